Background: an optimization exercise with open tools, aiming at small area. Do not read the settings as production practice. Where RTL was checked, it was by simulation tests only, not by an equivalence proof against the original. The runs stand in the order in which they began. Some may have run side by side, so a run need not build on the results above it, and the first need not be the original design. The series may have gaps, and a smaller design here may also do less where the tests do not look. The RTL of runs 3, 4, 7 and 8 was laid out without a check of its function. Power is estimated from default activity; no workload was simulated.

==> design/flow/design.v <==
`timescale 1ns / 100ps
module P1_Reg_8_bit (DataIn, DataOut, en, rst, clk);
    input [7:0] DataIn;
    output [7:0] DataOut;
    input en;
    input rst;
    input clk;
    reg [7:0] DataReg;
    always @(posedge clk or posedge rst)
        if(rst)
            DataReg <= 8'b0;
        else if(en)
            DataReg <= DataIn;
    assign DataOut = DataReg;
endmodule
module P1_Reg_5_bit (DataIn, DataOut, en, rst, clk);
    input [4:0] DataIn;
    output [4:0] DataOut;
    input en;
    input rst;
    input clk;
    reg [4:0] DataReg;
    always @(posedge clk or posedge rst)
        if(rst)
            DataReg <= 5'b0;
        else if(en)
            DataReg <= DataIn;
    assign DataOut = DataReg;
endmodule
module P1_Reg_4_bit (DataIn, DataOut, en, rst, clk);
    input [3:0] DataIn;
    output [3:0] DataOut;
    input en;
    input rst;
    input clk;
    reg [3:0] DataReg;
    always @(posedge clk or posedge rst)
        if(rst)
            DataReg <= 4'b0;
        else if(en)
            DataReg <= DataIn;
    assign DataOut = DataReg;
endmodule
module M216A_TopModule(
    clk_i,
    width_i,
    height_i,
    index_x_o,
    index_y_o,
    strike_o,
    rst_i
);
input clk_i;
input [4:0] width_i;
input [4:0] height_i;
output [7:0] index_x_o;
output [7:0] index_y_o;
output [3:0] strike_o;
input rst_i;
wire [4:0] width;
wire [4:0] height;
wire en1;
wire en2;
wire en3;
wire en4;
wire [3:0] strip_ID_addr;
wire [3:0] Id1;
wire [3:0] Id2;
wire [3:0] Id3;
wire [7:0] Width1;
wire [7:0] Width2;
wire [7:0] Width3;
wire [3:0] Id_optimal;
wire [7:0] Width_optimal;
wire strike;
wire [7:0] index_x_o_w;
wire [7:0] index_y_o_w;
wire [3:0] strike_o_w;
reg [4:0] width_reg;
controller controller_inst(
    .height(height_i),
    .clk(clk_i),
    .rst(rst_i),
    .en1(en1),
    .en2(en2),
    .en3(en3),
    .en4(en4)
);
P1_Reg_5_bit input_height_reg_5(
    .DataIn(height_i),
    .DataOut(height),
    .en(en1),
    .rst(rst_i),
    .clk(clk_i)
);
P1_Reg_5_bit input_width_reg_5(
    .DataIn(width_i),
    .DataOut(width),
    .en(en1),
    .rst(rst_i),
    .clk(clk_i)
);
preprocess p1(
    .clk(clk_i),
    .en(en2),
    .rst(rst_i),
    .height(height),
    .addr(strip_ID_addr)
);
rom_strip_id rom_strip_id_inst(
    .addr(strip_ID_addr), 
    .clk(clk_i),
    .en(en3),
    .Id1(Id1), 
    .Id2(Id2),
    .Id3(Id3),
    .rst(rst_i)
);
ram_occupied_width ram_occupied_width_inst(
    .clk(clk_i),
    .rst(rst_i),
    .en(en4),                
    .we(en3),                
    .write_id(Id_optimal),    
    .write_width(width_reg), 
    .Id1(Id1),         
    .Id2(Id2),
    .Id3(Id3),
    .Width1(Width1),
    .Width2(Width2),
    .Width3(Width3),
    .strike(strike)
);
optimal_strip_calculator optimal_strip_calculator_inst(
    .clk(clk_i),
    .rst(rst_i),
    .en(en1),
    .Id1(Id1),         
    .Id2(Id2),
    .Id3(Id3),
    .Width1(Width1),
    .Width2(Width2),
    .Width3(Width3),
    .Id_optimal(Id_optimal),
    .Width_optimal(Width_optimal)
);
always@(posedge clk_i or posedge rst_i) begin
    if (rst_i) begin
        width_reg <= 5'b0;
    end else if (en1) begin
        width_reg <= width;
    end
end
max_wdith_checker max_wdith_checker_inst(
    .clk(clk_i),
    .en(en2),
    .rst(rst_i),
    .width_i(width_reg),
    .occupied_width(Width_optimal),
    .strike(strike)
);
index_calc index_calc_inst(
    .clk(clk_i),
    .en(en3),
    .rst(rst_i),
    .strike(strike),
    .strip_id(Id_optimal),
    .occupied_width(Width_optimal),
    .index_x_o(index_x_o_w),
    .index_y_o(index_y_o_w),
    .strike_o(strike_o_w)
);
P1_Reg_8_bit output_width_reg_8(
    .DataIn(index_x_o_w),
    .DataOut(index_x_o),
    .en(en4),
    .rst(rst_i),
    .clk(clk_i)
);
P1_Reg_8_bit output_height_reg_8(
    .DataIn(index_y_o_w),
    .DataOut(index_y_o),
    .en(en4),
    .rst(rst_i),
    .clk(clk_i)
);
P1_Reg_4_bit output_strike_reg_4(
    .DataIn(strike_o_w),
    .DataOut(strike_o),
    .en(en4),
    .rst(rst_i),
    .clk(clk_i)
);
endmodule
module controller(
    input [4:0]height,
    input clk,
    input rst,
    output en1,
    output en2,
    output en3,
    output en4
);
wire start1;
assign start1 = (height!=5'b0);
reg start2;
reg [1:0]state;
always@(posedge clk or posedge rst)begin
    if(rst) begin
        state <= 2'b00;
        start2 <= 1'b0;
    end
    else if(start1 || start2) begin
        start2 <= 1'b1;
        case(state)
            2'b00:begin
                state <= 2'b01;
            end
            2'b01:begin
                state <= 2'b10;
            end
            2'b10:begin
                state <= 2'b11;
            end
            2'b11:begin
                state <= 2'b00;
            end
        endcase
    end
end
assign en1 = (state==2'b00) && (start1 || start2);
assign en2 = (state==2'b01);
assign en3 = (state==2'b10);
assign en4 = (state==2'b11);
endmodule
module preprocess(
    input [4:0]height,
    input clk,
    input en,
    input rst,
    output reg [3:0]addr
);
wire [4:0]sub4;
assign sub4 = height - 4;
always@(posedge clk or posedge rst)begin
    if(rst)
        addr <= 4'd0;
    else if(en)
        addr <= (sub4[3:0] >= 9)? 9 : sub4[3:0];
end
endmodule
module rom_strip_id(
    input [3:0] addr, 
    input clk,
    input en,
    input rst,
    output reg[3:0]Id1, 
    output reg[3:0]Id2,
    output reg[3:0]Id3
);
wire [11:0] DataID[9:0];
assign  DataID[0] = 12'h97D; 
assign  DataID[1] = 12'h75D; 
assign  DataID[2] = 12'h53D; 
assign  DataID[3] = 12'h301; 
assign  DataID[4] = 12'h012; 
assign  DataID[5] = 12'h24D; 
assign  DataID[6] = 12'h46D; 
assign  DataID[7] = 12'h68D; 
assign  DataID[8] = 12'h8DD; 
assign  DataID[9] = 12'hCBA; 
always@(posedge clk or posedge rst)begin
    if(rst)begin
        Id1 <= 4'd0;
        Id2 <= 4'd0;
        Id3 <= 4'd0;
    end
    else if(en)
    begin
        Id1 <= DataID[addr][11:8];
        Id2 <= DataID[addr][7:4];
        Id3 <= DataID[addr][3:0];
    end
end
endmodule
module ram_occupied_width(
    input clk,
    input rst,
    input en,                
    input we,                
    input [3:0] write_id,    
    input [4:0] write_width, 
    input [3:0] Id1,         
    input [3:0] Id2,
    input [3:0] Id3,
    input strike,
    output reg [7:0] Width1,
    output reg [7:0] Width2,
    output reg [7:0] Width3
);
    reg [7:0] mem [0:13];
    integer i;
    always @ (posedge clk or posedge rst) begin
        if (rst) begin
            mem[13] <= 8'd255;
            for (i = 0; i <= 12; i = i + 1) begin
                mem[i] <= 8'b0;
            end
        end else if (we) begin
            if(!strike)
                mem[write_id] <= mem[write_id]+ write_width;
        end
    end
    always @(posedge clk or posedge rst) begin
        if (rst) begin
            Width1 <= 8'd0;
            Width2 <= 8'd0;
            Width3 <= 8'd0;
        end
        else if (en) begin
            Width1 <= mem[Id1];
            Width2 <= mem[Id2];
            Width3 <= mem[Id3];
        end
    end
endmodule
module optimal_strip_calculator(
    input clk,
    input rst,
    input en,
    input [3:0] Id1,         
    input [3:0] Id2,
    input [3:0] Id3,
    input [7:0] Width1,
    input [7:0] Width2,
    input [7:0] Width3,
    output reg [3:0] Id_optimal,
    output reg [7:0] Width_optimal
);
    reg [3:0] id;
    reg [7:0] wid;
    always @(*) begin
        wid = Width1;
        id = Id1;
        if (Width2 < wid) begin
            wid = Width2;
            id = Id2;
        end
        if (Width3 < wid) begin
            wid = Width3;
            id = Id3;
        end
    end
    always @(posedge clk or posedge rst) begin
        if (rst) begin
            Id_optimal <= 4'd0;
            Width_optimal <= 8'd0;
        end
        else if (en) begin
            Id_optimal <= id;
            Width_optimal <= wid;
        end
    end
endmodule
module max_wdith_checker(
    input clk,
    input en,
    input rst,
    input [4:0] width_i,
    input [7:0] occupied_width,
    output reg strike
);
wire [7:0] sum_w = width_i + occupied_width;
wire strike_w = (sum_w > 8'd128) ? 1'b1 : 1'b0;
always @(posedge clk or posedge rst) begin
    if (rst) strike <= 1'b0;
    else if (en) strike <= strike_w;
end
endmodule
module rom_y_coord(
    input [3:0] addr,  
    input clk,
    input en,
    input rst,
    output reg[6:0] index_y  
);
wire [6:0] DataReg[13:0];
assign  DataReg[0]  = 7'd0;
assign  DataReg[1]  = 7'd8;
assign  DataReg[2]  = 7'd16;
assign  DataReg[3]  = 7'd25;
assign  DataReg[4]  = 7'd32;
assign  DataReg[5]  = 7'd42;
assign  DataReg[6]  = 7'd48;
assign  DataReg[7]  = 7'd59;
assign  DataReg[8]  = 7'd64;
assign  DataReg[9]  = 7'd76;
assign  DataReg[10] = 7'd80;
assign  DataReg[11] = 7'd96;
assign  DataReg[12] = 7'd112;
assign  DataReg[13] = 7'd0;
always@(posedge clk or posedge rst)begin
    if(rst)
        index_y <= 7'd0;
    else if(en)
        index_y <= DataReg[addr];
end
endmodule
module index_calc(
    input clk,
    input en,
    input rst,
    input strike,
    input [3:0] strip_id,
    input [7:0] occupied_width,
    output [7:0] index_x_o,
    output [7:0] index_y_o,
    output [3:0] strike_o
);
wire rom_en = (~strike && en);
reg [3:0] strike_count;
wire [6:0] index_y;
rom_y_coord ROM_Y (.clk(clk),
                    .en(rom_en),
                    .addr(strip_id),
                    .index_y(index_y),
                    .rst(rst));
assign index_y_o = (strike == 1'b1) ? 8'd128 : {1'b0, index_y};
assign index_x_o = (strike == 1'b1) ? 8'd128 : occupied_width;
assign strike_o = strike_count;
always@(posedge clk or posedge rst) begin
    if (rst) begin
        strike_count <= 4'b0;
    end
    else if (en) begin
        if (strike) begin
            strike_count <= strike_count + 4'b1;
        end
    end
end
endmodule
==> design/flow/run.sh <==
#!/bin/bash
# synth_recipe.tcl (not shown) runs the flow's synth.tcl, then flattens the netlist and writes it again
# the make line also repeats each setting of config.mk as NAME=value (left out here)
make -C /OpenROAD-flow-scripts/flow DESIGN_CONFIG=/design/flow/config.mk WORK_HOME=/design/flow/orfs CLKGATE_MAP_FILE= SYNTH_SCRIPT=/design/flow/synth_recipe.tcl finish
==> design/flow/config.mk <==
export PLATFORM = sky130hd
export DESIGN_NAME = M216A_TopModule
export DESIGN_NICKNAME = M216A_TopModule
export VERILOG_FILES = /design/flow/design.v
export SDC_FILE = /design/flow/constraint.sdc
export NUM_CORES = 4
export LEC_CHECK = 0
export CAP_MARGIN = 20
export CORE_MARGIN = 2
export CORE_UTILIZATION = 40
export SLEW_MARGIN = 20
==> design/flow/constraint.sdc <==
create_clock -name core_clock -period 6.0 [get_ports {clk_i}]
set_input_delay 1.2000 -clock core_clock [delete_from_list [all_inputs] [get_ports {clk_i}]]
set_output_delay 1.2000 -clock core_clock [all_outputs]
set_load 0.01 [all_outputs]
==> results of run 1 <==
==> per-stage QoR <==
step | worst slack (ps) | hold WS [ps]
after global routing | 1566 | 485.8
after floorplan | 2036 | 436.2
after global placement | 1872 | 450.5
final | 1770 | 461.9
after detailed placement | 1759 | 454.7
after CTS | 1721 | 466.0
==> worst max-delay path by stage <==
stage                                                      startpoint                                           to  slack, ps  depth (start not counted)
after floorplan                                                 rst_i                       controller_inst.start2       2040                          1
after global placement    optimal_strip_calculator_inst.Id_optimal[1]            ram_occupied_width_inst.mem[7][5]       1870                         12
after detailed placement  optimal_strip_calculator_inst.Id_optimal[1]            ram_occupied_width_inst.mem[1][5]       1760                         12
after CTS                 optimal_strip_calculator_inst.Id_optimal[1]            ram_occupied_width_inst.mem[1][5]       1720                         12
after global routing                ram_occupied_width_inst.Width1[2]  optimal_strip_calculator_inst.Id_optimal[1]       1570                         13
final                     optimal_strip_calculator_inst.Id_optimal[1]            ram_occupied_width_inst.mem[8][7]       1770                         14
==> cells by family (layout without fill, tap and decap cells) <==
group / Yosys count / after routing / synth area share
AOI/OAI and AO/OA: 541 / 541 / 0.2624
xor gates and xnor gates: 13 / 13 / 0.009104
adders and majority gates: 35 / 35 / 0.03398
buffers and inverters: 171 / 161 / 0.05134
DFF: 213 / 213 / 0.4006
muxes: 106 / 106 / 0.08897
and+or+nand+nor: 467 / 467 / 0.1536
==> worst max-delay path, cell delays in order (launching register included) <==
cell	delay, ps
dfrtp_1	320
buf_4	360
nor2_1	260
a22o_1	360
a222oi_1	370
nand3b_1	150
a221o_1	300
ha_1	290
a21o_1	110
a21oi_1	80
o21ai_0	490
nand3_1	250
xnor2_1	340
buf_4	260
o21ai_0	110
==> layout by cell type (no fill, tap or decap), types with 13 or more instances in the layout <==
master	count
nor2_1	100
nand3_1	44
o211ai_1	17
o21ai_1	21
a31oi_1	27
a221oi_1	17
mux2_2	59
nor3_1	20
a22oi_1	36
clkbuf_16	24
nand2b_1	13
nor2b_1	28
mux2i_1	42
a22o_1	34
o221ai_1	19
o21ai_0	167
buf_4	38
dfrtp_1	205
a32oi_1	16
inv_1	42
clkdlybuf4s50_1	31
a21oi_1	96
nand2_1	228
ha_1	32
==> cell type report <==
class,count,share of cell area
timing repair buffer,70,0.04132
clock inverter,15,0.01453
clock buffer,29,0.04426
tap,442,0.03712
multi-input combinational,1162,0.4922
sequential,213,0.3584
inverter,47,0.01209
==> layer usage <==
metal | part of all wire | up-vias | global-route usage
met5 | 0.00042 | - | 0
met4 | 0.066 | 4 | 0.1685
met3 | 0.11 | 228 | 0.08858
met2 | 0.41 | 794 | 0.4749
met1 | 0.41 | 6251 | 0.4433
li1 | - | 5629 | -
==> impl_metrics.yaml, run 1 <==
critical_path:
  cp_data_arrival_time_ps: 4610
  worstPathRequired_ps: 6380
  crit_type: "register to register"
  crit_path_start_kind: "register"
  cp_max_fo: 36
  ff2ff_path_depth: 14
  worstSetupEndpointType: "register"
  worstReg2RegEnd: "ram_occupied_width_inst.mem[8][7]"
  reg2reg_from: "optimal_strip_calculator_inst.Id_optimal[1]"
  r2r_slack_ps: 1770
logic_synthesis:
  avgSynthCellArea_um2: 8.623
  yosysMostFrequentCell: "nand2_1"
  ys_ff_latch: 213
  yosys-top-cells-area: "dfrtp_1 (38%), nand2_1 (6.4%), o21ai_0 (6.3%), mux2_2 (5.0%), a21oi_1 (3.6%)"
  synthCells: 1546
  async_reset_ff_frac: 1.000
  yosysWarnings: 13
  synth_ff_type: "dfrtp_1"
  synth_edf_count: 0
  yosysSeqAreaShare: 0.4006
  synth.top_cell.area_share: 0.3848
  syn_area_um2: 13330
  synth_area_leader_cell: "dfrtp_1"
  synth_common_cells: "nand2_1 (228), dfrtp_1 (205), o21ai_0 (167), nor2_1 (101), a21oi_1 (96)"
  synth_cell_types: 72
  syn_nets: 1593
global_route:
  grt_max_degree: 122
  antenna_found_initial: 3
  grt_pass1_vias: 12170
  track_usage: 0.3260
  grt_overflow: 0
  grt_pass1_wl_um: 84320
timing:
  period_share: 0.7051
  finalHoldViolCount: 0
  fmax_mhz: 236.4
  tns_ps: 0
  setup_viol: 0
  maxSlewHeadroom: 0.1124
  fin_skew_ps: 14.38
  slew_viol_final: 0
  rsz0062_at_grt: "false"
  final.min_clock_period_ps: 4230
  tightest_slew_ps: 1329
place:
  gp_congestion: 1.063
  placed_cells: 1934
  port_buffers: 31
  post_dp_cell_area_um2: 14010
  hpwl_um: 40200
min_path:
  worstHoldEndpoint: "index_calc_inst.strike_count[3]"
  hp-start: "index_calc_inst.strike_count[3]"
  hold_class: "register to register"
  worstHoldPathCells: 1
clocking:
  post-cts-setup-buffer-count: 0
  post_cts_resized: 0
  clockRootBuffer: "clkbuf_16"
  clockBufferDepth: 3
  cts_tree: "done"
  clkTransAtPathRegs_ps: 60
  cts_num_sinks: 213
  htreeDepth: 1
  hold_buffers: 0
  clk_latency_ps: 550
  cts_made_buffers: 24
finish:
  antenna_cells: 0
  fin_nets: 1565
  regArea_um2: 5340
  fin_cells: 1978
  layout-drive-gt1-share: 0.1094
  syn_to_final_growth_pct: 11.75
  multi_input_area_um2: 7333
  final_area_um2: 14900
  largest_reg_flops: 112
  regMostFlops: "ram_occupied_width_inst.mem"
  fin_util: 0.4556
  fillers: 3271
floorplan:
  die_h_um: 186.6
  start_util: 0.4077
  rows: 66
  fp.dieArea_um2: 34800
  ios: 32
  fp.dieW_um: 186.6
  core_area_um2: 32700
route:
  num_vias: 12910
  drt_iter0_markers: 1811
  remaining_drc_errors: 0
  dr.pass1.iters: 7
  finalWirelength_um: 57480
  vias_per_cell: 6.525
  postRouteAntennaNets: 0
  post_drt_wl_per_cell_um: 29.06
outcome:
  status: "complete, no violations"
flow_run:
  maxCapViolCount: 0
Power of run 1 is not shown: the default activity estimate is doubtful for this run.
==> inputs of run 2 (changes only) <==
==> design/flow/design.v (replaced) <==
module M216A_TopModule(
    input        clk_i,
    input  [4:0] width_i,
    input  [4:0] height_i,
    output [7:0] index_x_o,
    output [7:0] index_y_o,
    output [3:0] strike_o,
    input        rst_i
);
reg       act;       
reg [1:0] ph;        
reg       v2;        
wire samp  = act ? (ph == 2'd0) : (height_i != 5'd0);
wire shift = act & (ph == 2'd0);
wire fin   = act & (ph == 2'd3) & v2;
always @(posedge clk_i or posedge rst_i) begin
    if (rst_i) begin
        act <= 1'b0;
        ph  <= 2'd0;
        v2  <= 1'b0;
    end else begin
        if (samp) act <= 1'b1;
        if (samp | act) ph <= ph + 2'd1;
        if (shift) v2 <= 1'b1;
    end
end
reg [3:0] h1, h2;
reg [4:0] w1, w2;
always @(posedge clk_i) begin
    if (samp) begin
        h1 <= height_i[3:0];
        w1 <= width_i;
    end
    if (shift) begin
        h2 <= h1;
        w2 <= w1;
    end
end
wire [4:0] w = w2;
reg [6:0] occ [0:12];
reg [3:0] c1, c2, c3;
always @(*) begin
    case (h2)
        4'd4:  begin c1 = 4'd9;  c2 = 4'd7;  c3 = 4'd13; end
        4'd5:  begin c1 = 4'd7;  c2 = 4'd5;  c3 = 4'd13; end
        4'd6:  begin c1 = 4'd5;  c2 = 4'd3;  c3 = 4'd13; end
        4'd7:  begin c1 = 4'd3;  c2 = 4'd0;  c3 = 4'd1;  end
        4'd8:  begin c1 = 4'd0;  c2 = 4'd1;  c3 = 4'd2;  end
        4'd9:  begin c1 = 4'd2;  c2 = 4'd4;  c3 = 4'd13; end
        4'd10: begin c1 = 4'd4;  c2 = 4'd6;  c3 = 4'd13; end
        4'd11: begin c1 = 4'd6;  c2 = 4'd8;  c3 = 4'd13; end
        4'd12: begin c1 = 4'd8;  c2 = 4'd13; c3 = 4'd13; end
        default: begin c1 = 4'd12; c2 = 4'd11; c3 = 4'd10; end
    endcase
end
function [6:0] rd(input [3:0] s);
    rd = (s <= 4'd12) ? occ[s] : 7'd127;
endfunction
wire [6:0] u1 = rd(c1);
wire [6:0] u2 = rd(c2);
wire [6:0] u3 = rd(c3);
reg [6:0] umin;
reg [3:0] b;
always @(*) begin
    umin = u1; b = c1;
    if (u2 < umin) begin umin = u2; b = c2; end
    if (u3 < umin) begin umin = u3; b = c3; end
end
wire       z      = (umin == 7'd0);
wire [7:0] sum    = (umin | {7{z}}) + w;
wire       strike = sum[7] & ~z;
wire [6:0] unew   = sum[6:0];
wire       clr  = ~act;
wire [6:0] wdat = clr ? 7'd0 : unew;
integer i;
always @(posedge clk_i) begin
    for (i = 0; i <= 12; i = i + 1)
        if (clr | (fin & ~strike & (b == i)))
            occ[i] <= wdat;
end
reg [3:0] yc;
always @(*) begin
    case (b)
        4'd0:  yc = 4'd0;
        4'd1:  yc = 4'd1;
        4'd2:  yc = 4'd2;
        4'd3:  yc = 4'd3;
        4'd4:  yc = 4'd4;
        4'd5:  yc = 4'd5;
        4'd6:  yc = 4'd6;
        4'd7:  yc = 4'd7;
        4'd8:  yc = 4'd8;
        4'd9:  yc = 4'd9;
        4'd10: yc = 4'd10;
        4'd11: yc = 4'd12;
        default: yc = 4'd14;
    endcase
end
reg [6:0] xo;
reg [3:0] yo;
reg       so;
reg [3:0] cnt;
always @(posedge clk_i or posedge rst_i) begin
    if (rst_i) begin
        xo  <= 7'd0;
        yo  <= 4'd0;
        so  <= 1'b0;
        cnt <= 4'd0;
    end else if (fin) begin
        xo  <= strike ? 7'd0 : umin;
        yo  <= strike ? 4'd0 : yc;
        so  <= strike;
        cnt <= cnt + {3'd0, strike};
    end
end
wire [7:0] xdec = {1'b0, xo} + {7'd0, xo != 7'd0};
assign index_x_o = {so | xdec[7], xdec[6:0]};
assign index_y_o = {so, yo, yo == 4'd9, yo == 4'd5 || yo == 4'd7, yo == 4'd3 || yo == 4'd7};
assign strike_o  = cnt;
endmodule
--- a/design/flow/config.mk
+++ b/design/flow/config.mk
@@ -7,2 +7,3 @@
 export LEC_CHECK = 0
+export ABC_AREA = 1
 export CAP_MARGIN = 20
==> run 2 against run 1 <==
Clock skew shrank 4.3 ps. Worst hold slack worse by 44 ps. Critical path type unchanged. Largest cell class is now sequential cells. Via count down 42%. Worst setup slack worse by 1600 ps.
==> impl_metrics.yaml, run 2 <==
logic_synthesis:
  synthCells: 928
  avgSynthCellArea_um2: 8.634
  synth.top_cell.area_share: 0.4085
  async_reset_ff_frac: 0.1418
  synth_area_leader_cell: "edfxtp_1"
  synth_ff_type: "edfxtp_1"
  ys_ff_latch: 141
  syn_nets: 969
  yosys-top-cells-area: "edfxtp_1 (41%), nand2_1 (8.9%), o22ai_1 (7.9%), inv_1 (7.0%), dfrtp_1 (6.2%)"
  synth_common_cells: "nand2_1 (189), inv_1 (149), edfxtp_1 (109), o22ai_1 (101), nor2_1 (85)"
  syn_area_um2: 8013
  synth_cell_types: 42
  synth_edf_count: 109
  yosysSeqAreaShare: 0.5009
  yosysWarnings: 2
  yosysMostFrequentCell: "nand2_1"
timing:
  final.min_clock_period_ps: 5841
  tightest_slew_ps: 1015
  fin_skew_ps: 10.05
  slew_viol_final: 0
  period_share: 0.9736
  maxSlewHeadroom: 0.3237
  setup_viol: 0
  finalHoldViolCount: 0
  fmax_mhz: 171.2
flow_run:
  maxCapViolCount: 0
floorplan:
  ios: 32
  core_area_um2: 19590
  fp.dieArea_um2: 21180
  fp.dieW_um: 145.5
  die_h_um: 145.5
  rows: 51
  start_util: 0.4090
critical_path:
  cp_data_arrival_time_ps: 5980
  crit_family: "simple AND/OR/NAND/NOR gates"
  cp-endpoint: "occ[1][5]"
  crit_type: "register to register"
  critPathMaxStageDelay_ps: 410
  cp.buffers_inverters: 9
  crit_path_start_kind: "register"
  ff2ff_path_depth: 40
  worstSetupEndpointType: "register"
  worstPathRequired_ps: 6140
  r2r_slack_ps: 160
  worstReg2RegEnd: "occ[1][5]"
  cp_slowest_cell: "a2111oi_4"
  path_depth: 40
  crit_top_cell: "nand2_2"
  crit_start: "c2[3]"
  reg2reg_from: "c2[3]"
  cp_max_fo: 8
global_route:
  track_usage: 0.2497
  grt_pass1_vias: 6955
  grt_overflow: 0
  grt_pass1_wl_um: 40350
  grt_max_degree: 28
  antenna_found_initial: 0
clocking:
  clkTransAtPathRegs_ps: 60
  clk_latency_ps: 430
  clockBufferDepth: 2
  cts_made_buffers: 17
  cts_tree: "done"
  clockRootBuffer: "clkbuf_16"
  cts_num_sinks: 141
  htreeDepth: 4
min_path:
  hp-start: "w1[1]"
  hold_class: "register to register"
place:
  port_buffers: 31
  post_dp_cell_area_um2: 9562
  gp_congestion: 1.017
  hpwl_um: 19830
finish:
  final_common_cell: "inv_1"
  syn_to_final_growth_pct: 37.74
  final_area_um2: 11040
  largest_reg_flops: 91
  regMostFlops: "occ"
  fillers: 1731
  layout_common_cells: "inv_1 (139), nand2_1 (135), edfxtp_1 (109)"
  largestRegisters: "occ: 91 flops, xo: 7 flops"
  layout-drive-gt1-share: 0.3015
  fin_nets: 1139
  antenna_cells: 0
route:
  vias_per_cell: 5.426
  finalWirelength_um: 26910
  postRouteAntennaNets: 0
  post_drt_wl_per_cell_um: 19.56
  dr.pass1.iters: 5
  remaining_drc_errors: 0
  num_vias: 7466
  drt_iter0_markers: 678
outcome:
  status: "complete, no violations"
run 2: changes by cell type after synthesis, moves of 42 or more:
cell	change
dfrtp_1	-185
mux2i_1	-42
clkbuf_1	-81
inv_1	+106
mux2_2	-59
edfxtp_1	+109
a21oi_1	-75
o21ai_0	-139
o22ai_1	+89
run 2: layout make-up:
| type | instances | area [um2] | share of cell area |
|---|---|---|---|
| inverter | 156 | 585.6 | 0.05306 |
| clock buffer | 18 | 429.2 | 0.03888 |
| timing repair buffer | 160 | 1554 | 0.1408 |
| clock inverter | 14 | 147.6 | 0.01338 |
| sequential | 141 | 4031 | 0.3653 |
| tap | 265 | 331.6 | 0.03004 |
| multi-input combinational | 622 | 3958 | 0.3586 |
run 2: timing repair:
action / 4_1_cts / 5_1_grt
cloned: 0 / 3
endpoints found under the setup margin: 141 / 185
setup buffers: 2 / 24
hold buffers: 0 / 0
pin swaps: 2 / 53
gates resized for setup: 8 / 167
run 2: per-stage QoR:
step	cells	setup WS (ps)	TNS [ps]	hold slack, ps	utilization
after floorplan	928	33.33	0	400.3	-
after global placement	1315	-240.7	-16490	402.8	0.4881
after detailed placement	1315	-338.4	-28360	405.7	0.4881
after CTS	1349	3.450	0	420.8	0.5195
after global routing	1376	-96.54	-7336	433.2	0.5634
final	1376	158.7	0	418.2	0.5634
run 2: worst reg2reg max path, delay by kind of cell, from the launching register on:
family                   cells  cell delay, ps
buffers and inverters        9            1170
adder cells (fa/ha/maj)      3             790
flip-flops                   1             390
AND/OR/NAND/NOR             19            1620
AO/OA/AOI/OAI                9            1610
run 2: worst min-delay path by stage:
stage                        to  slack (ps)  depth (start not counted)
final                     w2[1]         420                          0
after global routing      w2[3]         430                          0
after global placement    w2[2]         400                          0
after floorplan           w2[0]         400                          0
after CTS                 w2[3]         420                          0
after detailed placement  w2[3]         410                          0
run 2: cells by family after synthesis:
group / synth area share
simple gates: 0.2195
compound gates: 0.1440
buf+inv: 0.08167
flops: 0.5009
fa+ha+maj: 0.04622
xor+xnor: 0.007652
run 2: per-layer routing:
layer	vias to the layer above	global-route usage	wire length [um]
met5	-	0	0
met4	0	0.07794	604
met3	49	0.05643	2278
met2	285	0.3723	11960
met1	3550	0.3624	12070
li1	3582	-	-
Power of run 2 is not shown: default switching activity piles up to over one toggle a cycle in this logic, so the estimate is an artifact.
==> inputs of run 3 (changes only) <==
==> design/flow/design.v (replaced) <==
module M216A_TopModule(
    input        clk_i,
    input  [4:0] width_i,
    input  [4:0] height_i,
    output [7:0] index_x_o,
    output [7:0] index_y_o,
    output [3:0] strike_o,
    input        rst_i
);
reg       act;       
reg [1:0] ph;        
reg       v2;        
wire samp  = act ? (ph == 2'd0) : (height_i != 5'd0);
wire shift = act & (ph == 2'd0);
wire fin   = act & (ph == 2'd3) & v2;
always @(posedge clk_i or posedge rst_i) begin
    if (rst_i) begin
        act <= 1'b0;
        ph  <= 2'd0;
        v2  <= 1'b0;
    end else begin
        if (samp) act <= 1'b1;
        if (samp | act) ph <= ph + 2'd1;
        if (shift) v2 <= 1'b1;
    end
end
reg [3:0] h1, h2;
reg [4:0] w1, w2;
always @(posedge clk_i) begin
    if (samp) begin
        h1 <= height_i[3:0];
        w1 <= width_i;
    end
    if (shift) begin
        h2 <= h1;
        w2 <= w1;
    end
end
wire [4:0] w = w2;
reg [6:0] occ [0:12];
wire hA = (h2 == 4'd4), hB = (h2 == 4'd5), hC = (h2 == 4'd6), hD = (h2 == 4'd7),
     hE = (h2 == 4'd8), hF = (h2 == 4'd9), hG = (h2 == 4'd10), hH = (h2 == 4'd11),
     hI = (h2 == 4'd12);
wire hJ = ~(hA | hB | hC | hD | hE | hF | hG | hH | hI);
wire [6:0] u1 = ({7{hA}} & occ[9]) | ({7{hB}} & occ[7]) | ({7{hC}} & occ[5]) |
                ({7{hD}} & occ[3]) | ({7{hE}} & occ[0]) | ({7{hF}} & occ[2]) |
                ({7{hG}} & occ[4]) | ({7{hH}} & occ[6]) | ({7{hI}} & occ[8]) |
                ({7{hJ}} & occ[12]);
wire [6:0] u2 = ({7{hA}} & occ[7]) | ({7{hB}} & occ[5]) | ({7{hC}} & occ[3]) |
                ({7{hD}} & occ[0]) | ({7{hE}} & occ[1]) | ({7{hF}} & occ[4]) |
                ({7{hG}} & occ[6]) | ({7{hH}} & occ[8]) | {7{hI}} |
                ({7{hJ}} & occ[11]);
wire [6:0] u3 = ({7{hD}} & occ[1]) | ({7{hE}} & occ[2]) | ({7{hJ}} & occ[10]) |
                {7{~(hD | hE | hJ)}};
reg l2, l3, strike;
always @(posedge clk_i) begin
    l2 <= u2 < u1;
    l3 <= u3 < (u2 < u1 ? u2 : u1);
end
wire [6:0] u12  = l2 ? u2 : u1;
wire [6:0] umin = l3 ? u3 : u12;
wire       j1   = ~l2 & ~l3;
wire       j2   = l2 & ~l3;
wire       j3   = l3;
wire [12:0] bs;
assign bs[0]  = (hD & j2) | (hE & j1);
assign bs[1]  = (hD & j3) | (hE & j2);
assign bs[2]  = (hE & j3) | (hF & j1);
assign bs[3]  = (hC & j2) | (hD & j1);
assign bs[4]  = (hF & j2) | (hG & j1);
assign bs[5]  = (hB & j2) | (hC & j1);
assign bs[6]  = (hG & j2) | (hH & j1);
assign bs[7]  = (hA & j2) | (hB & j1);
assign bs[8]  = (hH & j2) | hI;
assign bs[9]  = hA & j1;
assign bs[10] = hJ & j3;
assign bs[11] = hJ & j2;
assign bs[12] = hJ & j1;
wire       z      = (umin == 7'd0);
wire [7:0] sum    = (umin | {7{z}}) + w;
always @(posedge clk_i)
    strike <= sum[7] & ~z;
wire [6:0] unew   = sum[6:0];
wire       clr  = ~act;
wire [6:0] wdat = clr ? 7'd0 : unew;
integer i;
always @(posedge clk_i) begin
    for (i = 0; i <= 12; i = i + 1)
        if (clr | (fin & ~strike & bs[i]))
            occ[i] <= wdat;
end
wire [3:0] yc = {bs[8] | bs[9] | bs[10] | bs[11] | bs[12],
                 bs[4] | bs[5] | bs[6] | bs[7] | bs[11] | bs[12],
                 bs[2] | bs[3] | bs[6] | bs[7] | bs[10] | bs[12],
                 bs[1] | bs[3] | bs[5] | bs[7] | bs[9]};
reg [6:0] xo;
reg [3:0] yo;
reg       so;
reg [3:0] cnt;
always @(posedge clk_i or posedge rst_i) begin
    if (rst_i) begin
        xo  <= 7'd0;
        yo  <= 4'd0;
        so  <= 1'b0;
        cnt <= 4'd0;
    end else if (fin) begin
        xo  <= strike ? 7'd0 : umin;
        yo  <= strike ? 4'd0 : yc;
        so  <= strike;
        cnt <= cnt + {3'd0, strike};
    end
end
wire [7:0] xdec = {1'b0, xo} + {7'd0, xo != 7'd0};
assign index_x_o = {so | xdec[7], xdec[6:0]};
assign index_y_o = {so, yo, yo == 4'd9, yo == 4'd5 || yo == 4'd7, yo == 4'd3 || yo == 4'd7};
assign strike_o  = cnt;
endmodule
--- a/design/flow/config.mk
+++ b/design/flow/config.mk
@@ -11,2 +11,5 @@
 export CORE_UTILIZATION = 40
+export CTS_BUF_LIST = sky130_fd_sc_hd__clkbuf_4
+export CTS_CLUSTER_SIZE = 20
+export GPL_TIMING_DRIVEN = 0
 export SLEW_MARGIN = 20
==> run 3 against run 2 <==
Flip-flop and latch count shrank 9. Non-clock buffer count is 113 lower. Cell area decreased by 30%. Area after synthesis down 15%. Routed wire length fell by 32%. Fmax is 16% higher. Synthesized cell count is 22% lower. Global-route usage fell by 3.5 points. Utilization down 10 points. Die area is 15% lower. Via count fell by 28%. Register-to-register slack better by 830 ps. Critical path type unchanged. Critical endpoint is now occ[3][5]. Largest cell class unchanged. Highest routed layer unchanged.
==> impl_metrics.yaml, run 3 <==
floorplan:
  fp.dieW_um: 134.4
  start_util: 0.4101
  die_h_um: 134.4
  rows: 47
  core_area_um2: 16580
  ios: 32
  fp.dieArea_um2: 18060
timing:
  rsz0062_at_grt: "false"
  period_share: 0.8358
  maxSlewHeadroom: 0.3310
  tightest_slew_ps: 999.8
  tns_ps: 0
  fmax_mhz: 199.4
  fin_skew_ps: 23.77
  setup_viol: 0
  final.min_clock_period_ps: 5015
  slew_viol_final: 0
  finalHoldViolCount: 0
finish:
  fin_util: 0.4635
  layout-drive-gt1-share: 0.09682
  final_common_cell: "nand2_1"
  largestRegisters: "occ: 91 flops, xo: 7 flops"
  largest_reg_flops: 91
  regMostFlops: "occ"
  regArea_um2: 3834
  multi_input_area_um2: 2549
  syn_to_final_growth_pct: 13.01
  fillers: 1589
  layout_common_cells: "nand2_1 (200), edfxtp_1 (109), inv_1 (87)"
  fin_nets: 811
clocking:
  cts_made_buffers: 17
  hold_buffers: 0
  cts_tree: "done"
  post_cts_resized: 0
  post-cts-setup-buffer-count: 0
  clkTransAtPathRegs_ps: 100
  htreeDepth: 4
  clockBufferDepth: 2
  clk_latency_ps: 580
  clockRootBuffer: "clkbuf_4"
  cts_num_sinks: 132
place:
  hpwl_um: 13370
  gp_congestion: 0.9223
  port_buffers: 31
outcome:
  status: "complete, no violations"
route:
  postRouteAntennaNets: 0
  post_drt_wl_per_cell_um: 18.21
  finalWirelength_um: 18340
  vias_per_cell: 5.332
  remaining_drc_errors: 0
  num_vias: 5369
  drt_iter0_markers: 545
  dr.pass1.iters: 5
logic_synthesis:
  ys_ff_latch: 132
  yosysMostFrequentCell: "nand2_1"
  yosys-top-cells-area: "edfxtp_1 (48%), nand2_1 (11%), dfrtp_1 (7.4%), inv_1 (4.8%), ha_1 (4.6%)"
  yosysWarnings: 2
  synth_ff_type: "edfxtp_1"
  synth_cell_types: 45
  syn_area_um2: 6802
  synthCells: 721
  avgSynthCellArea_um2: 9.433
  yosysSeqAreaShare: 0.5636
  synth_edf_count: 109
  syn_nets: 759
  synth.top_cell.area_share: 0.4812
  synth_common_cells: "nand2_1 (200), edfxtp_1 (109), inv_1 (87), nor2_1 (65), nand3_1 (45)"
  synth_area_leader_cell: "edfxtp_1"
  async_reset_ff_frac: 0.1515
critical_path:
  worstPathRequired_ps: 6250
  critPathMaxStageDelay_ps: 690
  crit_top_cell: "nand2_1"
  crit_path_start_kind: "register"
  crit_path_cell_trace: "inv_1 > nand2_1 > nor2_1 > buf_2 > nand2_1 > o211ai_1 > nor2_1 > nand3_1 > nand3_1 > nand2_1 > nor2_4 > nand2_4 > nand2_1 > ha_1 > a21oi_1 > inv_1 > a31oi_1 > nor2_1 > a221o_1 > nand2_1 > nand2_1 > nor2_1"
  cp_slowest_cell: "nor2_1"
  r2r_slack_ps: 990
  crit_type: "register to register"
  cp_max_fo: 13
  cp_data_arrival_time_ps: 5260
  worstSetupEndpointType: "register"
power:
  p_per_area_nw_per_um2: 389.8
  power.leakage_nw: 3.303
  ir_drop_mv: 0.1950
global_route:
  gr-usage-met1: 0.2916
  track_usage: 0.2146
  busiest_layer: "met2"
  grt_pass1_vias: 4949
  grt_max_degree: 21
  grt_util_met3: 0.05556
  grt_overflow: 0
  met2_usage: 0.3294
  antenna_found_initial: 1
  grt_pass1_wl_um: 28340
flow_run:
  maxCapViolCount: 0
min_path:
  hold_class: "register to register"
run 3: cell types whose count changed after synthesis, sizes merged, moves of 6 or more:
cell | previous run | this run
nor2 | 96 | 73
nand3 | 74 | 50
o22ai | 101 | 22
inv | 155 | 92
o211ai | 0 | 6
a221oi | 6 | 0
a211oi | 15 | 0
dfxtp | 12 | 3
nor4 | 13 | 2
nand2 | 199 | 210
nand4 | 3 | 12
run 3: final timing paths:
path,startpoint,endpoint,depth (start not counted)
worst max-delay path,h2[3],occ[3][5],22
worst min-delay path,h1[1],h2[1],0
worst max register to register,h2[3],occ[3][5],22
worst min register to register,h1[1],h2[1],0
max in group asynchronous,rst_i,yo[0],2
min in group asynchronous,rst_i,ph[0],2
run 3: where the power goes:
group          internal (mW)  leakage, nW  switching (mW)  total, mW
Combinational          0.339         1.90           0.705       1.04
Sequential              1.32         1.26          0.0664       1.39
Clock                  0.260        0.145           0.305      0.565
run 3: routing by layer:
layer / vias up / wire (um) / share of wire
met3: 48 / 1413 / 0.077
met2: 252 / 8381 / 0.46
met4: 0 / 536 / 0.029
met1: 2535 / 8004 / 0.44
met5: - / 0 / 0
li1: 2534 / - / -
run 3: through the flow:
stage          instances  setup WS [ps]  hold slack, ps  total power, mW  area, um2
4_1_cts             1005           1093           433.4            2.991       7666
3_3_place_gp         972           1180           404.7            2.397       7387
5_1_grt             1006          512.8           437.9            3.170       7684
6_report            1007          985.1           428.8            2.996       7686
3_5_place_dp         974           1114           405.4            2.430       7412
2_1_floorplan        721           2415           400.3            2.010       6802
run 3: cell type report:
type,instances,share of cell area
sequential,132,0.4988
clock buffer,22,0.02149
timing repair buffer,33,0.04232
tap,220,0.03581
inverter,94,0.04623
buffer,14,0.01156
antenna,2,0.0006511
clock inverter,9,0.01156
multi-input combinational,481,0.3316
run 3: critical path, delay by kind of cell, from the launching register on:
kind                       cells  cell delay, ps
adders and majority gates      1             340
DFF                            1             530
AOI/OAI and AO/OA              4             860
buffers and inverters          3             570
and+or+nand+nor               14            2380
run 3: logic make-up (layout without fill, tap and decap cells):
kind of cell | count (synthesis) | after routing | share of synthesized area
flip-flops | 132 | 132 | 0.5637
buffers and inverters | 108 | 172 | 0.06530
AND/OR/NAND/NOR | 361 | 361 | 0.2345
other | 0 | 2 | 0
AO/OA/AOI/OAI | 84 | 84 | 0.07358
XOR/XNOR | 10 | 10 | 0.01398
adder cells (fa/ha/maj) | 26 | 26 | 0.04893
==> inputs of run 4 (changes only) <==
--- a/design/flow/config.mk
+++ b/design/flow/config.mk
@@ -11,5 +11,2 @@
 export CORE_UTILIZATION = 40
-export CTS_BUF_LIST = sky130_fd_sc_hd__clkbuf_4
-export CTS_CLUSTER_SIZE = 20
-export GPL_TIMING_DRIVEN = 0
 export SLEW_MARGIN = 20
==> run 4 against run 3 <==
Still clean. Cell count shrank 0.89%. Die area unchanged. Flip-flop and latch count is the same. Total power is 20% higher. Global-route usage grew 0.62 points. Worst setup slack improved by 81 ps. Clock power increased by 100%. Combinational power about the same. First-iteration DRC count up 4.2%. Clock-buffer cell count down 4. Largest power group unchanged. Highest routed layer unchanged.
==> impl_metrics.yaml, run 4 <==
floorplan:
  start_util: 0.4101
  fp.dieArea_um2: 18060
  rows: 47
  fp.dieW_um: 134.4
  core_area_um2: 16580
  ios: 32
  die_h_um: 134.4
logic_synthesis:
  synth_ff_type: "edfxtp_1"
  yosysMostFrequentCell: "nand2_1"
  synthCells: 721
  avgSynthCellArea_um2: 9.433
  yosys-top-cells-area: "edfxtp_1 (48%), nand2_1 (11%), dfrtp_1 (7.4%), inv_1 (4.8%), ha_1 (4.6%)"
  yosysWarnings: 2
  synth.top_cell.area_share: 0.4812
  syn_area_um2: 6802
  synth_cell_types: 45
  ys_ff_latch: 132
  syn_nets: 759
  synth_common_cells: "nand2_1 (200), edfxtp_1 (109), inv_1 (87), nor2_1 (65), nand3_1 (45)"
  synth_edf_count: 109
  yosysSeqAreaShare: 0.5636
  async_reset_ff_frac: 0.1515
  synth_area_leader_cell: "edfxtp_1"
finish:
  layout_common_cells: "nand2_1 (200), edfxtp_1 (109), inv_1 (87)"
  layout-drive-gt1-share: 0.09254
  largestRegisters: "occ: 91 flops, xo: 7 flops"
  final_area_um2: 8010
  fillers: 1561
  fin_nets: 804
  antenna_cells: 0
  regMostFlops: "occ"
  final_common_cell: "nand2_1"
  syn_to_final_growth_pct: 17.77
  largest_reg_flops: 91
timing:
  final.min_clock_period_ps: 4934
  fin_skew_ps: 6.549
  fmax_mhz: 202.7
  slew_viol_final: 0
  setup_viol: 0
  maxSlewHeadroom: 0.3203
  tns_ps: 0
  finalHoldViolCount: 0
  period_share: 0.8224
  rsz0062_at_grt: "false"
  tightest_slew_ps: 1016
min_path:
  hp-start: "w1[3]"
  worstHoldPathCells: 0
  hold_class: "register to register"
  worstHoldEndpoint: "w2[3]"
route:
  remaining_drc_errors: 0
  post_drt_wl_per_cell_um: 19.07
  num_vias: 5360
  vias_per_cell: 5.371
  postRouteAntennaNets: 0
  drt_iter0_markers: 568
  dr.pass1.iters: 7
  finalWirelength_um: 19030
clocking:
  cts_tree: "done"
  htreeDepth: 4
  post-cts-setup-buffer-count: 0
  clk_latency_ps: 420
  cts_num_sinks: 132
  clkTransAtPathRegs_ps: 60
  hold_buffers: 0
  clockBufferDepth: 2
  clockRootBuffer: "clkbuf_16"
  cts_made_buffers: 17
  post_cts_resized: 0
place:
  port_buffers: 31
  post_dp_cell_area_um2: 7371
  gp_congestion: 0.9177
  hpwl_um: 13660
global_route:
  grt_pass1_vias: 5071
  grt_pass1_wl_um: 29210
  track_usage: 0.2208
  grt_max_degree: 24
  grt_overflow: 0
  antenna_found_initial: 0
critical_path:
  cp_slowest_cell: "nor2_1"
  cp_max_fo: 14
  worstSetupEndpointType: "register"
  reg2reg_from: "h2[3]"
  ff2ff_path_depth: 22
  crit_path_start_kind: "register"
  critPathMaxStageDelay_ps: 660
  worstPathRequired_ps: 6100
  crit_type: "register to register"
  crit_top_cell: "nand2_1"
  worstReg2RegEnd: "occ[0][5]"
  cp_data_arrival_time_ps: 5040
  r2r_slack_ps: 1070
  crit_path_cell_trace: "inv_1 > nor2_2 > nand2_2 > inv_2 > nand2_1 > nand2_1 > inv_1 > nand4_1 > nand3_1 > nand2_1 > nor2_4 > nand2_4 > nand2_1 > ha_1 > a21oi_1 > inv_1 > a31oi_1 > nor2_1 > a221o_1 > nand2_1 > nand2_1 > nor2_1"
power:
  power.leakage_nw: 3.446
  clock_power_share: 0.315
  switchingPower_mw: 1.174
  switching_share: 0.3269
  p_per_area_nw_per_um2: 448.4
  ir_drop_mv: 0.2649
  p_int_mw: 2.418
  p_comb_frac: 0.294
  power.share.sequential: 0.391
outcome:
  status: "complete, no violations"
flow_run:
  maxCapViolCount: 0
run 4: cell counts after synthesis:
No cell type changed its count.
run 4: layout make-up:
cell class	count	area, um2	area share
Clock buffer	18	429.2	0.05358
Inverter	94	355.3	0.04436
Sequential cell	132	3834	0.4786
Multi-Input combinational cell	481	2532	0.3162
Clock inverter	13	206.4	0.02577
Tap cell	220	275.3	0.03436
Timing Repair Buffer	40	377.9	0.04717
run 4: metal layers:
metal	GRT usage	wire (um)	up-vias
met5	0	0	-
met4	0.07602	466	0
met3	0.05593	1603	34
met2	0.3262	8309	260
met1	0.3170	8649	2535
li1	-	-	2531
run 4: worst max-delay path by stage:
stage	start	end	slack [ps]	depth (start not counted)
6_report	h2[3]	occ[0][5]	1070	22
5_1_grt	h2[3]	occ[6][5]	620	24
4_1_cts	h2[3]	occ[8][5]	1050	22
3_5_place_dp	h2[3]	occ[1][5]	1090	22
3_3_place_gp	h2[1]	occ[11][5]	1230	22
2_1_floorplan	h2[1]	occ[0][5]	2420	22
run 4: power groups by stage:
stage	Sequential, mW	Clock (mW)	Combinational (mW)
2_1_floorplan	1.39	0	0.615
3_3_place_gp	1.41	0	1.03
3_5_place_dp	1.42	0	1.05
4_1_cts	1.40	1.14	1.06
5_1_grt	1.42	1.18	1.17
6_report	1.40	1.13	1.06
run 4: metrics by stage:
stage               utilization  hold slack, ps  worst slack (ps)  cells  power [mW]
floorplan                     -           400.3              2415    721       2.010
global placement         0.4442           404.1              1234    967       2.447
detailed placement       0.4445           406.1              1088    967       2.472
CTS                      0.4828           418.3              1050    998       3.602
global route             0.4830           432.1             615.7    998       3.766
finish                   0.4830           414.1              1066    998       3.592
run 4: critical path: cells and delay by family (launching register included):
kind	cells	cell delay, ps
adders and majority gates	1	330
and+or+nand+nor	14	2520
AOI/OAI and AO/OA	3	700
DFF	1	500
buffers and inverters	4	540
run 4: kinds of logic after synthesis:
group / count (synthesis) / share of synthesized area
and+or+nand+nor: 361 / 0.2345
DFF: 132 / 0.5637
buffers and inverters: 108 / 0.06530
AOI/OAI and AO/OA: 84 / 0.07358
adders and majority gates: 26 / 0.04893
xor gates and xnor gates: 10 / 0.01398
==> inputs of run 5 (changes only) <==
==> design/flow/design.v (replaced) <==
module M216A_TopModule(
    input        clk_i,
    input  [4:0] width_i,
    input  [4:0] height_i,
    output [7:0] index_x_o,
    output [7:0] index_y_o,
    output [3:0] strike_o,
    input        rst_i
);
reg       act;       
reg [1:0] ph;        
reg       v2;        
wire samp  = act ? (ph == 2'd0) : (height_i != 5'd0);
wire shift = act & (ph == 2'd0);
wire fin   = act & (ph == 2'd3) & v2;
always @(posedge clk_i or posedge rst_i) begin
    if (rst_i) begin
        act <= 1'b0;
        ph  <= 2'd0;
        v2  <= 1'b0;
    end else begin
        if (samp) act <= 1'b1;
        if (samp | act) ph <= ph + 2'd1;
        if (shift) v2 <= 1'b1;
    end
end
reg [3:0] h1;
reg [4:0] w1, w2;
always @(posedge clk_i) begin
    if (samp) begin
        h1 <= height_i[3:0];
        w1 <= width_i;
    end
    if (shift)
        w2 <= w1;
end
reg [6:0] occ [0:12];
reg [6:0] ru;
reg [3:0] rid;
reg       rf;
wire [12:0] rs;      
genvar g;
generate
    for (g = 0; g <= 12; g = g + 1) begin : dec
        assign rs[g] = (rid == g);
    end
endgenerate
wire hA = (h1 == 4'd4), hB = (h1 == 4'd5), hC = (h1 == 4'd6), hD = (h1 == 4'd7),
     hE = (h1 == 4'd8), hF = (h1 == 4'd9), hG = (h1 == 4'd10), hH = (h1 == 4'd11),
     hI = (h1 == 4'd12);
wire hJ = ~(hA | hB | hC | hD | hE | hF | hG | hH | hI);
wire [12:0] s1 = {hJ, 1'b0, 1'b0, hA, hI, hB, hH, hC, hG, hD, hF, 1'b0, hE};
wire [12:0] s2 = {1'b0, rs[12], 1'b0, 1'b0, rs[6], rs[9], rs[4], rs[7], rs[2],
                  rs[5], 1'b0, rs[0], rs[3]};
wire [12:0] s3 = {1'b0, 1'b0, (rs[12] & ~rf) | (rs[11] & rf), 7'd0,
                  (rs[0] & ~rf) | (rs[1] & rf), (rs[3] & ~rf) | (rs[0] & rf), 1'b0};
wire rd1 = (ph == 2'd0);
wire rd2 = (ph == 2'd1);
wire rd3 = (ph == 2'd2);
wire [12:0] sel = rd1 ? s1 : rd2 ? s2 : rd3 ? s3 : 13'd0;
reg [6:0] cu;
reg [3:0] cid;
integer i;
always @(*) begin
    cu  = 7'd0;
    cid = 4'd0;
    for (i = 0; i <= 12; i = i + 1) begin
        cu  = cu  | ({7{sel[i]}} & occ[i]);
        cid = cid | ({4{sel[i]}} & i[3:0]);
    end
end
wire take = rd1 | ((sel != 13'd0) & (cu < ru));
always @(posedge clk_i) begin
    if (take) begin
        ru  <= cu;
        rid <= cid;
        rf  <= rd2;
    end
end
wire       z      = (ru == 7'd0);
wire [7:0] sum    = (ru | {7{z}}) + w2;
wire       strike = sum[7] & ~z;
wire       clr  = ~act;
wire [6:0] wdat = clr ? 7'd0 : sum[6:0];
always @(posedge clk_i) begin
    for (i = 0; i <= 12; i = i + 1)
        if (clr | (fin & ~strike & rs[i]))
            occ[i] <= wdat;
end
wire [3:0] yc = (rid == 4'd11) ? 4'd12 : (rid == 4'd12) ? 4'd14 : rid;
reg [6:0] xo;
reg [3:0] yo;
reg       so;
reg [3:0] cnt;
always @(posedge clk_i or posedge rst_i) begin
    if (rst_i) begin
        xo  <= 7'd0;
        yo  <= 4'd0;
        so  <= 1'b0;
        cnt <= 4'd0;
    end else if (fin) begin
        xo  <= strike ? 7'd0 : ru;
        yo  <= strike ? 4'd0 : yc;
        so  <= strike;
        cnt <= cnt + {3'd0, strike};
    end
end
wire [7:0] xdec = {1'b0, xo} + {7'd0, xo != 7'd0};
assign index_x_o = {so | xdec[7], xdec[6:0]};
assign index_y_o = {so, yo, yo == 4'd9, yo == 4'd5 || yo == 4'd7, yo == 4'd3 || yo == 4'd7};
assign strike_o  = cnt;
endmodule
--- a/design/flow/config.mk
+++ b/design/flow/config.mk
@@ -10,3 +10,6 @@
 export CORE_MARGIN = 2
-export CORE_UTILIZATION = 40
+export CORE_UTILIZATION = 60
+export CTS_BUF_LIST = sky130_fd_sc_hd__clkbuf_8
+export CTS_CLUSTER_SIZE = 30
+export GPL_TIMING_DRIVEN = 0
 export SLEW_MARGIN = 20
==> run 5 against run 4 <==
Combinational power grew 6%. Clock power down 35%. Worst setup slack improved by 890 ps. Cell area decreased by 12%. Fmax grew 22%. Die area fell by 39%. Worst hold slack better by 8.9 ps. Total power decreased by 6.5%. Synthesized cell count down 25%. Critical endpoint is now ru[4].
==> impl_metrics.yaml, run 5 <==
timing:
  period_share: 0.6743
  slew_viol_final: 0
  fmax_mhz: 247.2
  rsz0062_at_grt: "false"
  tightest_slew_ps: 1034
  maxSlewHeadroom: 0.3108
  finalHoldViolCount: 0
  fin_skew_ps: 12.64
  tns_ps: 0
  final.min_clock_period_ps: 4046
  setup_viol: 0
place:
  hpwl_um: 9671
  gp_congestion: 0.8688
  post_dp_cell_area_um2: 6634
  port_buffers: 31
clocking:
  clkTransAtPathRegs_ps: 80
  clockRootBuffer: "clkbuf_8"
  cts_num_sinks: 137
  cts_made_buffers: 17
  post_cts_resized: 0
  cts_tree: "done"
  clk_latency_ps: 440
  hold_buffers: 0
  htreeDepth: 4
  clockBufferDepth: 2
  post-cts-setup-buffer-count: 0
finish:
  syn_to_final_growth_pct: 14.39
  fin_nets: 628
  antenna_cells: 0
  fillers: 708
  final_area_um2: 7033
  regMostFlops: "occ"
  largest_reg_flops: 91
  largestRegisters: "occ: 91 flops, ru: 7 flops, xo: 7 flops"
  layout_common_cells: "edfxtp_1 (117), nand2_1 (116), inv_1 (65)"
  layout-drive-gt1-share: 0.1102
  final_common_cell: "edfxtp_1"
critical_path:
  worstSetupEndpointType: "register"
  crit_path_start_kind: "register"
  critPathMaxStageDelay_ps: 480
  crit_top_cell: "nand2_1"
  reg2reg_from: "ph[0]"
  worstPathRequired_ps: 6080
  cp_data_arrival_time_ps: 4120
  ff2ff_path_depth: 16
  cp_slowest_cell: "a211oi_1"
  cp_max_fo: 12
  crit_type: "register to register"
  cp.buffers_inverters: 3
  crit_start: "ph[0]"
  crit_path_cell_trace: "inv_1 > ha_1 > buf_4 > nand3_1 > nand2_1 > a22o_1 > a211oi_1 > nand3_1 > ha_1 > nand2_1 > nor2_1 > a211oi_1 > o21ai_1 > inv_1 > nand2_1 > nand2_1"
  worstReg2RegEnd: "ru[4]"
  r2r_slack_ps: 1950
  crit_family: "simple AND/OR/NAND/NOR gates"
route:
  dr.pass1.iters: 6
  drt_iter0_markers: 409
  postRouteAntennaNets: 0
  remaining_drc_errors: 0
  vias_per_cell: 5.657
  post_drt_wl_per_cell_um: 18.33
  finalWirelength_um: 13590
  num_vias: 4192
logic_synthesis:
  avgSynthCellArea_um2: 11.30
  synth.top_cell.area_share: 0.5714
  yosysWarnings: 2
  async_reset_ff_frac: 0.1460
  syn_nets: 577
  yosys-top-cells-area: "edfxtp_1 (57%), dfrtp_1 (8.1%), nand2_1 (7.1%), ha_1 (4.1%), inv_1 (3.8%)"
  synthCells: 544
  yosysSeqAreaShare: 0.6528
  yosysMostFrequentCell: "edfxtp_1"
  ys_ff_latch: 137
  synth_area_leader_cell: "edfxtp_1"
  synth_edf_count: 117
  synth_common_cells: "edfxtp_1 (117), nand2_1 (116), inv_1 (63), nor2_1 (39), nand3_1 (36)"
  synth_ff_type: "edfxtp_1"
  synth_cell_types: 41
  syn_area_um2: 6148
global_route:
  grt_pass1_vias: 3908
  track_usage: 0.2593
  grt_overflow: 0
  antenna_found_initial: 0
  grt_max_degree: 21
  grt_pass1_wl_um: 21080
power:
  ir_drop_mv: 0.2885
  power.leakage_nw: 2.858
  p_per_area_nw_per_um2: 477.5
min_path:
  hp-start: "w1[2]"
  worstHoldEndpoint: "w2[2]"
  hold_class: "register to register"
  worstHoldPathCells: 0
floorplan:
  rows: 36
  ios: 32
  start_util: 0.6233
  core_area_um2: 9864
  fp.dieArea_um2: 11070
  fp.dieW_um: 105.2
  die_h_um: 105.2
outcome:
  status: "complete, no violations"
flow_run:
  maxCapViolCount: 0
## run 5: cell types whose count changed in the layout (fill, tap and decap cells not counted), moves of 6 or more
cell       previous run  this run
inv_1                87        65
clkbuf_16            17         0
edfxtp_1            109       117
a211oi_1              0         7
nand3_1              45        36
a22o_1                0         6
nand2_1             200       116
o21ai_0              24        11
nor2_1               65        38
o22ai_1              22         8
a221oi_1              0         6
clkbuf_8              0        17
## run 5: layer usage
layer / global-route usage / vias to the layer above / part of all wire
met5: 0 / - / 0
met4: 0.1086 / 0 / 0.022
met3: 0.05071 / 28 / 0.077
met2: 0.3963 / 169 / 0.47
met1: 0.3674 / 1999 / 0.43
li1: - / 1996 / -
## run 5: worst max-delay path by stage
stage,endpoint,slack (ps),depth (start not counted)
after floorplan,rf,3040,16
after global placement,ru[3],2040,16
after detailed placement,ru[4],2030,16
after CTS,rid[0],1960,16
after global routing,rid[0],1750,16
final,ru[4],1950,16
## run 5: cells by family after synthesis
group	Yosys count	share of synthesized area
fa+ha+maj	21	0.04396
xor+xnor	8	0.01140
buf+inv	78	0.04965
compound gates	75	0.08059
flops	137	0.6528
simple gates	225	0.1616
## run 5: layout make-up
| class | count | area [um2] | share of cell area |
|---|---|---|---|
| sequential | 137 | 4014 | 0.5707 |
| buffer | 7 | 38.79 | 0.005515 |
| inverter | 71 | 266.5 | 0.03789 |
| clock buffer | 17 | 234.0 | 0.03327 |
| multi-input combinational | 329 | 1844 | 0.2622 |
| clock inverter | 15 | 151.4 | 0.02153 |
| timing repair buffer | 32 | 317.8 | 0.04519 |
| tap | 133 | 166.4 | 0.02366 |
## run 5: stage by stage
stage                     instances  power [mW]  hold slack [ps]  worst slack (ps)  utilization
after floorplan                 544       2.174            400.3              3043            -
after global placement          708       2.587            402.6              2036       0.6716
after detailed placement        708       2.626            408.1              2027       0.6725
after CTS                       740       3.351            426.3              1956       0.7116
after global routing            741       3.542            429.5              1747       0.7130
final                           741       3.358            423.0              1954       0.7130
## run 5: report_power, final
group,internal (mW),total (mW),switching [mW],leakage [nW]
logic,0.361,1.12,0.760,1.34
registers,1.41,1.51,0.0985,1.32
clock network,0.369,0.731,0.362,0.191
total,2.14,3.36,1.22,2.86
## run 5: worst register-to-register path, delay by kind of cell, from the launching register on
family	cells	cell delay [ps]
flops	1	420
compound gates	4	1120
simple gates	7	1240
buf+inv	3	330
fa+ha+maj	2	580
==> inputs of run 6 (changes only) <==
--- a/design/flow/config.mk
+++ b/design/flow/config.mk
@@ -12,3 +12,4 @@
 export CTS_BUF_LIST = sky130_fd_sc_hd__clkbuf_8
-export CTS_CLUSTER_SIZE = 30
+export CTS_CLUSTER_DIAMETER = 200
+export CTS_CLUSTER_SIZE = 50
 export GPL_TIMING_DRIVEN = 0
==> run 6 against run 5 <==
Still clean. Clock-buffer cell count unchanged. Worst setup slack did not move. Die area unchanged. Fmax stayed put. Sequential share of layout area unchanged. Routed wire length unchanged. Via count unchanged. Clock power about the same. Area after synthesis stayed put. Utilization stayed put. Flip-flop and latch count unchanged. Synthesized cell count is the same. Critical path type unchanged.
==> impl_metrics.yaml, run 6 <==
finish:
  layout-drive-gt1-share: 0.1102
  final_common_cell: "edfxtp_1"
  regMostFlops: "occ"
  fin_nets: 628
  largest_reg_flops: 91
  fillers: 708
  antenna_cells: 0
  multi_input_area_um2: 1844
  regArea_um2: 4014
  largestRegisters: "occ: 91 flops, ru: 7 flops, xo: 7 flops"
  syn_to_final_growth_pct: 14.39
  fin_cells: 741
  layout_common_cells: "edfxtp_1 (117), nand2_1 (116), inv_1 (65)"
logic_synthesis:
  yosysSeqAreaShare: 0.6528
  synth_cell_types: 41
  avgSynthCellArea_um2: 11.30
  synthMuxAreaShare: 0
  synth_area_leader_cell: "edfxtp_1"
  synth.top_cell.area_share: 0.5714
  async_reset_ff_frac: 0.1460
  synth_ff_type: "edfxtp_1"
  synth_common_cells: "edfxtp_1 (117), nand2_1 (116), inv_1 (63), nor2_1 (39), nand3_1 (36)"
  synth-xor-area-share: 0.01140
  synth-compound-area-share: 0.08059
  yosys-top-cells-area: "edfxtp_1 (57%), dfrtp_1 (8.1%), nand2_1 (7.1%), ha_1 (4.1%), inv_1 (3.8%)"
  synth-simple-area-share: 0.1616
  synth_fa_ha_area_frac: 0.04396
  syn_nets: 577
  synth_top_family_by_area: "simple AND/OR/NAND/NOR gates"
  yosysMostFrequentCell: "edfxtp_1"
  synth_edf_count: 117
  syn_area_um2: 6148
  yosysWarnings: 2
  synthCells: 544
  ys_ff_latch: 137
clocking:
  clkTransAtPathRegs_ps: 80
  clk_latency_ps: 440
  post_cts_resized: 0
  htreeDepth: 4
  post-cts-setup-buffer-count: 0
  cts_tree: "done"
  hold_buffers: 0
  cts_made_buffers: 17
  cts_num_sinks: 137
  clockBufferDepth: 2
  clockRootBuffer: "clkbuf_8"
timing:
  period_share: 0.6743
  timing.hold.ws_ps: 423.0
  maxSlewHeadroom: 0.3108
  setup_viol: 0
  tightest_slew_ps: 1034
  finalHoldViolCount: 0
  tns_ps: 0
  rsz0062_at_grt: "false"
  fin_skew_ps: 12.64
  fmax_mhz: 247.2
  final.min_clock_period_ps: 4046
  slew_viol_final: 0
critical_path:
  crit_type: "register to register"
  worstPathRequired_ps: 6080
  crit_start: "ph[0]"
  crit_path_cell_trace: "inv_1 > ha_1 > buf_4 > nand3_1 > nand2_1 > a22o_1 > a211oi_1 > nand3_1 > ha_1 > nand2_1 > nor2_1 > a211oi_1 > o21ai_1 > inv_1 > nand2_1 > nand2_1"
  crit_top_cell: "nand2_1"
  cp_data_arrival_time_ps: 4120
  crit_path_start_kind: "register"
  crit_family: "simple AND/OR/NAND/NOR gates"
  cp.buffers_inverters: 3
  reg2reg_from: "ph[0]"
  worstSetupEndpointType: "register"
  cp_max_fo: 12
  cp_slowest_cell: "a211oi_1"
  critPathMaxStageDelay_ps: 480
power:
  p_per_area_nw_per_um2: 477.5
  power.leakage_nw: 2.858
  ir_drop_mv: 0.2885
floorplan:
  ios: 32
  fp.dieW_um: 105.2
  fp.dieArea_um2: 11070
  rows: 36
  start_util: 0.6233
  core_area_um2: 9864
  die_h_um: 105.2
route:
  vias_per_cell: 5.657
  postRouteAntennaNets: 0
  remaining_drc_errors: 0
  dr.pass1.iters: 6
  num_vias: 4192
  post_drt_wl_per_cell_um: 18.33
  drt_iter0_markers: 409
  finalWirelength_um: 13590
global_route:
  grt_pass1_wl_um: 21080
  grt_pass1_vias: 3908
  grt_max_degree: 21
  antenna_found_initial: 0
  track_usage: 0.2593
  grt_overflow: 0
place:
  port_buffers: 31
  placed_cells: 708
  hpwl_um: 9671
  gp_congestion: 0.8688
min_path:
  hp-start: "w1[2]"
  hold_class: "register to register"
outcome:
  status: "complete, no violations"
flow_run:
  maxCapViolCount: 0
## run 6: cell counts after synthesis
Identical to the previous run, type by type.
## run 6: worst paths after layout
check | cells past startpoint | slack [ps] | end
setup / recovery | 16 | 1950 | ru[4]
min in group asynchronous | 2 | 1210 | yo[1]
hold reg to reg | 0 | 420 | w2[2]
hold / removal | 0 | 420 | w2[2]
setup reg to reg | 16 | 1950 | ru[4]
max in group asynchronous | 2 | 4290 | yo[3]
## run 6: final cells by class
class	count	share of cell area
plain buffers	7	0.005515
clock buffers	17	0.03327
flip-flops and latches	137	0.5707
inverters	71	0.03789
well taps	133	0.02366
repair buffers	32	0.04519
clock inverters	15	0.02153
multi-input cells	329	0.2622
## run 6: cell families after synthesis
family / Yosys count
adder cells (fa/ha/maj): 21
XOR/XNOR: 8
AND/OR/NAND/NOR: 225
flip-flops: 137
AO/OA/AOI/OAI: 75
buffers and inverters: 78
## run 6: where the power goes
part	internal, mW	leakage [nW]	switching (mW)
combinational	0.361	1.34	0.760
clock	0.369	0.191	0.362
sequential	1.41	1.32	0.0985
total	2.14	2.86	1.22
## run 6: per-stage QoR
step / utilization / area, um2 / setup WS, ps / total power [mW]
after floorplan: - / 6148 / 3043 / 2.174
after global placement: 0.6716 / 6625 / 2036 / 2.587
final: 0.7130 / 7033 / 1954 / 3.358
after global routing: 0.7130 / 7033 / 1747 / 3.542
after detailed placement: 0.6725 / 6634 / 2027 / 2.626
after CTS: 0.7116 / 7019 / 1956 / 3.351
## run 6: worst reg2reg max path, stage by stage (launching register included)
cell and delay, ps:
dfrtp_1 420, inv_1 90, ha_1 240, buf_4 180, nand3_1 110, nand2_1 230, a22o_1 290, a211oi_1 480
nand3_1 250, ha_1 340, nand2_1 80, nor2_1 50, a211oi_1 240, o21ai_1 110, inv_1 60, nand2_1 80
nand2_1 440
## run 6: routing by layer
layer	vias up	wire length (um)	global-route usage
met5	-	0	0
met4	0	300	0.1086
met3	28	1044	0.05071
met2	169	6332	0.3963
met1	1999	5908	0.3674
li1	1996	-	-
==> inputs of run 7 (changes only) <==
--- a/design/flow/design.v
+++ b/design/flow/design.v
@@ -9,18 +9,14 @@
 );
-reg       act;       
-reg [1:0] ph;        
-reg       v2;        
-wire samp  = act ? (ph == 2'd0) : (height_i != 5'd0);
-wire shift = act & (ph == 2'd0);
-wire fin   = act & (ph == 2'd3) & v2;
+reg [2:0] c;
+wire idle  = (c == 3'd0);
+wire samp  = idle ? (height_i != 5'd0) : (c == 3'd4);
+wire shift = (c == 3'd4);
+wire fin   = (c == 3'd7);
 always @(posedge clk_i or posedge rst_i) begin
-    if (rst_i) begin
-        act <= 1'b0;
-        ph  <= 2'd0;
-        v2  <= 1'b0;
-    end else begin
-        if (samp) act <= 1'b1;
-        if (samp | act) ph <= ph + 2'd1;
-        if (shift) v2 <= 1'b1;
-    end
+    if (rst_i)
+        c <= 3'd0;
+    else if (fin)
+        c <= 3'd4;
+    else if (!idle || samp)
+        c <= c + 3'd1;
 end
@@ -56,5 +52,5 @@
                   (rs[0] & ~rf) | (rs[1] & rf), (rs[3] & ~rf) | (rs[0] & rf), 1'b0};
-wire rd1 = (ph == 2'd0);
-wire rd2 = (ph == 2'd1);
-wire rd3 = (ph == 2'd2);
+wire rd1 = (c == 3'd4);
+wire rd2 = (c == 3'd5);
+wire rd3 = (c == 3'd6);
 wire [12:0] sel = rd1 ? s1 : rd2 ? s2 : rd3 ? s3 : 13'd0;
@@ -82,3 +78,3 @@
 wire       strike = sum[7] & ~z;
-wire       clr  = ~act;
+wire       clr  = idle;
 wire [6:0] wdat = clr ? 7'd0 : sum[6:0];
==> design/flow/flow/run.sh (new file) <==
#!/bin/bash
# Layout flow: the standard synthesis, then its combinational logic is
# mapped again for area with ABC (every register instance is kept as it is,
# same name and cell), then the standard layout steps from floorplan on.
# Each tool's output goes to a log of its own in the work folder.
set -euo pipefail
W=$(pwd)
R=$W/orfs/results/$FLOW_PLATFORM/M216A_TopModule/base
LIB=$FLOW_HOME/platforms/$FLOW_PLATFORM/lib/sky130_fd_sc_hd__tt_025C_1v80.lib
YOSYS=$(dirname "$FLOW_HOME")/tools/install/yosys/bin/yosys

bash standard.sh synth > "$W/flow_synth.log" 2>&1
cp "$R/1_2_yosys.v" "$W/std_synth.v"

# register cell types in the standard netlist
FFS=$(grep -o 'sky130_fd_sc_hd__[a-z]*df[a-z0-9_]*\|sky130_fd_sc_hd__dl[a-z0-9_]*' "$W/std_synth.v" | sort -u | tr '\n' ' ')
DONT=$(sed -n '/DONT_USE_CELLS += /,/^$/p' "$FLOW_HOME/platforms/$FLOW_PLATFORM/config.mk" \
       | grep -o 'sky130_fd_sc_hd__[a-z0-9_]*' | sed 's/^/-dont_use /' | tr '\n' ' ')

# 1: combinational cells as logic, register cells kept as instances; map again
cat > "$W/remap1.ys" <<EOT
read_liberty -ignore_miss_func $LIB
read_verilog $W/std_synth.v
hierarchy -top $FLOW_TOP
setattr -mod -set keep_hierarchy 1 $FFS
flatten
opt -purge $FLOW_TOP
abc -liberty $LIB $DONT -script $W/flow/remap.abc $FLOW_TOP
cd $FLOW_TOP
select -set ports i:* o:* %u
rename -hide w:* @ports %d
opt_clean -purge
cd
select $FLOW_TOP
write_verilog -noattr -nohex -nodec -selected $W/remap1.v
EOT
"$YOSYS" -s "$W/remap1.ys" > "$W/flow_remap1.log" 2>&1

# 2: clean up as ORFS's synthesis does, with the cells as black boxes
cat > "$W/remap2.ys" <<EOT
read_liberty -lib $LIB
read_verilog $W/remap1.v
hierarchy -check -top $FLOW_TOP
splitnets
opt_clean -purge
hilomap -singleton -hicell sky130_fd_sc_hd__conb_1 HI -locell sky130_fd_sc_hd__conb_1 LO
insbuf -buf sky130_fd_sc_hd__buf_4 A X
check -assert -mapped
stat -liberty $LIB
write_verilog -noattr -nohex -nodec $W/remap.v
EOT
"$YOSYS" -s "$W/remap2.ys" > "$W/flow_remap2.log" 2>&1
cp "$W/remap.v" "$R/1_2_yosys.v"

bash standard.sh finish > "$W/flow_layout.log" 2>&1
==> design/flow/flow/remap.abc (new file) <==
strash
dc2
irw
dch -f
amap
topo
stime -c
==> design/flow/standard.sh (new file) <==
#!/bin/bash
# synth_recipe.tcl (not shown) runs the flow's synth.tcl, then flattens the netlist and writes it again
# the make line also repeats each setting of config.mk as NAME=value (left out here)
make -C /OpenROAD-flow-scripts/flow DESIGN_CONFIG=/design/flow/config.mk WORK_HOME=/design/flow/orfs CLKGATE_MAP_FILE= SYNTH_SCRIPT=/design/flow/synth_recipe.tcl "${@:-finish}"
--- a/design/flow/config.mk
+++ b/design/flow/config.mk
@@ -12,4 +12,3 @@
 export CTS_BUF_LIST = sky130_fd_sc_hd__clkbuf_8
-export CTS_CLUSTER_DIAMETER = 200
-export CTS_CLUSTER_SIZE = 50
+export CTS_CLUSTER_SIZE = 30
 export GPL_TIMING_DRIVEN = 0
removed: design/flow/run.sh
==> run 7 against run 6 <==
Routed wire length down 4.9%. Via count down 7.3%. Cell area down 8.2%. Critical path depth up 3. Cell count down 19%. Utilization up 2.0 points. Non-clock buffer count up 4. Sequential share of layout area up 4.7 points. Clock skew down 4.0 ps. Die area down 10%. First-iteration DRC count up 17%.
==> impl_metrics.yaml, run 7 <==
critical_path:
  crit_type: "register to register"
  worstSetupEndpointType: "register"
  cp_max_fo: 13
  cp_slowest_cell: "nor4_1"
  worstPathRequired_ps: 6220
  crit_path_start_kind: "register"
  cp_data_arrival_time_ps: 4960
  crit_path_cell_trace: "clkinv_1 > nand4_1 > nor4_1 > or2_0 > nand2_1 > clkinv_1 > nand2_1 > o21ai_0 > and2_0 > nor2_1 > o22ai_1 > and2_0 > nor2_1 > nor2_1 > clkinv_1 > o21ai_2 > buf_6 > o21ai_1 > buf_4"
  critPathMaxStageDelay_ps: 670
finish:
  layout_common_cells: "edfxtp_1 (117), clkinv_1 (54), nor2_1 (41)"
  regMostFlops: "occ"
  final_common_cell: "edfxtp_1"
  fillers: 625
  largest_reg_flops: 91
  multi_input_area_um2: 1356
  fin_cells: 598
  largestRegisters: "occ: 91 flops, ru: 7 flops, xo: 7 flops"
  fin_nets: 489
  syn_to_final_growth_pct: 17.73
  layout-drive-gt1-share: 0.1102
  regArea_um2: 3989
  antenna_cells: 0
floorplan:
  core_area_um2: 8806
  fp.dieArea_um2: 9921
  start_util: 0.6228
  rows: 34
  ios: 32
  fp.dieW_um: 99.61
  die_h_um: 99.61
clocking:
  htreeDepth: 4
  hold_buffers: 0
  cts_num_sinks: 136
  post_cts_resized: 0
  clockBufferDepth: 2
  clockRootBuffer: "clkbuf_8"
  clkTransAtPathRegs_ps: 80
  cts_tree: "done"
  clk_latency_ps: 450
  cts_made_buffers: 17
  post-cts-setup-buffer-count: 0
global_route:
  grt_pass1_wl_um: 19740
  grt_overflow: 0
  antenna_found_initial: 0
  track_usage: 0.2761
  grt_max_degree: 20
  grt_pass1_vias: 3734
route:
  wl_met2_um: 5889
  dr.max_layer_used: "met4"
  drt_iter0_markers: 478
  met3_length_um: 1472
  dr.pass1.iters: 7
  postRouteAntennaNets: 0
  finalWirelength_um: 12920
  remaining_drc_errors: 0
  vias_per_cell: 6.497
  num_vias: 3885
  post_drt_wl_per_cell_um: 21.61
  met1_length_um: 5093
place:
  gp_congestion: 0.9119
  hpwl_um: 8962
  placed_cells: 566
  port_buffers: 31
timing:
  fmax_mhz: 210.9
  slew_viol_final: 0
  setup_viol: 0
  maxSlewHeadroom: 0.1988
  fin_skew_ps: 8.645
  period_share: 0.7902
  finalHoldViolCount: 0
  tightest_slew_ps: 1202
  final.min_clock_period_ps: 4741
  rsz0062_at_grt: "false"
logic_synthesis:
  avgSynthCellArea_um2: 13.21
  synthCells: 415
  yosysWarnings: 2
  syn_nets: 427
  syn_area_um2: 5484
outcome:
  status: "complete, no violations"
flow_run:
  maxCapViolCount: 0
min_path:
  hold_class: "register to register"
-- run 7: worst max-delay path, delay by kind of cell, from the launching register on --
family	cells	cell delay, ps
AND/OR/NAND/NOR	10	2120
AO/OA/AOI/OAI	4	1040
buffers and inverters	5	910
flip-flops	1	420
-- run 7: cell type report --
type | count | area share
Clock buffer | 17 | 0.03624
Clock inverter | 15 | 0.02151
Inverter | 53 | 0.03081
Multi-Input combinational cell | 226 | 0.2101
Sequential cell | 136 | 0.6178
Tap cell | 108 | 0.02093
Timing Repair Buffer | 43 | 0.06260
-- run 7: worst paths after layout --
kind | startpoint | endpoint | slack, ps | depth (start not counted)
min in group asynchronous | rst_i | c[2] | 1070 | 2
max in group asynchronous | rst_i | cnt[0] | 4590 | 2
min reg2reg | w1[1] | w2[1] | 420 | 0
max reg2reg | ru[5] | occ[8][3] | 1260 | 19
min | w1[1] | w2[1] | 420 | 0
max | ru[5] | occ[8][3] | 1260 | 19
-- run 7: per-layer routing --
layer,track usage,vias to the layer above
li1,-,1749
met1,0.3801,1847
met2,0.4137,236
met3,0.08644,53
met4,0.1159,0
met5,0,-
-- run 7: per-stage QoR --
stage	setup TNS, ps	setup slack [ps]	hold WS, ps	utilization	cell area [um2]
final	0	1259	422.7	0.7332	6456
after global routing	0	842.2	434.7	0.7332	6456
after CTS	0	1403	425.1	0.7320	6446
after detailed placement	0	1472	405.4	0.6897	6073
after global placement	-18630	-426.1	403.7	0.6733	5929
after floorplan	0	1463	400.3	-	5484
Power of run 7 is not shown: the default activity estimate is doubtful for this run.
==> inputs of run 8 (changes only) <==
--- a/design/flow/flow/run.sh
+++ b/design/flow/flow/run.sh
@@ -54,2 +54,6 @@
 
-bash standard.sh finish > "$W/flow_layout.log" 2>&1
+# Clock tree as the standard flow builds it, without the dummy loads it adds
+# to balance the tree.
+CTS_ARGS="-sink_clustering_enable -repair_clock_nets -sink_clustering_size 30"
+CTS_ARGS="$CTS_ARGS -buf_list ${CTS_BUF:-sky130_fd_sc_hd__clkbuf_8} -dont_use_dummy_load"
+bash standard.sh CTS_ARGS="$CTS_ARGS" finish > "$W/flow_layout.log" 2>&1
==> run 8 against run 7 <==
Global-route usage fell by 0.20 points. Clock skew rose by 21 ps. Register-to-register slack barely moved. Clock-buffer cell count did not move. Cell count fell by 2.5%. Worst setup slack got worse by 8.8 ps. Sequential share of layout area rose by 1.4 points. Routed wire length fell by 0.75%. Highest routed layer unchanged.
==> impl_metrics.yaml, run 8 <==
min_path:
  hp-start: "w1[1]"
  worstHoldPathCells: 0
  hold_class: "register to register"
  worstHoldEndpoint: "w2[1]"
route:
  remaining_drc_errors: 0
  dr.max_layer_used: "met4"
  wl_met2_um: 5899
  post_drt_wl_per_cell_um: 22.00
  finalWirelength_um: 12830
  postRouteAntennaNets: 0
  dr.pass1.iters: 5
  drt_iter0_markers: 550
  met3_length_um: 1390
  vias_per_cell: 6.576
  met1_length_um: 5187
  num_vias: 3834
critical_path:
  r2r_slack_ps: 1250
  ff2ff_path_depth: 19
  cp_data_arrival_time_ps: 4950
  cp_max_fo: 13
  crit_path_cell_trace: "clkinv_1 > nand4_1 > nor4_1 > or2_0 > nand2_1 > clkinv_1 > nand2_1 > o21ai_0 > and2_0 > nor2_1 > o22ai_1 > and2_0 > nor2_1 > nor2_1 > clkinv_1 > o21ai_2 > buf_6 > o21ai_1 > buf_4"
  critPathMaxStageDelay_ps: 680
  worstPathRequired_ps: 6200
  crit_path_start_kind: "register"
  crit_type: "register to register"
  worstReg2RegEnd: "occ[8][3]"
  worstSetupEndpointType: "register"
  reg2reg_from: "ru[5]"
  cp_slowest_cell: "nor4_1"
timing:
  tightest_slew_ps: 1213
  period_share: 0.7916
  fmax_mhz: 210.5
  setup_viol: 0
  finalHoldViolCount: 0
  slew_viol_final: 0
  maxSlewHeadroom: 0.1911
  final.min_clock_period_ps: 4750
  fin_skew_ps: 29.18
  rsz0062_at_grt: "false"
  timing.hold.ws_ps: 419.7
clocking:
  cts_num_sinks: 136
  cts_tree: "done"
  hold_buffers: 0
  post_cts_resized: 0
  clockBufferDepth: 2
  post-cts-setup-buffer-count: 0
  clkTransAtPathRegs_ps: 60
  clk_latency_ps: 450
  clockRootBuffer: "clkbuf_8"
  htreeDepth: 4
  cts_made_buffers: 17
global_route:
  grt_pass1_wl_um: 19600
  antenna_found_initial: 0
  grt_pass1_vias: 3696
  grt_overflow: 0
  grt_max_degree: 20
  track_usage: 0.2741
logic_synthesis:
  syn_nets: 427
  syn_area_um2: 5484
  yosysWarnings: 2
  synthCells: 415
  avgSynthCellArea_um2: 13.21
finish:
  fin_util: 0.7174
  layout-drive-gt1-share: 0.08421
  final_area_um2: 6317
  largestRegisters: "occ: 91 flops, ru: 7 flops, xo: 7 flops"
  layout_common_cells: "edfxtp_1 (117), clkinv_1 (53), nor2_1 (41)"
  antenna_cells: 0
  fin_nets: 489
  regMostFlops: "occ"
  fillers: 643
  final_common_cell: "edfxtp_1"
  syn_to_final_growth_pct: 15.20
  largest_reg_flops: 91
floorplan:
  start_util: 0.6228
  die_h_um: 99.61
  rows: 34
  core_area_um2: 8806
  fp.dieArea_um2: 9921
  ios: 32
  fp.dieW_um: 99.61
outcome:
  status: "complete, no violations"
place:
  hpwl_um: 8962
  port_buffers: 31
  gp_congestion: 0.9119
  post_dp_cell_area_um2: 6073
flow_run:
  maxCapViolCount: 0
==> run 8: metrics by stage <==
step	worst slack (ps)	cells	TNS, ps
2_1_floorplan	1463	415	0
5_1_grt	909.3	583	0
3_5_place_dp	1472	566	0
4_1_cts	1447	583	0
6_report	1250	583	0
3_3_place_gp	-426.1	554	-18630
==> run 8: worst max path at each step <==
stage / from / endpoint / slack [ps]
3_3_place_gp: ru[5] / occ[8][6] / -430
4_1_cts: ru[5] / occ[8][3] / 1450
6_report: ru[5] / occ[8][3] / 1250
5_1_grt: ru[2] / occ[8][3] / 910
2_1_floorplan: ru[5] / occ[10][0] / 1460
3_5_place_dp: ru[5] / occ[8][6] / 1470
==> run 8: cell type report <==
cell class                      count  area [um2]  area share
Clock buffer                       17       234.0     0.03704
Inverter                           53       198.9     0.03149
Multi-Input combinational cell    226        1356      0.2147
Sequential cell                   136        3989      0.6314
Tap cell                          108       135.1     0.02139
Timing Repair Buffer               43       404.1     0.06397
==> run 8: routing by layer <==
metal	track usage	vias up
met5	0	-
met4	0.1106	0
met3	0.08433	41
met2	0.4111	232
met1	0.3801	1826
li1	-	1735
==> run 8: worst max-delay path, delay by kind of cell (launching register included) <==
kind	cells	cell delay (ps)
simple gates	10	2140
compound gates	4	1050
buf+inv	5	900
flops	1	410
Power of run 8 is not shown: the default activity estimate is doubtful for this run.
==> inputs of run 9 (changes only) <==
--- a/design/flow/design.v
+++ b/design/flow/design.v
@@ -33,2 +33,5 @@
 reg [6:0] occ [0:12];
+function [3:0] yc(input integer s);
+    yc = (s == 11) ? 4'd12 : (s == 12) ? 4'd14 : s[3:0];
+endfunction
 reg [6:0] ru;
@@ -40,3 +43,3 @@
     for (g = 0; g <= 12; g = g + 1) begin : dec
-        assign rs[g] = (rid == g);
+        assign rs[g] = (rid == yc(g));
     end
@@ -64,6 +67,6 @@
         cu  = cu  | ({7{sel[i]}} & occ[i]);
-        cid = cid | ({4{sel[i]}} & i[3:0]);
+        cid = cid | ({4{sel[i]}} & yc(i));
     end
 end
-wire take = rd1 | ((sel != 13'd0) & (cu < ru));
+wire take = rd1 | ((sel != 13'd0) & ({cu == 7'd1, cu} < {ru == 7'd1, ru}));
 always @(posedge clk_i) begin
@@ -75,7 +78,6 @@
 end
-wire       z      = (ru == 7'd0);
-wire [7:0] sum    = (ru | {7{z}}) + w2;
-wire       strike = sum[7] & ~z;
+wire [7:0] sum    = ru + w2;
+wire       strike = (ru == 7'd1) ? (w2 != 5'd0) : (sum[7] & (sum[6:0] != 7'd0));
 wire       clr  = idle;
-wire [6:0] wdat = clr ? 7'd0 : sum[6:0];
+wire [6:0] wdat = clr ? 7'd0 : {sum[6:1], sum[0] | sum[7]};
 always @(posedge clk_i) begin
@@ -85,6 +87,4 @@
 end
-wire [3:0] yc = (rid == 4'd11) ? 4'd12 : (rid == 4'd12) ? 4'd14 : rid;
 reg [6:0] xo;
 reg [3:0] yo;
-reg       so;
 reg [3:0] cnt;
@@ -94,8 +94,6 @@
         yo  <= 4'd0;
-        so  <= 1'b0;
         cnt <= 4'd0;
     end else if (fin) begin
-        xo  <= strike ? 7'd0 : ru;
-        yo  <= strike ? 4'd0 : yc;
-        so  <= strike;
+        xo  <= strike ? 7'd2 : ru;
+        yo  <= strike ? 4'd0 : rid;
         cnt <= cnt + {3'd0, strike};
@@ -103,4 +101,5 @@
 end
-wire [7:0] xdec = {1'b0, xo} + {7'd0, xo != 7'd0};
-assign index_x_o = {so | xdec[7], xdec[6:0]};
+wire       so   = (xo == 7'd2);
+wire       x128 = (xo[6:2] == 5'd0) & (xo[1] ^ xo[0]);
+assign index_x_o = x128 ? 8'd128 : {1'b0, xo};
 assign index_y_o = {so, yo, yo == 4'd9, yo == 4'd5 || yo == 4'd7, yo == 4'd3 || yo == 4'd7};
==> run 9 against run 8 <==
Cell area fell by 1.6%. Still clean. Critical path type unchanged. Synthesized cell count fell by 3.6%. Sequential share of layout area rose by 0.64 points. Clock skew rose by 2.3 ps. Critical path depth fell by 2. Routed wire length fell by 0.72%. Non-clock buffer count fell by 5. Global-route usage rose by 0.19 points. Register-to-register slack got worse by 490 ps.
==> impl_metrics.yaml, run 9 <==
outcome:
  status: "complete, no violations"
finish:
  layout-drive-gt1-share: 0.06608
  antenna_cells: 0
  final_common_cell: "edfxtp_1"
  largestRegisters: "occ: 91 flops, ru: 7 flops, xo: 7 flops"
  fin_nets: 468
  regMostFlops: "occ"
  final_area_um2: 6215
  syn_to_final_growth_pct: 14.11
  largest_reg_flops: 91
  layout_common_cells: "edfxtp_1 (117), clkinv_1 (49), clkdlybuf4s50_1 (31)"
clocking:
  post_cts_resized: 0
  clkTransAtPathRegs_ps: 60
  post-cts-setup-buffer-count: 0
  hold_buffers: 0
  htreeDepth: 4
  cts_made_buffers: 17
  cts_num_sinks: 135
  clockRootBuffer: "clkbuf_8"
  clk_latency_ps: 440
  cts_tree: "done"
  clockBufferDepth: 2
critical_path:
  cp_data_arrival_time_ps: 5270
  cp_max_fo: 12
  crit_top_cell: "o21ai_0"
  crit_path_cell_trace: "clkinv_1 > nor3_1 > o21ai_0 > o21ai_0 > clkinv_1 > a222oi_1 > nand4_1 > a221oi_1 > clkinv_1 > o22ai_1 > o21ai_0 > o221ai_1 > o221ai_1 > o21ai_0 > a221oi_1 > nor2_1 > or2_0"
  worstPathRequired_ps: 6030
  worstSetupEndpointType: "register"
  cp_slowest_cell: "or2_0"
  crit_path_start_kind: "register"
  cp.buffers_inverters: 3
  crit_family: "compound AO/OA/AOI/OAI gates"
  critPathMaxStageDelay_ps: 700
  crit_type: "register to register"
timing:
  setup_viol: 0
  fmax_mhz: 190.8
  tightest_slew_ps: 1043
  finalHoldViolCount: 0
  maxSlewHeadroom: 0.3045
  rsz0062_at_grt: "false"
  final.min_clock_period_ps: 5242
  tns_ps: 0
  period_share: 0.8737
  slew_viol_final: 0
  fin_skew_ps: 31.49
global_route:
  grt_pass1_wl_um: 19580
  busiest_layer: "met2"
  grt_util_met3: 0.08292
  grt_pass1_vias: 3561
  grt_max_degree: 23
  antenna_found_initial: 0
  met2_usage: 0.4168
  grt_overflow: 0
  gr-usage-met1: 0.3930
  track_usage: 0.2761
floorplan:
  die_h_um: 99.28
  fp.dieArea_um2: 9856
  start_util: 0.6215
  core_area_um2: 8763
  rows: 34
  ios: 32
  fp.dieW_um: 99.28
logic_synthesis:
  synthCells: 400
  yosysWarnings: 2
  avgSynthCellArea_um2: 13.62
  syn_area_um2: 5446
  syn_nets: 412
place:
  gp_congestion: 0.8839
  hpwl_um: 9075
  port_buffers: 31
  post_dp_cell_area_um2: 5981
route:
  vias_per_cell: 6.598
  remaining_drc_errors: 0
  postRouteAntennaNets: 0
  num_vias: 3708
  post_drt_wl_per_cell_um: 22.66
  finalWirelength_um: 12730
  dr.pass1.iters: 7
  drt_iter0_markers: 344
min_path:
  hold_class: "register to register"
flow_run:
  maxCapViolCount: 0
## run 9: worst reg2reg max path, delay by kind of cell (launching register included)
family	cells	cell delay, ps
flip-flops	1	400
buffers and inverters	3	760
AND/OR/NAND/NOR	4	1590
AO/OA/AOI/OAI	10	2110
## run 9: layout make-up
class | instances | area (um2)
multi-input combinational | 215 | 1330
buffer | 1 | 12.51
inverter | 49 | 183.9
sequential | 135 | 3964
fill | 627 | 2549
clock buffer | 17 | 234.0
timing repair buffer | 37 | 355.3
tap | 108 | 135.1
## run 9: stage by stage
stage / cells / setup slack, ps / utilization / hold WS [ps]
floorplan: 400 / 2150 / - / 400.3
global placement: 539 / 549.2 / 0.6723 / 406.4
detailed placement: 545 / 904.0 / 0.6825 / 416.8
CTS: 562 / 868.0 / 0.7092 / 418.3
global route: 562 / 305.2 / 0.7092 / 426.8
finish: 562 / 757.5 / 0.7092 / 424.4
## run 9: final timing paths
path | slack (ps) | start | end | depth (start not counted)
hold reg to reg | 420 | w1[1] | w2[1] | 0
max in group asynchronous | 4560 | rst_i | yo[3] | 2
hold / removal | 420 | w1[1] | w2[1] | 0
setup reg to reg | 760 | c[0] | rid[1] | 17
min in group asynchronous | 1090 | rst_i | cnt[2] | 2
setup / recovery | 760 | c[0] | rid[1] | 17
## run 9: per-layer routing
metal	wire [um]	vias up
met1	5247	1806
met3	1422	22
met4	246	0
met2	5816	199
met5	0	-
li1	-	1681
Power of run 9 is not shown: the default activity estimate is doubtful for this run.
==> inputs of run 10 (changes only) <==
--- a/design/flow/flow/run.sh
+++ b/design/flow/flow/run.sh
@@ -58,2 +58,6 @@
 CTS_ARGS="$CTS_ARGS -buf_list ${CTS_BUF:-sky130_fd_sc_hd__clkbuf_8} -dont_use_dummy_load"
-bash standard.sh CTS_ARGS="$CTS_ARGS" finish > "$W/flow_layout.log" 2>&1
+# Every input and output port gets a buffer, as in the standard flow; here
+# the smallest buffer cell.
+bash standard.sh CTS_ARGS="$CTS_ARGS" \
+    BUFFER_PORTS_ARGS="-buffer_cell sky130_fd_sc_hd__buf_1" \
+    finish > "$W/flow_layout.log" 2>&1
==> run 10 against run 9 <==
Highest routed layer unchanged. Fmax is 2.8% higher. Clock skew fell by 4.5 ps. Via count decreased by 0.30%. Worst hold slack got worse by 4.1 ps. Critical path type unchanged. Still clean on timing, DRC and antenna. Global-route usage is 0.13 points higher. Critical path depth unchanged. Die area stayed put. Sequential share of layout area is 2.2 points higher. Cell area down 3.3%. Non-clock buffer count unchanged.
==> impl_metrics.yaml, run 10 <==
finish:
  regArea_um2: 3964
  fin_nets: 468
  layout_common_cells: "edfxtp_1 (117), clkinv_1 (49), buf_1 (31)"
  antenna_cells: 0
  multi_input_area_um2: 1324
  largest_reg_flops: 91
  syn_to_final_growth_pct: 10.38
  largestRegisters: "occ: 91 flops, ru: 7 flops, xo: 7 flops"
  final_common_cell: "edfxtp_1"
  fillers: 670
  regMostFlops: "occ"
  layout-drive-gt1-share: 0.06388
clocking:
  post-cts-setup-buffer-count: 0
  cts_tree: "done"
  clockBufferDepth: 2
  clk_latency_ps: 440
  clockRootBuffer: "clkbuf_8"
  clkTransAtPathRegs_ps: 60
  post_cts_resized: 0
  hold_buffers: 0
  cts_made_buffers: 17
  cts_num_sinks: 135
  htreeDepth: 4
route:
  finalWirelength_um: 12960
  dr.pass1.iters: 5
  post_drt_wl_per_cell_um: 23.06
  num_vias: 3697
  drt_iter0_markers: 419
  postRouteAntennaNets: 0
  remaining_drc_errors: 0
  vias_per_cell: 6.578
logic_synthesis:
  synthCells: 400
  syn_nets: 412
  yosysWarnings: 2
  avgSynthCellArea_um2: 13.62
  syn_area_um2: 5446
timing:
  rsz0062_at_grt: "false"
  period_share: 0.8500
  tightest_slew_ps: 1060
  maxSlewHeadroom: 0.2916
  slew_viol_final: 0
  fin_skew_ps: 26.99
  setup_viol: 0
  tns_ps: 0
  finalHoldViolCount: 0
  fmax_mhz: 196.1
  timing.hold.ws_ps: 420.3
  final.min_clock_period_ps: 5100
critical_path:
  crit_path_start_kind: "register"
  worstPathRequired_ps: 6050
  cp_data_arrival_time_ps: 5150
  worstSetupEndpointType: "register"
  crit_start: "c[0]"
  crit_type: "register to register"
  reg2reg_from: "c[0]"
  cp_max_fo: 12
global_route:
  antenna_found_initial: 0
  grt_pass1_wl_um: 19530
  grt_max_degree: 23
  grt_overflow: 0
  grt_pass1_vias: 3525
  track_usage: 0.2774
floorplan:
  fp.dieArea_um2: 9856
  start_util: 0.6215
  ios: 32
  rows: 34
  fp.dieW_um: 99.28
  core_area_um2: 8763
  die_h_um: 99.28
min_path:
  hold_class: "register to register"
  hp-start: "w1[0]"
flow_run:
  maxCapViolCount: 0
outcome:
  status: "complete, no violations"
place:
  port_buffers: 31
  hpwl_um: 9108
  gp_congestion: 0.9103
-- run 10: cell types whose count changed in the layout (fill, tap and decap cells not counted) --
cell,previous run,this run
buf_1,0,31
clkdlybuf4s50_1,31,0
a221oi_1,11,12
a221oi_2,1,0
buf_2,0,1
buf_4,6,5
-- run 10: area by class of cell --
type | count | share of cell area
well taps | 108 | 0.02248
inverters | 49 | 0.03059
plain buffers | 1 | 0.002081
flip-flops and latches | 135 | 0.6593
clock buffers | 17 | 0.03892
repair buffers | 37 | 0.02643
multi-input cells | 215 | 0.2202
-- run 10: final timing paths --
check	to	slack, ps	cells after the start
setup / recovery	rf	900	17
hold / removal	w2[0]	420	0
setup reg to reg	rf	900	17
hold reg to reg	w2[0]	420	0
max in group asynchronous	cnt[1]	4910	2
min in group asynchronous	cnt[2]	760	2
-- run 10: worst max-delay path: stages (launching register included) --
cell	delay, ps
dfrtp_1	390
clkinv_1	160
nor3_1	500
o21ai_0	130
o21ai_0	140
clkinv_1	350
a222oi_1	390
nand4_1	180
a221oi_1	650
clkinv_1	260
o22ai_1	210
o21ai_0	100
o221ai_1	80
o221ai_1	140
o21ai_0	130
a221oi_1	110
nor2_1	160
or2_0	640
-- run 10: per-layer routing --
layer / track usage / share of wire / up-vias
met1: 0.4076 / 0.42 / 1791
met2: 0.4174 / 0.45 / 193
li1: - / - / 1690
met3: 0.07309 / 0.11 / 23
met5: 0 / 0 / -
met4: 0.07903 / 0.019 / 0
-- run 10: stage by stage --
stage | setup WS [ps] | cell area (um2) | utilization | std cells
finish | 899.7 | 6012 | 0.6860 | 562
global route | 511.7 | 6012 | 0.6860 | 562
CTS | 903.6 | 6012 | 0.6860 | 562
detailed placement | 955.4 | 5778 | 0.6593 | 545
global placement | 461.7 | 5698 | 0.6502 | 539
floorplan | 2150 | 5446 | - | 400
Power of run 10 is not shown: the default activity estimate is doubtful for this run.
==> inputs of run 11 (changes only) <==
==> design/flow/flow/remap.abc (replaced) <==
strash
&get -n
&deepsyn -T 60 -S 1
&put
dch -f
amap
topo
stime -c
==> run 11 against run 10 <==
Sequential share of layout area rose by 0.88 points. Routed wire length down 6.4%. Register-to-register slack got worse by 330 ps. Utilization decreased by 0.57 points. Clock-buffer cell count unchanged. Area after synthesis is 0.60% lower. Cell area decreased by 1.3%. Worst setup slack lost 330 ps. Non-clock buffer count is 5 lower.
==> impl_metrics.yaml, run 11 <==
clocking:
  clockBufferDepth: 2
  cts_tree: "done"
  cts_made_buffers: 17
  htreeDepth: 4
  clk_latency_ps: 430
  clockRootBuffer: "clkbuf_8"
  clkTransAtPathRegs_ps: 60
  hold_buffers: 0
  post_cts_resized: 0
  cts_num_sinks: 135
  post-cts-setup-buffer-count: 0
finish:
  antenna_cells: 0
  largestRegisters: "occ: 91 flops, ru: 7 flops, xo: 7 flops"
  regMostFlops: "occ"
  final_common_cell: "edfxtp_1"
  largest_reg_flops: 91
  layout-drive-gt1-share: 0.05157
  layout_common_cells: "edfxtp_1 (117), clkinv_1 (42), nor2_1 (37)"
  fin_nets: 460
  syn_to_final_growth_pct: 9.591
critical_path:
  cp_data_arrival_time_ps: 5450
  crit_type: "register to register"
  critPathMaxStageDelay_ps: 820
  reg2reg_from: "c[1]"
  cp_slowest_cell: "o22ai_1"
  crit_path_start_kind: "register"
  cp_max_fo: 12
  crit_start: "c[1]"
  worstSetupEndpointType: "register"
  worstPathRequired_ps: 6020
  crit_path_cell_trace: "nor2_1 > clkinv_1 > nor2_1 > clkinv_1 > or3_1 > o22ai_1 > a222oi_1 > nand4_1 > o22ai_1 > a21oi_1 > a21oi_1 > a21oi_1 > a221oi_1 > a211oi_1 > nor2_1 > a211oi_1 > a311oi_1 > or2_0"
  r2r_slack_ps: 570
global_route:
  grt_max_degree: 19
  grt_pass1_vias: 3410
  grt_pass1_wl_um: 18780
  antenna_found_initial: 0
  track_usage: 0.2631
  grt_overflow: 0
timing:
  fin_skew_ps: 32.36
  finalHoldViolCount: 0
  tns_ps: 0
  fmax_mhz: 184.2
  setup_viol: 0
  slew_viol_final: 0
  period_share: 0.9046
  tightest_slew_ps: 1056
  maxSlewHeadroom: 0.2958
  final.min_clock_period_ps: 5428
  rsz0062_at_grt: "false"
floorplan:
  fp.dieW_um: 98.99
  ios: 32
  fp.dieArea_um2: 9799
  core_area_um2: 8721
  die_h_um: 98.99
  start_util: 0.6208
  rows: 34
logic_synthesis:
  syn_area_um2: 5414
  synthCells: 397
  yosysWarnings: 2
  avgSynthCellArea_um2: 13.64
  syn_nets: 409
route:
  vias_per_cell: 6.623
  num_vias: 3669
  post_drt_wl_per_cell_um: 21.90
  dr.pass1.iters: 5
  finalWirelength_um: 12130
  postRouteAntennaNets: 0
  drt_iter0_markers: 309
  remaining_drc_errors: 0
place:
  gp_congestion: 0.9198
  port_buffers: 31
  hpwl_um: 8348
min_path:
  hold_class: "register to register"
  hp-start: "w1[0]"
outcome:
  status: "complete, no violations"
flow_run:
  maxCapViolCount: 0
run 11: worst max-delay path, delay by kind of cell (launching register included):
family | cells | cell delay, ps
compound gates | 10 | 2190
simple gates | 6 | 2090
flops | 1 | 410
buf+inv | 2 | 340
run 11: layout make-up:
class                      count  area, um2
fill                         620       2788
tap                          108      135.1
timing repair buffer          32      121.4
buffer                         1      12.51
clock buffer                  17      234.0
multi-input combinational    219       1309
inverter                      42      157.7
sequential                   135       3964
run 11: path summary, 6_finish.rpt:
check | endpoint | depth (start not counted)
max | rf | 18
max in group asynchronous | cnt[2] | 2
max reg2reg | rf | 18
min reg2reg | w2[0] | 0
min | w2[0] | 0
min in group asynchronous | xo[3] | 2
run 11: layer usage:
metal	global-route usage	up-vias	routed length (um)
met4	0.06744	0	78
met5	0	-	0
met2	0.3976	209	5830
li1	-	1661	-
met1	0.3866	1790	5163
met3	0.07163	9	1057
run 11: through the flow:
stage            util  setup slack (ps)  cells  instance area, um2  hold slack [ps]
2_1_floorplan       -              2010    397                5414            400.3
4_1_cts        0.6798             664.1    553                5928            419.7
3_3_place_gp   0.6496             898.2    536                5665            403.1
6_report       0.6803             572.3    554                5933            418.6
5_1_grt        0.6803             117.3    554                5933            424.2
3_5_place_dp   0.6529             728.6    536                5694            406.5
Power of run 11 is not shown: the default activity estimate is doubtful for this run.
==> inputs of run 12 (changes only) <==
--- a/design/flow/config.mk
+++ b/design/flow/config.mk
@@ -8,3 +8,3 @@
 export ABC_AREA = 1
-export CAP_MARGIN = 20
+export CAP_MARGIN = 0
 export CORE_MARGIN = 2
@@ -14,2 +14,2 @@
 export GPL_TIMING_DRIVEN = 0
-export SLEW_MARGIN = 20
+export SLEW_MARGIN = 0
==> run 12 against run 11 <==
Cell area fell by 0.49%. Critical path depth did not move. Clock-buffer cell count did not move. Still clean. Critical path type unchanged. Fmax rose by 1.8%. Non-clock buffer count did not move. Highest routed layer unchanged.
==> impl_metrics.yaml, run 12 <==
critical_path:
  cp_max_fo: 12
  reg2reg_from: "c[1]"
  cp_slowest_cell: "o22ai_1"
  worstPathRequired_ps: 6030
  crit_start: "c[1]"
  crit_path_cell_trace: "nor2_1 > clkinv_1 > nor2_1 > clkinv_1 > or3_1 > o22ai_1 > a22oi_1 > nand4_1 > o22ai_1 > a21oi_1 > a21oi_1 > a21oi_1 > a221oi_1 > a211oi_1 > nor2_1 > a211oi_1 > a311oi_1 > or2_0"
  cp.buffers_inverters: 2
  r2r_slack_ps: 670
  cp_data_arrival_time_ps: 5360
  crit_type: "register to register"
  crit_path_start_kind: "register"
  cp-endpoint: "rid[1]"
  ff2ff_path_depth: 18
  worstReg2RegEnd: "rid[1]"
  crit_family: "simple AND/OR/NAND/NOR gates"
  critPathMaxStageDelay_ps: 840
  worstSetupEndpointType: "register"
  path_depth: 18
place:
  port_buffers: 31
  hpwl_um: 8305
  gp_congestion: 0.9198
timing:
  period_share: 0.8889
  maxSlewHeadroom: 0.02296
  fin_skew_ps: 39.34
  fmax_mhz: 187.5
  slew_viol_final: 0
  setup_viol: 0
  final.min_clock_period_ps: 5333
  tightest_slew_ps: 1450
  finalHoldViolCount: 0
  tns_ps: 0
  rsz0062_at_grt: "false"
floorplan:
  fp.dieArea_um2: 9799
  die_h_um: 98.99
  ios: 32
  core_area_um2: 8721
  rows: 34
  fp.dieW_um: 98.99
  start_util: 0.6208
route:
  finalWirelength_um: 12050
  vias_per_cell: 6.657
  num_vias: 3688
  drt_iter0_markers: 269
  post_drt_wl_per_cell_um: 21.75
  dr.pass1.iters: 6
  remaining_drc_errors: 0
  postRouteAntennaNets: 0
clocking:
  cts_made_buffers: 17
  clockRootBuffer: "clkbuf_8"
  cts_tree: "done"
  clockBufferDepth: 2
  clkTransAtPathRegs_ps: 60
  hold_buffers: 0
  clk_latency_ps: 450
  post_cts_resized: 0
  htreeDepth: 4
  post-cts-setup-buffer-count: 0
  cts_num_sinks: 135
finish:
  largestRegisters: "occ: 91 flops, ru: 7 flops, xo: 7 flops"
  antenna_cells: 0
  layout_common_cells: "edfxtp_1 (117), clkinv_1 (42), nor2_1 (37)"
  regMostFlops: "occ"
  final_common_cell: "edfxtp_1"
  largest_reg_flops: 91
  layout-drive-gt1-share: 0.04036
  syn_to_final_growth_pct: 9.059
  fin_nets: 460
  fillers: 624
min_path:
  hold_class: "register to register"
global_route:
  grt_pass1_vias: 3333
  grt_pass1_wl_um: 18640
  track_usage: 0.2624
  antenna_found_initial: 0
  grt_overflow: 0
  grt_max_degree: 19
flow_run:
  maxCapViolCount: 0
logic_synthesis:
  avgSynthCellArea_um2: 13.64
  syn_nets: 409
  yosysWarnings: 2
  synthCells: 397
  syn_area_um2: 5414
outcome:
  status: "complete, no violations"
## run 12: worst register-to-register path, cell delays in order (launching register included)
cell      delay [ps]
dfrtp_1          410
nor2_1           160
clkinv_1         110
nor2_1           600
clkinv_1         190
or3_1            440
o22ai_1          850
a22oi_1          250
nand4_1          330
o22ai_1          120
a21oi_1          170
a21oi_1           60
a21oi_1          120
a221oi_1          60
a211oi_1         220
nor2_1            70
a211oi_1         200
a311oi_1          70
or2_0            520
## run 12: how the worst min path moves through the flow
stage               start  endpoint  slack (ps)  cells past startpoint
finish              w1[4]     w2[4]         410                      0
global placement    w1[0]     w2[0]         400                      0
CTS                 w1[4]     w2[4]         410                      0
detailed placement  w1[4]     w2[4]         400                      0
global route        w1[2]     w2[2]         420                      0
floorplan           w1[0]     w2[0]         400                      0
## run 12: final cells by class
cell class | count | area (um2) | share of cell area
flip-flops and latches | 135 | 3964 | 0.6713
multi-input cells | 219 | 1280 | 0.2168
clock buffers | 17 | 234.0 | 0.03963
inverters | 42 | 157.7 | 0.02670
well taps | 108 | 135.1 | 0.02289
repair buffers | 32 | 121.4 | 0.02056
plain buffers | 1 | 12.51 | 0.002119
## run 12: routing by layer
layer	GRT usage	wire length, um
met1	0.3950	5340
met4	0.07271	187
met2	0.3867	5542
met5	0	0
met3	0.06738	976
## run 12: stage by stage
stage                     utilization  cell area, um2  hold slack, ps  setup slack (ps)  cells
final                          0.6770            5904           408.3             666.7    554
after global routing           0.6770            5904           423.1             86.83    554
after CTS                      0.6770            5904           407.1             687.3    554
after detailed placement       0.6502            5670           404.5             737.1    537
after global placement         0.6496            5665           403.1             898.2    536
after floorplan                     -            5414           400.3              2010    397
Power of run 12 is not shown: the default activity estimate is doubtful for this run.
==> inputs of run 13 (changes only) <==
--- a/design/flow/config.mk
+++ b/design/flow/config.mk
@@ -8,5 +8,5 @@
 export ABC_AREA = 1
-export CAP_MARGIN = 0
+export CAP_MARGIN = 20
 export CORE_MARGIN = 2
-export CORE_UTILIZATION = 60
+export CORE_UTILIZATION = 75
 export CTS_BUF_LIST = sky130_fd_sc_hd__clkbuf_8
@@ -14,2 +14,2 @@
 export GPL_TIMING_DRIVEN = 0
-export SLEW_MARGIN = 0
+export SLEW_MARGIN = 20
==> run 13 against run 12 <==
Fmax down 5.1%. Clock-buffer cell count unchanged. Register-to-register slack worse by 290 ps. Synthesized cell count unchanged. Global-route usage up 8.6 points. Utilization up 18 points. Non-clock buffer count unchanged. Routed wire length up 6.0%. Cell area up 0.23%.
==> impl_metrics.yaml, run 13 <==
finish:
  fin_util: 0.8569
  regMostFlops: "occ"
  fillers: 355
  regArea_um2: 3964
  syn_to_final_growth_pct: 9.314
  layout_common_cells: "edfxtp_1 (117), clkinv_1 (42), nor2_1 (37)"
  fin_nets: 460
  antenna_cells: 0
  largest_reg_flops: 91
  final_common_cell: "edfxtp_1"
  layout-drive-gt1-share: 0.05157
  largestRegisters: "occ: 91 flops, ru: 7 flops, xo: 7 flops"
  multi_input_area_um2: 1309
clocking:
  clockRootBuffer: "clkbuf_8"
  post-cts-setup-buffer-count: 0
  clockBufferDepth: 2
  cts_tree: "done"
  clkTransAtPathRegs_ps: 50
  cts_num_sinks: 135
  cts_made_buffers: 17
  clk_latency_ps: 450
  post_cts_resized: 0
  htreeDepth: 4
  hold_buffers: 0
critical_path:
  r2r_slack_ps: 380
  crit_type: "register to register"
  worstSetupEndpointType: "register"
  ff2ff_path_depth: 18
  worstPathRequired_ps: 6020
  cp_max_fo: 12
  crit_path_start_kind: "register"
  cp_data_arrival_time_ps: 5640
timing:
  setup_viol: 0
  slew_viol_final: 0
  fmax_mhz: 177.9
  finalHoldViolCount: 0
  tightest_slew_ps: 1031
  rsz0062_at_grt: "false"
  maxSlewHeadroom: 0.3124
  fin_skew_ps: 42.37
  timing.hold.ws_ps: 417.1
  tns_ps: 0
  period_share: 0.9368
  final.min_clock_period_ps: 5621
global_route:
  gr-usage-met1: 0.4802
  busiest_layer: "met2"
  grt_util_met3: 0.09880
  grt_max_degree: 19
  met2_usage: 0.5332
  grt_pass1_wl_um: 19200
  grt_overflow: 0
  grt_pass1_vias: 3595
  track_usage: 0.3488
  antenna_found_initial: 0
floorplan:
  ios: 32
  core_area_um2: 6907
  fp.dieArea_um2: 7914
  die_h_um: 88.96
  start_util: 0.7839
  fp.dieW_um: 88.96
  rows: 30
min_path:
  worstHoldPathCells: 0
  hold_class: "register to register"
place:
  gp_congestion: 0.8949
  hpwl_um: 8664
  port_buffers: 31
logic_synthesis:
  syn_nets: 409
  avgSynthCellArea_um2: 13.64
  synthCells: 397
  yosysWarnings: 2
  syn_area_um2: 5414
route:
  drt_iter0_markers: 656
  post_drt_wl_per_cell_um: 23.56
  vias_per_cell: 7.199
  finalWirelength_um: 12770
  postRouteAntennaNets: 0
  remaining_drc_errors: 0
  num_vias: 3902
  dr.pass1.iters: 7
flow_run:
  maxCapViolCount: 0
outcome:
  status: "complete, no violations"
-- run 13: worst paths after layout --
path | startpoint | endpoint
max in group asynchronous | rst_i | yo[1]
min in group asynchronous | rst_i | xo[6]
min | w1[0] | w2[0]
max | c[1] | ru[0]
min reg2reg | w1[0] | w2[0]
max reg2reg | c[1] | ru[0]
-- run 13: final cells by class --
| cell class | count | area share |
|---|---|---|
| multi-input combinational | 219 | 0.2211 |
| sequential | 135 | 0.6698 |
| inverter | 42 | 0.02664 |
| tap | 96 | 0.02030 |
| buffer | 1 | 0.002114 |
| timing repair buffer | 32 | 0.02051 |
| clock buffer | 17 | 0.03953 |
-- run 13: through the flow --
step	std cells	area, um2	worst slack, ps
after floorplan	397	5414	2010
after global placement	524	5650	1003
after detailed placement	525	5674	682.8
after CTS	542	5908	588.6
after global routing	542	5918	32.05
final	542	5918	379.4
-- run 13: layer usage --
layer / routed length, um / share of wire
met1: 4549 / 0.36
met2: 6000 / 0.47
met3: 1653 / 0.13
met4: 569 / 0.045
met5: 0 / 0
-- run 13: worst max-delay path, stage by stage (launching register included) --
cell and delay (ps):
dfrtp_1 400, nor2_1 170, clkinv_1 150, nor2_1 630, clkinv_1 250, or3_1 470
o22ai_1 740, a222oi_1 300, nand4_1 320, o22ai_1 130, a21oi_1 150, a21oi_1 60
a21oi_1 150, a221oi_1 80, a211oi_1 270, nor2_1 100, a211oi_1 240, a311oi_1 70
or2_0 530
Power of run 13 is not shown: the default activity estimate is doubtful for this run.

## afterwards: timing with drivers on the ports
No port has a modelled driver above. Below, the same layouts with a new extraction and two added sets of constraints. Step 1 (the two cells are an assumption about what drives the block):
set clk [get_ports {clk_i}]
set_driving_cell -lib_cell sky130_fd_sc_hd__clkbuf_16 $clk
set_driving_cell -lib_cell sky130_fd_sc_hd__buf_2 [delete_from_list [all_inputs] $clk]
Step 2, shift: input delay + t, output delay - t, t = (earliest + latest rising clock arrival at the registers) / 2. This alone moves slack from input paths to output paths. Slacks: ideal ports / drivers / drivers and shift; pairs: ideal ports / drivers.
| run | shift t [ns] | setup WS [ns] | worst data-port slew with drivers (ns) |
|---|---|---|---|
| run 1 | 0.589 | 1.770 / 1.770 / 1.770 | 0.03 |
| run 2 | 0.469 | 0.159 / 0.159 / 0.159 | 0.03 |
| run 3 | 0.603 | 0.985 / 0.985 / 0.985 | 0.03 |
| run 4 | 0.456 | 1.066 / 1.066 / 1.066 | 0.03 |
| run 5 | 0.459 | 1.954 / 1.954 / 1.954 | 0.04 |
| run 6 | 0.459 | 1.954 / 1.954 / 1.954 | 0.04 |
| run 7 | 0.485 | 1.259 / 1.259 / 1.259 | 0.03 |
| run 8 | 0.471 | 1.250 / 1.250 / 1.250 | 0.03 |
| run 9 | 0.454 | 0.758 / 0.758 / 0.758 | 0.04 |
| run 10 | 0.459 | 0.900 / 0.900 / 0.900 | 0.03 |
| run 11 | 0.442 | 0.572 / 0.572 / 0.572 | 0.03 |
| run 12 | 0.458 | 0.667 / 0.667 / 0.667 | 0.03 |
| run 13 | 0.455 | 0.379 / 0.379 / 0.379 | 0.03 |
After both steps every run listed still meets setup and hold.
